Background: an optimization exercise with open tools, aiming at small area. Do not read the settings as production practice.
In this exercise RTL edits were held to simulation tests only and were not proved equivalent to the original.
Order is by start time. A run may have started before the one above it ended, and the first run may already hold edits.
Not every run is shown, and edits may drop behaviour that the tests do not exercise.
The flow treats the clock pin as an ideal source, which a real chip does not have.
Power figures rest on the tool's default switching activity, not on a simulated workload.

### design.v
`timescale 1ns / 1ps
module hexto7segment(
    input[3:0] x,
    output reg [6:0] r
    );
    always@(*)
        case (x)
            4'b0000 : r = 7'b0000001;
            4'b0001 : r = 7'b1001111;
            4'b0010 : r = 7'b0010010;
            4'b0011 : r = 7'b0000110;
            4'b0100 : r = 7'b1001100;
            4'b0101 : r = 7'b0100100;
            4'b0110 : r = 7'b0100000;
            4'b0111 : r = 7'b0001111;
            4'b1000 : r = 7'b0000000;
            4'b1001 : r = 7'b0000100;
            default : r = 7'b1111111;
        endcase
endmodule
`timescale 1ns / 1ps
module clk_div_disp #(
    parameter WIDTH = 4
    )(
    input clk,
    input sys_reset,
    output slow_clk,
    output tick
    );
    reg[WIDTH-1:0] COUNT;
    wire[WIDTH-1:0] next_count = COUNT + 1'b1;
    assign slow_clk=COUNT[WIDTH-1];
    assign tick = next_count[WIDTH-1] & ~COUNT[WIDTH-1];
    always @(posedge clk)
    begin
        if (sys_reset)
            COUNT <= 0;
        else
            COUNT <= next_count;
    end
endmodule
`timescale 1ns / 1ps
module clk_div_timer #(
    parameter WIDTH = 6
    )(
    input clk,
    input sys_reset,
    output slow_clk,
    output tick
    );
    reg[WIDTH-1:0] COUNT;
    wire[WIDTH-1:0] next_count = slow_clk ? {WIDTH{1'b0}} : COUNT + 1'b1;
    assign slow_clk= COUNT[WIDTH-1]&COUNT[WIDTH-2]&COUNT[WIDTH-3]&COUNT[WIDTH-4];
    assign tick = (&next_count[WIDTH-1:WIDTH-4]) & ~slow_clk;
    always @(posedge clk)
    begin
    if (sys_reset)
        COUNT <= 0;
    else
        COUNT <= next_count;
    end
endmodule
`timescale 1ns / 1ps
module HLSM(
    input clk,
    input sys_reset,
    input reset,
    input start,
    output [2:0] state
    );
    reg [2:0] current_state;
    reg[2:0] next_state;
    assign state = current_state;
    localparam STATE0 = 3'b000,
               STATE1 = 3'b001,
               STATE2 = 3'b010,
               STATE3 = 3'b011,
               STATE4 = 3'b100,
               STATE5 = 3'b101;
    always @(*) begin
        case (current_state)
            STATE0: begin
                if(start) next_state = STATE3;
                else next_state = STATE0;
                end
            STATE1: begin
                if (reset) next_state = STATE4;
                else if (start) next_state = STATE5;
                else next_state = STATE1;
                end
            STATE2 : begin
                if (reset) next_state = STATE4;
                else if (start) next_state = STATE3;
                else next_state = STATE2;
                end
            STATE3 : begin
                if (!start) next_state = STATE1;
                else next_state = STATE3;
                end
            STATE4: begin
                if (!reset) next_state = STATE0;
                else next_state = STATE4;
                end
            STATE5: begin
                if (!start) next_state = STATE2;
                else next_state = STATE5;
                end
            default : begin
                if(reset && !start) next_state = STATE4;
                else if (start && !reset) next_state = STATE3;
                else if (start && reset) next_state = STATE3;
                else if (!start && !reset) next_state = STATE0;
                else next_state = STATE0;
                end
       endcase
    end
    always @(posedge clk) begin
        if (sys_reset) current_state <= STATE0;
        else current_state <= next_state;
    end
endmodule
`timescale 1ns / 1ps
module time_count(
    input clk,
    input sys_reset,
    input en,
    input [2:0] state,
    input [1:0] m,
    input [3:0] load1,
    input [3:0] load2,
    output [3:0] time0,
    output [3:0] time1,
    output [3:0] time2,
    output [3:0] time3
    );
    reg [14:0] count;
    reg [1:0] current_mode;
    wire [14:0] initial_load;
    assign time0 = count % 10;
    assign time1 = (count/10) % 10;
    assign time2 = (count/100) % 10;
    assign time3 = (count/1000) % 10;
    assign initial_load = ((load2%10)*1000) + ((load1%10)*100);
    always@ (*) begin
        case(m)
            2'b00: current_mode = 2'b00;
            2'b01: current_mode = 2'b01;
            2'b10: current_mode = 2'b10;
            2'b11: current_mode = 2'b11;
            default : current_mode = 2'b00;
        endcase
    end
    always@ (posedge clk) begin
        if (sys_reset) count <= 0;
        else if (en)
        case (current_mode)
            2'b00: case(state)
                    3'b000 : count <= 0;
                    3'b001 : begin
                        if (count >= 9999) count <= 9999;
                        else count <= count +1;
                        end
                    default : count <= count;
                  endcase
            2'b01: case(state)
                     3'b000 : count <= initial_load;
                     3'b001 : begin
                        if (count >= 9999) count <= 9999;
                        else count <= count +1;
                        end
                     default : count <= count;
                   endcase
            2'b10: case(state)
                    3'b000 : count <= 9999;
                    3'b001 : begin
                        if (count == 0) count <= 0;
                        else count <= count -1;
                        end
                    default : count <= count;
                  endcase
             2'b11: case (state)
                      3'b000: count <= initial_load;
                      3'b001 : begin
                        if (count == 0) count <= 0;
                        else count <= count -1;
                        end
                      default : count <= count;
                    endcase
            default : count <= count;
        endcase
    end
endmodule
`timescale 1ns / 1ps
module time_mux_state_machine(
    input clk,
    input sys_reset,
    input en,
    input [6:0] in0,
    input [6:0] in1,
    input [6:0] in2,
    input [6:0] in3,
    output reg [3:0] an,
    output reg [6:0] sseg,
    output reg dp
    );
    reg [1:0] cs;
    reg [1:0] ns;
    always @(*) begin
        case(cs)
            2'b00 : ns = 2'b01;
            2'b01 : ns = 2'b10;
            2'b10 : ns = 2'b11;
            2'b11 : ns = 2'b00;
            default : ns = 2'b00;
         endcase
      end
      always @(*) begin
        case (cs)         
            2'b00 : sseg = in0;
            2'b01 : sseg = in1;
            2'b10 : sseg = in2;
            2'b11 : sseg = in3;
            default : sseg = in0;
         endcase
        case (cs)
            2'b00 : begin
                an = 4'b1110;
                dp = 1'b1;
                end
            2'b01 : begin
                an = 4'b1101;
                dp = 1'b1;
                end
            2'b10 : begin
                an = 4'b1011;
                dp = 1'b0;
                end
            2'b11 : begin
                an = 4'b0111;
                dp = 1'b1;
                end
            default : begin
                an = 4'b1110;
                dp = 1'b1;
                end
        endcase
      end
      always @(posedge clk) begin
            if (sys_reset) cs <= 2'b00;
            else if (en) cs <= ns;
       end
endmodule
`timescale 1ns / 1ps
module time_multiplexing_main(
    input clk,
    input sys_reset,
    input reset,
    input start,
    input [1:0] m,
    input [3:0] load1,
    input [3:0] load2,
    output [3:0] an,
    output [6:0] sseg,
    output dp
    );
    wire [6:0] in0, in1, in2, in3;
    wire [3:0] time0, time1, time2, time3;
    wire slow_clk_t, slow_clk_d;
    wire tick_t, tick_d;
    wire [2:0] state;
    hexto7segment c1(.x(time0), .r(in0));
    hexto7segment c2(.x(time1), .r(in1));
    hexto7segment c3(.x(time2), .r(in2));
    hexto7segment c4(.x(time3), .r(in3));
    clk_div_disp c5 (.clk(clk), .sys_reset(sys_reset), .slow_clk(slow_clk_d), .tick(tick_d));
    clk_div_timer c6 (.clk(clk), .sys_reset(sys_reset), .slow_clk(slow_clk_t), .tick(tick_t));
    HLSM c8 (.clk(clk), .sys_reset(sys_reset), .reset(reset), .start(start), .state(state)); 
    time_count timer(.clk(clk), .sys_reset(sys_reset), .en(tick_t), .state(state), .m(m), .load1(load1), .load2(load2), .time0(time0), .time1(time1), .time2(time2), .time3(time3));
    time_mux_state_machine c7 (
        .clk (clk),
        .sys_reset (sys_reset),
        .en (tick_d),
        .in0 (in0),
        .in1 (in1),
        .in2 (in2),
        .in3 (in3),
        .an (an),
        .sseg (sseg),
        .dp(dp));
endmodule
### run.sh
#!/bin/bash
# synth_recipe.tcl (not shown) runs the flow's synth.tcl, then flattens the netlist and writes it again
# the make line also repeats each setting of config.mk as NAME=value (left out here)
make -C /OpenROAD-flow-scripts/flow DESIGN_CONFIG=/design/flow/config.mk WORK_HOME=/design/flow/orfs CLKGATE_MAP_FILE= SYNTH_SCRIPT=/design/flow/synth_recipe.tcl finish
### config.mk
export PLATFORM = sky130hd
export DESIGN_NAME = time_multiplexing_main
export DESIGN_NICKNAME = time_multiplexing_main
export VERILOG_FILES = /design/flow/design.v
export SDC_FILE = /design/flow/constraint.sdc
export NUM_CORES = 4
export LEC_CHECK = 0
export CAP_MARGIN = 20
export CORE_MARGIN = 2
export CORE_UTILIZATION = 40
export SLEW_MARGIN = 20
### constraint.sdc
create_clock -name core_clock -period 25.0 [get_ports {clk}]
set_input_delay 5.0000 -clock core_clock [delete_from_list [all_inputs] [get_ports {clk}]]
set_output_delay 5.0000 -clock core_clock [all_outputs]
set_load 0.01 [all_outputs]
==> flow_summary.yaml, run 1 <==
sta:
  hold_violations: 0
  fin_setup_tns_ns: 0
  fin_crit_sh_pct: 76.8
  finClkSkew_ns: 0.00951
  rsz0062_at_grt: "false"
  max_freq_mhz: 52.1
  final-setup-viol-count: 0
  tightest_slew_ns: 1.01
  period_minus_slack_ns: 19.20
  drv_slew: 0
  relSlewSlack_pct: 32.3
pwr:
  power.share.switching_pct: 44.0
  power_leakage_nw: 6.00
  p_int_mw: 0.260
  power_frac_clock_pct: 18.0
  power_switching_mw: 0.204
  comb_power_share_pct: 71.0
  power_frac_seq_pct: 11.0
  total_power_mw: 0.464
  worst_ir_drop_vdd_mv: 0.0415
  power_density_nw_per_um2: 31.9
cts:
  clk_path_buf_depth: 2
  root_buffer: "clkbuf_16"
  path_clk_slew_ns: 0.06
  cts_buffers: 5
  cts_tree: "built"
  postCtsSetupBuffers: 0
  cts.repair.resized: 0
  clock-sinks: 30
  ctsHoldBuffers: 0
  clk_latency_ns: 0.29
  htree_num_levels: 2
hold_path:
  hold_path_end: "c6.COUNT[0]"
  hp-class: "reg2reg"
  min-delay-start: "c6.COUNT[0]"
  min_delay_path_depth: 1
drt:
  num_vias: 14800
  drtIter0Drc: 1388
  dr.pass1.iters: 5
  drc: 0
  via_per_inst: 6.20
  wl_per_cell_um: 17.1
  postRouteAntennaNets: 0
  drt_wl_total_um: 40800
yosys:
  syn_inst: 1976
  synth_edf_count: 0
  synth.top_cell.area_share_pct: 10.5
  synthXorXnorAreaFrac_pct: 8.40
  synth_cell_type_count: 124
  syn-cell-area_um2: 13800
  ys_ff_latch: 30
  synth_flop_cell: "dfxtp_1"
  yosysTopAreaCell: "ha_1"
  ys_warn_count: 6
  synth-compound-area-share_pct: 34.1
  synth.most_common_cell: "nor2_1"
  synthAdderAreaFrac_pct: 16.0
  synthTopCellsByArea: "ha_1 (11%), xnor2_1 (6.4%), nor2_1 (5.4%)"
  synth_top_family_by_area: "compound AO/OA/AOI/OAI gates"
  async_reset_ff_share_pct: 0
  postSynthAreaPerCell_um2: 6.98
  synthSimpleGateAreaFrac_pct: 26.2
  seq_area_frac_synth_pct: 4.35
  synthMuxAreaShare_pct: 3.70
  synth_commonest_cells: "nor2_1 (199), nand2_1 (152), inv_1 (127)"
place:
  port_buffers: 25
  gp_congestion: 0.908
  post-dp-hpwl_um: 31300
critical_path:
  critPathMaxStageDelay_ns: 0.75
  r2r_start: "timer.count[8]"
  cp_max_fo: 38
  reg2regPathDepth: 12
  arrival_ns: 14.20
  rr_endpoint: "timer.count[7]"
  crit_path_start_kind: "flop"
  crit_slowest_cell: "nor3_2"
  worst-setup-path-type: "reg2out"
  critPathRequiredTime_ns: 20.00
  crit_top_cell: "ha_1"
  endpoint_kind: "primary output"
  r2r_setup_slack_ns: 21.21
global_route:
  grt_use_met3_pct: 1.79
  grt-ovfl-total: 0
  grt_pass1_wl_um: 68400
  grt_max_degree: 45
  grt_antenna_before_repair: 0
  met1_usage_pct: 31.0
  grt_use_met2_pct: 37.2
  grt_pass1_vias: 13800
  track_usage_pct: 22.3
  grt.busiest_layer: "met2"
die:
  coreArea_um2: 34300
  die_x_um: 190
  initial_core_util_pct: 40.2
  die-area_um2: 36000
  die_h_um: 190
  rows: 68
  ios: 26
flow_run:
  cap_violations: 0
run_status:
  status: "timing/DRC/antenna clean"
finish:
  diodes: 0
  area_delta_synth_final_pct: 5.48
  num-nets-final: 2098
  drive_gt1_share_pct: 6.97
routing by layer:
metal	wire length, um	up-vias
li1	-	7258
met1	18900	6988
met2	18600	516
met3	2390	68
met4	980	0
met5	0	-
power groups by stage:
stage | sequential (mW) | combinational [mW] | clock [mW]
floorplan | 0.0513 | 0.261 | 0
global placement | 0.0521 | 0.323 | 0
detailed placement | 0.0522 | 0.333 | 0
CTS | 0.0512 | 0.335 | 0.0846
global route | 0.0515 | 0.378 | 0.0862
finish | 0.0513 | 0.329 | 0.0836
registers in the layout (all words and copies together), names as in the netlist:
register          cells
c7.cs                 2
c8.current_state      3
timer.count          15
c5.COUNT              4
c6.COUNT              6
cell usage in the layout (no fill, tap or decap), types with 23 or more instances in the layout:
| master | instances |
|---|---|
| o211ai_1 | 24 |
| a211oi_1 | 29 |
| o21a_1 | 27 |
| a21oi_1 | 126 |
| nor3_1 | 57 |
| dfxtp_1 | 30 |
| a31oi_1 | 39 |
| ha_1 | 116 |
| fa_1 | 31 |
| inv_1 | 127 |
| nand2b_1 | 30 |
| nand2_1 | 152 |
| a21o_1 | 23 |
| or3_1 | 28 |
| nand3_1 | 57 |
| nor2_1 | 199 |
| xnor2_1 | 101 |
| xor2_1 | 25 |
| mux2i_1 | 33 |
| clkdlybuf4s50_1 | 24 |
| o21ai_0 | 101 |
| nand4_1 | 23 |
worst max path at each step:
stage | startpoint | endpoint | slack [ns] | cells after the start
floorplan | timer.count[12] | sseg[2] | 9.46 | 43
global placement | timer.count[12] | sseg[6] | 6.83 | 39
detailed placement | timer.count[12] | sseg[3] | 6.31 | 39
CTS | timer.count[12] | sseg[6] | 5.96 | 39
global route | timer.count[12] | sseg[6] | 4.78 | 39
finish | timer.count[12] | sseg[6] | 5.80 | 39
logic make-up after synthesis:
logic type,after synthesis
AO/OA/AOI/OAI,646
XOR/XNOR,129
adder cells (fa/ha/maj),161
buffers and inverters,245
flip-flops,30
multiplexers,49
other,2
AND/OR/NAND/NOR,714
final cells by class:
type / count / area (um^2)
fill: 3540 / 19700
sequential: 30 / 601
inverter: 138 / 518
clock inverter: 2 / 60.1
timing repair buffer: 45 / 393
clock buffer: 6 / 139
tap: 455 / 569
multi-input combinational: 1717 / 12300
critical path, delay by kind of cell, from the launching register on:
family	cells	cell delay, ns
AOI/OAI and AO/OA	19	6.00
xor gates and xnor gates	1	0.40
and+or+nand+nor	11	4.96
buffers and inverters	4	1.00
adders and majority gates	4	1.23
DFF	1	0.29
metrics by stage:
step	cells	utilization [%]	setup slack (ns)	hold WS, ns	area (um^2)
2_1_floorplan	1992	-	9.46	0.413	13900
3_3_place_gp	2384	41.9	6.83	0.429	14400
3_5_place_dp	2384	41.9	6.31	0.440	14400
4_1_cts	2392	42.4	5.96	0.451	14500
5_1_grt	2393	42.4	4.78	0.464	14600
6_report	2393	42.4	5.80	0.450	14600
==> run 2, diff against run 1 <==
==> design.v (replaced) <==
`timescale 1ns / 1ps
module time_multiplexing_main(
    input clk,
    input sys_reset,
    input reset,
    input start,
    input [1:0] m,
    input [3:0] load1,
    input [3:0] load2,
    output [3:0] an,
    output [6:0] sseg,
    output dp
    );
    reg [5:0] dc;
    wire [5:0] dc_c = {&dc[4:0], &dc[3:0], &dc[2:0], &dc[1:0], dc[0], 1'b1};
    always @(posedge clk)
        if (sys_reset) dc <= 6'b001000;
        else dc <= dc ^ dc_c;
    wire [1:0] P = dc[5:4];
    reg [5:0] T;
    wire [5:0] T_c = {&T[4:0], &T[3:0], &T[2:0], &T[1:0], T[0], 1'b1};
    always @(posedge clk)
        if (sys_reset | (&T[5:2])) T <= 6'd0;
        else T <= T ^ T_c;
    wire tick_t = T[5] & T[4] & T[3] & ~T[2] & T[1] & T[0];    
    localparam IDLE = 3'd0, RUN = 3'd1, PAUSE = 3'd2, ARM = 3'd3, CLR = 3'd4, HOLD_R = 3'd5;
    reg [2:0] S, S_n;
    always @(*)
        case (S)
            IDLE:    S_n = start ? ARM : IDLE;
            RUN:     S_n = reset ? CLR : start ? HOLD_R : RUN;
            PAUSE:   S_n = reset ? CLR : start ? ARM : PAUSE;
            ARM:     S_n = start ? ARM : RUN;
            CLR:     S_n = reset ? CLR : IDLE;
            HOLD_R:  S_n = start ? HOLD_R : PAUSE;
            default: S_n = IDLE;
        endcase
    always @(posedge clk)
        if (sys_reset) S <= IDLE;
        else S <= S_n;
    reg [15:0] d;
    wire up = ~m[1];
    wire ld = tick_t & (S == IDLE);
    function [3:0] mod10;
        input [3:0] x;
        reg ge;
        begin
            ge = x[3] & (x[2] | x[1]);
            mod10 = {x[3] & ~ge, ge ? x[2] & x[1] : x[2], ge ? x[2] & ~x[1] : x[1], x[0]};
        end
    endfunction
    wire nine = m[1] & ~m[0];
    wire [3:0] l1 = mod10(load1), l2 = mod10(load2);
    wire [15:0] L = {m[0] ? l2 : {nine, 2'b00, nine},
                     m[0] ? l1 : {nine, 2'b00, nine},
                     nine, 2'b00, nine, nine, 2'b00, nine};
    function term;
        input [3:0] a;
        input u;
        term = u ? (a[3] & a[0]) : ~(a[3] | a[2] | a[1] | a[0]);
    endfunction
    function [3:0] step;
        input [3:0] a;
        input u;
        step = u ? {(a[3] & ~a[0]) | (a[2] & a[1] & a[0]),
                    a[2] ^ (a[1] & a[0]),
                    ~a[3] & (a[1] ^ a[0]),
                    ~a[0]}
                 : {~a[2] & ~a[1] & ~(a[3] ^ a[0]),
                    (a[2] & (a[1] | a[0])) | (a[3] & ~a[0]),
                    ~(a[1] ^ a[0]) & (a[3] | a[2] | a[1]),
                    ~a[0]};
    endfunction
    wire t0 = term(d[3:0], up), t1 = term(d[7:4], up), t2 = term(d[11:8], up), t3 = term(d[15:12], up);
    wire e0 = tick_t & (S == RUN) & ~(t0 & t1 & t2 & t3);
    wire e1 = e0 & t0, e2 = e1 & t1, e3 = e2 & t2;
    wire [15:0] St = {step(d[15:12], up), step(d[11:8], up), step(d[7:4], up), step(d[3:0], up)};
    always @(posedge clk)
        if (sys_reset) d <= 16'd0;
        else if (ld) d <= L;
        else begin
            if (e0) d[3:0] <= St[3:0];
            if (e1) d[7:4] <= St[7:4];
            if (e2) d[11:8] <= St[11:8];
            if (e3) d[15:12] <= St[15:12];
        end
    wire [3:0] x = P[1] ? (P[0] ? d[15:12] : d[11:8]) : (P[0] ? d[7:4] : d[3:0]);
    reg [6:0] seg;
    always @(*)
        case (x)
            4'd0: seg = 7'b0000001;
            4'd1: seg = 7'b1001111;
            4'd2: seg = 7'b0010010;
            4'd3: seg = 7'b0000110;
            4'd4: seg = 7'b1001100;
            4'd5: seg = 7'b0100100;
            4'd6: seg = 7'b0100000;
            4'd7: seg = 7'b0001111;
            4'd8: seg = 7'b0000000;
            4'd9: seg = 7'b0000100;
            default: seg = 7'b1111111;
        endcase
    assign sseg = seg;
    assign an = {~(P[1] & P[0]), ~(P[1] & ~P[0]), ~(~P[1] & P[0]), ~(~P[1] & ~P[0])};
    assign dp = ~(P[1] & ~P[0]);
endmodule
--- a/config.mk
+++ b/config.mk
@@ -6,4 +6,5 @@
 export NUM_CORES = 4
 export LEC_CHECK = 0
+export ABC_AREA = 1
 export CAP_MARGIN = 20
 export CORE_MARGIN = 2
==> flow_summary.yaml, run 2 <==
run_status:
  status: "timing/DRC/antenna clean"
finish:
  largest_reg_flops: 14
  diodes: 0
  num-nets-final: 409
  reg_top3: "d: 14 flops, T: 6 flops, dc: 6 flops"
  area_delta_synth_final_pct: 16.1
  layout_common_cells: "inv_1 (44), nor2_1 (41), nand2_1 (39)"
  final_common_cell: "inv_1"
  drive_gt1_share_pct: 13.6
  utilization_pct: 48.6
  finish.instance_area_um2: 2890
  regMostFlops: "d"
  stdcell_count: 443
drt:
  drtIter0Drc: 239
  drc: 0
  via_per_inst: 5.00
  wl_per_cell_um: 11.9
  dr.pass1.iters: 4
  num_vias: 2217
  drt_wl_total_um: 5260
  postRouteAntennaNets: 0
global_route:
  grt-ovfl-total: 0
  grt_antenna_before_repair: 0
  track_usage_pct: 16.2
  grt_pass1_vias: 2123
  grt_pass1_wl_um: 9470
  grt_max_degree: 21
yosys:
  ys_warn_count: 1
  synth_edf_count: 0
  synth.most_common_cell: "inv_1"
  seq_area_frac_synth_pct: 24.9
  yosysTopAreaCell: "dfxtp_1"
  async_reset_ff_share_pct: 0
  synth_flop_cell: "dfxtp_1"
  synthTopCellsByArea: "dfxtp_1 (25%), ha_1 (14%), inv_1 (6.6%)"
  syn-cell-area_um2: 2490
  synth_commonest_cells: "inv_1 (44), nor2_1 (41), nand2_1 (39)"
  synth.top_cell.area_share_pct: 24.9
  postSynthAreaPerCell_um2: 7.26
  syn_inst: 343
  synth_cell_type_count: 49
  ys_ff_latch: 31
critical_path:
  reg2regPathDepth: 5
  crit_chain: "inv_1 -> nand2_1 -> nor2_1 -> nor4_1 -> inv_1 -> ha_1 -> o21ai_0 -> o21ai_0 -> clkdlybuf4s50_1"
  crit_slowest_cell: "nor4_1"
  critPathMaxStageDelay_ns: 0.69
  critPathRequiredTime_ns: 20.00
  rr_endpoint: "d[3]"
  r2r_start: "S[1]"
  endpoint_kind: "primary output"
  worst-setup-path-type: "reg2out"
  crit_path_start_kind: "flop"
  r2r_setup_slack_ns: 23.26
  cp_max_fo: 5
  startpoint: "dc[5]"
  arrival_ns: 2.86
sta:
  max_freq_mhz: 127
  drv_slew: 0
  fin_crit_sh_pct: 31.4
  hold_violations: 0
  fin_ws_ns: 17.14
  whs_ns: 0.419
  finClkSkew_ns: 0.00217
  relSlewSlack_pct: 46.3
  fin_setup_tns_ns: 0
  rsz0062_at_grt: "false"
  period_minus_slack_ns: 7.86
  tightest_slew_ns: 0.798
  final-setup-viol-count: 0
place:
  placed_area_um2: 2790
  dpl.cell_count: 435
  port_buffers: 25
  pre_cts_ws_ns: 17.41
  gp_congestion: 0.833
  post-dp-hpwl_um: 4170
cts:
  path_clk_slew_ns: 0.07
  clk_path_buf_depth: 2
  postCtsSetupBuffers: 0
  cts_buffers: 5
  cts.repair.resized: 0
  htree_num_levels: 2
  clock-sinks: 31
  ctsHoldBuffers: 0
  root_buffer: "clkbuf_8"
  clk_latency_ns: 0.28
  cts_tree: "built"
pwr:
  power_density_nw_per_um2: 38.2
  total_power_mw: 0.110
  power_leakage_nw: 1.27
  worst_ir_drop_vdd_mv: 0.0248
flow_run:
  cap_violations: 0
hold_path:
  hold_path_end: "dc[0]"
  hp-class: "reg2reg"
  min-delay-start: "dc[0]"
  min_delay_path_depth: 1
die:
  die_x_um: 82.9
  coreArea_um2: 5960
  rows: 28
  die_h_um: 82.9
  initial_core_util_pct: 41.8
  ios: 26
  die-area_um2: 6870
==> run 2: changes by cell type after synthesis, sizes merged, moves of 81 or more <==
cell	change
a21oi	-109
ha	-88
inv	-81
nand2	-102
nor2	-154
xnor2	-97
==> run 2: kinds of logic (layout without fill, tap and decap cells) <==
family                   Yosys count  count (layout)  synth area share (%)
AND/OR/NAND/NOR                  136             136                  28.6
AO/OA/AOI/OAI                     79              79                  19.5
buffers and inverters             60              85                  9.79
flip-flops                        31              31                  24.9
adder cells (fa/ha/maj)           28              28                  14.1
XOR/XNOR                           9               9                  3.16
==> run 2: metal layers <==
metal  routed length [um]  up-vias  track usage [%]
met5                    0        -                0
met4                   92        0             5.81
met3                  244        9             3.78
met2                 2270       62             25.5
met1                 2660      963             21.6
li1                     -     1183                -
==> run 2: worst max path at each step <==
stage,slack (ns),to,depth (start not counted)
after floorplan,18.05,sseg[3],8
after global placement,17.43,sseg[1],8
after detailed placement,17.41,sseg[3],8
after CTS,17.10,sseg[3],9
after global routing,16.82,sseg[1],8
final,17.14,sseg[6],9
==> run 2: final cells by class <==
class	instances	area, um^2
sequential	31	621
timing repair buffer	25	250
tap	75	93.8
clock inverter	1	7.51
clock buffer	7	96.3
multi-input combinational	252	1630
inverter	52	196
fill	598	3060
==> run 2: worst max-delay path, delay by kind of cell, from the launching register on <==
| kind | cells | cell delay (ns) |
|---|---|---|
| AND/OR/NAND/NOR | 3 | 0.90 |
| buffers and inverters | 3 | 0.75 |
| flip-flops | 1 | 0.38 |
| AO/OA/AOI/OAI | 2 | 0.31 |
| adder cells (fa/ha/maj) | 1 | 0.24 |
==> run 2: power breakdown <==
part | total [mW] | switching, mW | leakage, nW | internal (mW)
registers | 0.0523 | 0.00137 | 0.252 | 0.0509
logic | 0.0138 | 0.00805 | 0.971 | 0.00577
clock network | 0.0444 | 0.0193 | 0.0505 | 0.0250
total | 0.110 | 0.0288 | 1.27 | 0.0817
==> run 3, diff against run 2 <==
--- a/design.v
+++ b/design.v
@@ -41,5 +41,7 @@
     reg [15:0] d;
     wire up = ~m[1];
-    wire ld = tick_t & (S == IDLE);
+    wire ld = sys_reset | (tick_t & (S == IDLE));
+    wire nine = ~sys_reset & m[1] & ~m[0];
+    wire lsel = ~sys_reset & m[0];
     function [3:0] mod10;
         input [3:0] x;
@@ -50,39 +52,26 @@
         end
     endfunction
-    wire nine = m[1] & ~m[0];
     wire [3:0] l1 = mod10(load1), l2 = mod10(load2);
-    wire [15:0] L = {m[0] ? l2 : {nine, 2'b00, nine},
-                     m[0] ? l1 : {nine, 2'b00, nine},
+    wire [15:0] L = {lsel ? l2 : {nine, 2'b00, nine},
+                     lsel ? l1 : {nine, 2'b00, nine},
                      nine, 2'b00, nine, nine, 2'b00, nine};
     function term;
-        input [3:0] a;
+        input [3:0] q;
         input u;
-        term = u ? (a[3] & a[0]) : ~(a[3] | a[2] | a[1] | a[0]);
+        term = u ? (q[3] & q[0]) : ~(q[3] | q[2] | q[1] | q[0]);
     endfunction
-    function [3:0] step;
-        input [3:0] a;
+    function [3:0] delta;
+        input [3:0] q;
         input u;
-        step = u ? {(a[3] & ~a[0]) | (a[2] & a[1] & a[0]),
-                    a[2] ^ (a[1] & a[0]),
-                    ~a[3] & (a[1] ^ a[0]),
-                    ~a[0]}
-                 : {~a[2] & ~a[1] & ~(a[3] ^ a[0]),
-                    (a[2] & (a[1] | a[0])) | (a[3] & ~a[0]),
-                    ~(a[1] ^ a[0]) & (a[3] | a[2] | a[1]),
-                    ~a[0]};
+        delta = u ? {q[0] & (q[3] | (q[1] & q[2])), q[0] & q[1], q[0] & ~q[3], 1'b1}
+                  : {~q[0] & ~q[1] & ~q[2], ~q[0] & ~q[1] & (q[2] | q[3]), ~q[0] & (q[1] | q[2] | q[3]), 1'b1};
     endfunction
     wire t0 = term(d[3:0], up), t1 = term(d[7:4], up), t2 = term(d[11:8], up), t3 = term(d[15:12], up);
     wire e0 = tick_t & (S == RUN) & ~(t0 & t1 & t2 & t3);
     wire e1 = e0 & t0, e2 = e1 & t1, e3 = e2 & t2;
-    wire [15:0] St = {step(d[15:12], up), step(d[11:8], up), step(d[7:4], up), step(d[3:0], up)};
+    wire [15:0] tg = {{4{e3}} & delta(d[15:12], up), {4{e2}} & delta(d[11:8], up),
+                      {4{e1}} & delta(d[7:4], up), {4{e0}} & delta(d[3:0], up)};
     always @(posedge clk)
-        if (sys_reset) d <= 16'd0;
-        else if (ld) d <= L;
-        else begin
-            if (e0) d[3:0] <= St[3:0];
-            if (e1) d[7:4] <= St[7:4];
-            if (e2) d[11:8] <= St[11:8];
-            if (e3) d[15:12] <= St[15:12];
-        end
+        d <= ld ? L : d ^ tg;
     wire [3:0] x = P[1] ? (P[0] ? d[15:12] : d[11:8]) : (P[0] ? d[7:4] : d[3:0]);
     reg [6:0] seg;
==> flow/run.sh (new file) <==
#!/bin/bash
# Own layout flow: the standard synthesis, then the combinational logic between the
# standard synthesis's registers is re-mapped for area (registers untouched), then the
# standard ORFS layout with small port buffers and a lean clock tree.
set -euo pipefail
W=$(pwd)
R=$W/orfs/results/${FLOW_PLATFORM:-sky130hd}/time_multiplexing_main/base
YOSYS=$(command -v yosys || echo $FLOW_HOME/../tools/install/yosys/bin/yosys)
LIB=$FLOW_HOME/platforms/sky130hd/lib/sky130_fd_sc_hd__tt_025C_1v80.lib

bash standard.sh synth > $W/flow_synth.log 2>&1

python3 flow/mkmap.py $LIB $W/cellmap.v > $W/flow_mkmap.log 2>&1
cp $R/1_2_yosys.v $W/std_netlist.v
sed -e "s|@LIB@|$LIB|g" -e "s|@IN@|$W/std_netlist.v|g" -e "s|@OUT@|$R/1_2_yosys.v|g" \
    -e "s|@MAP@|$W/cellmap.v|g" -e "s|@ABC@|$W/flow/area.abc|g" flow/resyn.ys > $W/resyn.ys
$YOSYS -s $W/resyn.ys > $W/flow_resyn.log 2>&1
rm -f $R/1_synth.odb $R/1_synth.sdc

bash standard.sh \
    "BUFFER_PORTS_ARGS=-buffer_cell sky130_fd_sc_hd__buf_1" \
    "CTS_ARGS=-sink_clustering_enable -repair_clock_nets -dont_use_dummy_load -buf_list sky130_fd_sc_hd__clkbuf_4" \
    finish > $W/flow_layout.log 2>&1
==> flow/area.abc (new file) <==
strash
&get -n
&deepsyn -T 10 -S 7
&put
dch -f
amap
==> flow/mkmap.py (new file) <==
# Writes a Yosys techmap file that turns each combinational liberty cell into its function.
import re, sys
txt = open(sys.argv[1]).read()
out = []
for m in re.finditer(r'\n\s*cell\s*\(\s*"?(\w+)"?\s*\)\s*\{', txt):
    name, i, depth = m.group(1), m.end(), 1
    start = i
    while depth:
        depth += {'{': 1, '}': -1}.get(txt[i], 0)
        i += 1
    body = txt[start:i]
    if re.search(r'\b(ff|latch|statetable)\s*\(', body):
        continue
    ins, outs = [], []
    for pn, pb in re.findall(r'\n\s*pin\s*\(\s*"?(\w+)"?\s*\)\s*\{(.*?)\n\s{8}\}', body, re.S):
        d = re.search(r'direction\s*:\s*"?(\w+)', pb)
        f = re.search(r'function\s*:\s*"([^"]*)"', pb)
        if d and d.group(1) == 'input':
            ins.append(pn)
        elif d and d.group(1) == 'output' and f:
            outs.append((pn, f.group(1)))
    if not outs:
        continue
    def conv(f):
        f = f.replace('!', '~')
        f = re.sub(r'(?<=[\w)])\s+(?=[\w(~])', ' & ', f)
        return f.replace('+', '|').replace('*', '&')
    s = "module %s(%s);\n" % (name, ", ".join(ins + [o for o, _ in outs]))
    s += "".join("  input %s;\n" % p for p in ins)
    s += "".join("  output %s;\n  assign %s = %s;\n" % (o, o, conv(f)) for o, f in outs)
    out.append(s + "endmodule\n")
open(sys.argv[2], 'w').write("".join(out))
==> flow/resyn.ys (new file) <==
# re-map the combinational logic of the standard synthesis netlist; the flip-flops
# (liberty blackboxes, not in the map) keep their cells and instance names
read_liberty -lib @LIB@
read_verilog @IN@
hierarchy -top time_multiplexing_main
techmap -map @MAP@
techmap
opt -fast
opt_clean
abc -script @ABC@ -liberty @LIB@ -dont_use *probe* -dont_use *lpflow*
opt_clean -purge
hilomap -singleton -hicell sky130_fd_sc_hd__conb_1 HI -locell sky130_fd_sc_hd__conb_1 LO
splitnets
opt_clean -purge
insbuf -buf sky130_fd_sc_hd__buf_1 A X
check -assert
tee -o resyn_stat.txt stat -liberty @LIB@
write_verilog -noattr -nohex -nodec @OUT@
==> standard.sh (new file) <==
#!/bin/bash
# synth_recipe.tcl (not shown) runs the flow's synth.tcl, then flattens the netlist and writes it again
# the make line also repeats each setting of config.mk as NAME=value (left out here)
make -C /OpenROAD-flow-scripts/flow DESIGN_CONFIG=/design/flow/config.mk WORK_HOME=/design/flow/orfs CLKGATE_MAP_FILE= SYNTH_SCRIPT=/design/flow/synth_recipe.tcl "${@:-finish}"
removed: run.sh
==> flow_summary.yaml, run 3 <==
global_route:
  grt_pass1_wl_um: 7220
  grt_max_degree: 12
  grt-ovfl-total: 0
  track_usage_pct: 18.4
  grt_antenna_before_repair: 0
  grt_pass1_vias: 1601
finish:
  regArea_um2: 621
  regMostFlops: "d"
  drive_gt1_share_pct: 2.11
  stdcell_count: 334
  area_delta_synth_final_pct: 11.5
  fill_cells: 424
  largest_reg_flops: 16
  reg_top3: "d: 16 flops, T: 6 flops, dc: 6 flops"
  multi_input_area_um2: 950
  num-nets-final: 300
  layout_common_cells: "nor2_1 (51), clkinv_1 (37), dfxtp_1 (31)"
  final_common_cell: "nor2_1"
  diodes: 0
pwr:
  power.share.switching_pct: 26.9
  comb_power_share_pct: 12.1
  power_switching_mw: 0.0238
  power_density_nw_per_um2: 46.3
  total_power_mw: 0.0885
  worst_ir_drop_vdd_mv: 0.0348
  power_frac_seq_pct: 59.4
  power_leakage_nw: 0.627
  p_int_mw: 0.0647
  power_frac_clock_pct: 28.5
cts:
  cts_buffers: 5
  clk_latency_ns: 0.33
  postCtsSetupBuffers: 0
  root_buffer: "clkbuf_4"
  cts_tree: "built"
  cts.repair.resized: 0
  path_clk_slew_ns: 0.09
  ctsHoldBuffers: 0
  clock-sinks: 31
  clk_path_buf_depth: 2
  htree_num_levels: 2
sta:
  relSlewSlack_pct: 59.9
  tightest_slew_ns: 0.595
  rsz0062_at_grt: "false"
  hold_violations: 0
  fin_setup_tns_ns: 0
  finClkSkew_ns: 0.0167
  drv_slew: 0
  period_minus_slack_ns: 7.64
  whs_ns: 0.439
  max_freq_mhz: 131
  final-setup-viol-count: 0
  fin_crit_sh_pct: 30.6
die:
  die-area_um2: 4820
  die_h_um: 69.4
  die_x_um: 69.4
  initial_core_util_pct: 42.2
  ios: 26
  coreArea_um2: 4060
  rows: 23
place:
  port_buffers: 25
  gp_congestion: 0.846
  dpl.cell_count: 329
  post-dp-hpwl_um: 3210
drt:
  num_vias: 1778
  via_per_inst: 5.32
  drc: 0
  drt_wl_total_um: 4080
  drtIter0Drc: 66
  wl_per_cell_um: 12.2
  postRouteAntennaNets: 0
  dr.pass1.iters: 4
yosys:
  ys_warn_count: 1
  syn_inst: 254
  syn-cell-area_um2: 1710
  postSynthAreaPerCell_um2: 6.74
critical_path:
  cp_max_fo: 11
  critPathRequiredTime_ns: 25.27
  worst-setup-path-type: "in2reg"
  arrival_ns: 7.91
  crit_path_start_kind: "input port"
  endpoint_kind: "flop"
run_status:
  status: "timing/DRC/antenna clean"
flow_run:
  cap_violations: 0
hold_path:
  hp-class: "reg2reg"
-- run 3: per-layer routing --
metal	global-route usage, %	share of wire [%]
met1	24.9	50
met2	28.7	43
met3	4.36	5.0
met4	6.54	1.7
met5	0	0
-- run 3: power by group through the flow --
stage / Sequential (mW) / Clock (mW) / Combinational [mW]
detailed placement: 0.0537 / 0 / 0.0108
global placement: 0.0537 / 0 / 0.0107
floorplan: 0.0533 / 0 / 0.00766
CTS: 0.0525 / 0.0266 / 0.0108
global route: 0.0528 / 0.0290 / 0.0126
finish: 0.0525 / 0.0252 / 0.0107
-- run 3: worst paths after layout --
path,start,endpoint,slack [ns],cells after the start
setup / recovery,m[1],d[10],17.36,16
hold / removal,T[0],T[0],0.44,1
setup reg to reg,d[5],d[10],22.11,15
hold reg to reg,T[0],T[0],0.44,1
-- run 3: layout make-up --
| type | instances | share of cell area [%] |
|---|---|---|
| Sequential cell | 31 | 32.5 |
| Tap cell | 50 | 3.27 |
| Timing Repair Buffer | 26 | 5.30 |
| Inverter | 37 | 7.27 |
| Multi-Input combinational cell | 185 | 49.7 |
| Clock buffer | 5 | 1.96 |
-- run 3: critical path: stages --
cell and delay, ns:
buf_1 0.28, clkinv_1 0.37, a311oi_1 0.36, a21oi_1 0.13
clkinv_1 0.08, nor4_1 0.05, nor2_1 0.17, clkinv_1 0.11
nor2_1 0.18, clkinv_1 0.14, nor2_1 0.17, nand2_1 0.12
nor4_1 0.35, nor2_1 0.07, a211oi_1 0.19, a31o_1 0.12
-- run 3: through the flow --
| step | setup WS, ns | utilization (%) | instance area (um^2) |
|---|---|---|---|
| 2_1_floorplan | 17.86 | - | 1710 |
| 4_1_cts | 17.39 | 47.1 | 1910 |
| 6_report | 17.36 | 47.1 | 1910 |
| 3_5_place_dp | 17.04 | 46.2 | 1870 |
| 3_3_place_gp | 17.18 | 46.2 | 1870 |
| 5_1_grt | 16.94 | 47.1 | 1910 |
==> run 4, diff against run 3 <==
==> design.v (replaced) <==
`timescale 1ns / 1ps
module time_multiplexing_main(
    input clk,
    input sys_reset,
    input reset,
    input start,
    input [1:0] m,
    input [3:0] load1,
    input [3:0] load2,
    output [3:0] an,
    output [6:0] sseg,
    output dp
    );
    reg [5:0] dc;
    wire [5:0] dc_c = {&dc[4:0], &dc[3:0], &dc[2:0], &dc[1:0], dc[0], 1'b1};
    always @(posedge clk)
        if (sys_reset) dc <= 6'b001000;
        else dc <= dc ^ dc_c;
    wire [1:0] P = dc[5:4];
    reg [5:0] T;
    wire [5:0] T_c = {&T[4:0], &T[3:0], &T[2:0], &T[1:0], T[0], 1'b1};
    wire tick_t = &T;
    always @(posedge clk)
        if (sys_reset) T <= 6'd4;
        else T <= (T ^ T_c) | {4'b0, tick_t, tick_t};
    localparam IDLE = 3'd0, RUN = 3'd1, PAUSE = 3'd2, ARM = 3'd3, CLR = 3'd4, HOLD_R = 3'd5;
    reg [2:0] S, S_n;
    always @(*)
        case (S)
            IDLE:    S_n = start ? ARM : IDLE;
            RUN:     S_n = reset ? CLR : start ? HOLD_R : RUN;
            PAUSE:   S_n = reset ? CLR : start ? ARM : PAUSE;
            ARM:     S_n = start ? ARM : RUN;
            CLR:     S_n = reset ? CLR : IDLE;
            HOLD_R:  S_n = start ? HOLD_R : PAUSE;
            default: S_n = IDLE;
        endcase
    always @(posedge clk)
        if (sys_reset) S <= IDLE;
        else S <= S_n;
    reg [15:0] s;
    reg c;
    wire ld = sys_reset | (tick_t & (S == IDLE));
    wire flip = c ^ m[1];
    function [3:0] comp9;             
        input [3:0] q;
        input f;
        comp9 = {f ? ~(q[3] | q[2] | q[1]) : q[3], q[2] ^ (f & q[1]), q[1], q[0] ^ f};
    endfunction
    function [3:0] mod10;
        input [3:0] x;
        reg ge;
        begin
            ge = x[3] & (x[2] | x[1]);
            mod10 = {x[3] & ~ge, ge ? x[2] & x[1] : x[2], ge ? x[2] & ~x[1] : x[1], x[0]};
        end
    endfunction
    wire lsel = ~sys_reset & m[0];
    wire [15:0] L = {lsel ? mod10(load2) : 4'd0, lsel ? mod10(load1) : 4'd0, 8'd0};
    wire [15:0] si = {comp9(s[15:12], flip), comp9(s[11:8], flip), comp9(s[7:4], flip), comp9(s[3:0], flip)};
    wire n0 = si[3] & si[0], n1 = si[7] & si[4], n2 = si[11] & si[8], n3 = si[15] & si[12];
    wire e0 = tick_t & (S == RUN) & ~(n0 & n1 & n2 & n3);
    wire e1 = e0 & n0, e2 = e1 & n1, e3 = e2 & n2;
    function [3:0] incd;              
        input [3:0] q;
        incd = {q[0] & (q[3] | (q[1] & q[2])), q[0] & q[1], q[0] & ~q[3], 1'b1};
    endfunction
    wire [15:0] tg = {{4{e3}} & incd(si[15:12]), {4{e2}} & incd(si[11:8]),
                      {4{e1}} & incd(si[7:4]), {4{e0}} & incd(si[3:0])};
    always @(posedge clk) begin
        s <= ld ? L : si ^ tg;
        c <= ld ? ~sys_reset & m[1] & ~m[0] : m[1];
    end
    wire [3:0] xs = P[1] ? (P[0] ? s[15:12] : s[11:8]) : (P[0] ? s[7:4] : s[3:0]);
    wire [3:0] x = comp9(xs, c);
    wire [6:0] seg_on = {
        x[3] | x[1] | (x[2] & x[0]) | (~x[2] & ~x[0]),                                      
        ~x[2] | (~x[1] & ~x[0]) | (x[1] & x[0]),                                            
        x[2] | ~x[1] | x[0],                                                                
        x[3] | (~x[2] & ~x[0]) | (~x[2] & x[1]) | (x[1] & ~x[0]) | (x[2] & ~x[1] & x[0]),   
        (~x[2] & ~x[0]) | (x[1] & ~x[0]),                                                   
        x[3] | (~x[1] & ~x[0]) | (x[2] & ~x[1]) | (x[2] & ~x[0]),                           
        x[3] | (~x[2] & x[1]) | (x[2] & ~x[1]) | (x[1] & ~x[0])};                           
    wire [6:0] seg = ~seg_on;
    assign sseg = seg;
    assign an = {~(P[1] & P[0]), ~(P[1] & ~P[0]), ~(~P[1] & P[0]), ~(~P[1] & ~P[0])};
    assign dp = ~(P[1] & ~P[0]);
endmodule
--- a/flow/run.sh
+++ b/flow/run.sh
@@ -20,4 +20,4 @@
 bash standard.sh \
     "BUFFER_PORTS_ARGS=-buffer_cell sky130_fd_sc_hd__buf_1" \
-    "CTS_ARGS=-sink_clustering_enable -repair_clock_nets -dont_use_dummy_load -buf_list sky130_fd_sc_hd__clkbuf_4" \
+    "CTS_ARGS=${CTS_OVR:-$(cat flow/cts_args)}" \
     finish > $W/flow_layout.log 2>&1
==> flow/cts_args (new file) <==
-sink_clustering_enable -repair_clock_nets -dont_use_dummy_load -buf_list sky130_fd_sc_hd__clkbuf_4
==> flow_summary.yaml, run 4 <==
cts:
  cts.repair.resized: 0
  clk_latency_ns: 0.34
  path_clk_slew_ns: 0.11
  postCtsSetupBuffers: 0
  cts_buffers: 5
  htree_num_levels: 2
  clk_path_buf_depth: 2
  clock-sinks: 32
  cts_tree: "built"
  root_buffer: "clkbuf_4"
  ctsHoldBuffers: 0
critical_path:
  arrival_ns: 8.71
  crit_chain: "buf_1 -> nor2_1 -> a21oi_1 -> clkinv_1 -> o32ai_1 -> clkinv_1 -> nor4_1 -> nor2_1 -> nand3_1 -> nor2_1 -> and3_1 -> nand2_1 -> clkinv_1 -> o32ai_1"
  critPathRequiredTime_ns: 25.23
  crit_slowest_cell: "a21oi_1"
  worst-setup-path-type: "in2reg"
  cp_max_fo: 13
  endpoint_kind: "flop"
  crit_path_start_kind: "input port"
  critPathMaxStageDelay_ns: 0.74
die:
  die-area_um2: 4690
  ios: 26
  initial_core_util_pct: 41.5
  rows: 23
  coreArea_um2: 4000
  die_x_um: 68.5
  die_h_um: 68.5
place:
  port_buffers: 25
  post-dp-hpwl_um: 2970
  gp_congestion: 0.926
global_route:
  grt_use_met2_pct: 28.4
  grt_pass1_vias: 1472
  grt_pass1_wl_um: 6180
  grt_use_met3_pct: 4.44
  grt_max_degree: 16
  grt.busiest_layer: "met2"
  grt_antenna_before_repair: 0
  met1_usage_pct: 23.4
  track_usage_pct: 17.9
  grt-ovfl-total: 0
pwr:
  power_switching_mw: 0.0299
  power_density_nw_per_um2: 53.8
  power_leakage_nw: 0.642
  worst_ir_drop_vdd_mv: 0.0288
  p_int_mw: 0.0702
  power.share.switching_pct: 29.9
  total_power_mw: 0.100
  comb_power_share_pct: 18.6
  power_frac_seq_pct: 56.1
  power_frac_clock_pct: 25.4
sta:
  rsz0062_at_grt: "false"
  drv_slew: 0
  relSlewSlack_pct: 36.1
  fin_setup_tns_ns: 0
  period_minus_slack_ns: 8.48
  finClkSkew_ns: 0.0235
  max_freq_mhz: 118
  final-setup-viol-count: 0
  tightest_slew_ns: 0.959
  fin_crit_sh_pct: 33.9
  hold_violations: 0
finish:
  layout_common_cells: "nor2_1 (52), clkinv_1 (39), dfxtp_1 (32)"
  reg_top3: "s: 16 flops, T: 6 flops, dc: 6 flops"
  diodes: 0
  drive_gt1_share_pct: 2.19
  largest_reg_flops: 16
  num-nets-final: 290
  area_delta_synth_final_pct: 11.9
  utilization_pct: 46.5
  regMostFlops: "s"
  final_common_cell: "nor2_1"
drt:
  drc: 0
  wl_per_cell_um: 11.8
  via_per_inst: 5.22
  dr.pass1.iters: 4
  num_vias: 1692
  postRouteAntennaNets: 0
  drt_wl_total_um: 3810
  drtIter0Drc: 65
run_status:
  status: "timing/DRC/antenna clean"
hold_path:
  hp-class: "reg2reg"
flow_run:
  cap_violations: 0
yosys:
  syn_inst: 244
  ys_warn_count: 1
  syn-cell-area_um2: 1660
  postSynthAreaPerCell_um2: 6.81
==> run 4: cell count changes in the layout (fill, tap and decap cells not counted), moves of 2 or more <==
cell,delta
a21oi_1,-8
a22oi_1,-2
a31oi_1,-2
and3_1,+3
clkinv_1,+2
nand3_1,+5
nor3_1,+2
o211ai_1,-3
o21ai_0,-11
o221ai_1,-4
o22ai_1,+3
o32ai_1,+7
==> run 4: metrics by stage <==
| step | area, um^2 | cells | worst slack [ns] | hold slack (ns) |
|---|---|---|---|---|
| after detailed placement | 1820 | 319 | 16.26 | 0.442 |
| after global placement | 1820 | 319 | 16.36 | 0.434 |
| after global routing | 1860 | 324 | 16.14 | 0.489 |
| final | 1860 | 324 | 16.52 | 0.460 |
| after floorplan | 1660 | 244 | 17.11 | 0.416 |
| after CTS | 1860 | 324 | 16.60 | 0.466 |
==> run 4: metal layers <==
layer / routed length, um / vias up
li1: - / 910
met4: 60 / 0
met2: 1700 / 26
met3: 133 / 6
met5: 0 / -
met1: 1920 / 750
==> run 4: critical path: cells and delay by family <==
family / cells / cell delay [ns]
and+or+nand+nor: 7 / 1.15
buffers and inverters: 4 / 0.91
AOI/OAI and AO/OA: 3 / 1.65
==> run 4: layout make-up <==
type	instances	area (um^2)
Fill cell	445	2140
Multi-Input combinational cell	172	871
Clock buffer	5	37.5
Sequential cell	32	641
Inverter	39	146
Tap cell	50	62.6
Timing Repair Buffer	26	101
==> run 4: path summary, 6_finish.rpt <==
kind	slack (ns)	depth (start not counted)	from	to
hold reg to reg	0.46	1	dc[0]	dc[0]
hold / removal	0.46	1	dc[0]	dc[0]
setup reg to reg	20.92	13	c	s[12]
setup / recovery	16.52	14	m[1]	s[12]
==> run 4: power by group through the flow <==
| stage | clock network (mW) | logic [mW] | registers (mW) |
|---|---|---|---|
| floorplan | 0 | 0.0137 | 0.0567 |
| CTS | 0.0265 | 0.0186 | 0.0561 |
| global route | 0.0283 | 0.0215 | 0.0566 |
| detailed placement | 0 | 0.0185 | 0.0573 |
| global placement | 0 | 0.0184 | 0.0573 |
| finish | 0.0254 | 0.0186 | 0.0561 |
==> run 5, diff against run 4 <==
--- a/design.v
+++ b/design.v
@@ -19,10 +19,9 @@
     wire [1:0] P = dc[5:4];
     reg [5:0] T;
-    wire [5:0] T_c = {&T[4:0], &T[3:0], &T[2:0], &T[1:0], T[0], 1'b1};
-    wire tick_t = &T;
+    wire tick_t = T[4] & ~T[3] & T[2] & ~T[1] & T[0];
     always @(posedge clk)
-        if (sys_reset) T <= 6'd4;
-        else T <= (T ^ T_c) | {4'b0, tick_t, tick_t};
-    localparam IDLE = 3'd0, RUN = 3'd1, PAUSE = 3'd2, ARM = 3'd3, CLR = 3'd4, HOLD_R = 3'd5;
+        if (sys_reset) T <= 6'b010111;
+        else T <= {T[4:0], (T[5] ^ T[4]) | tick_t};
+    localparam IDLE = 3'd1, RUN = 3'd3, PAUSE = 3'd7, ARM = 3'd2, CLR = 3'd5, HOLD_R = 3'd6;
     reg [2:0] S, S_n;
     always @(*)
--- a/flow/run.sh
+++ b/flow/run.sh
@@ -13,11 +13,26 @@
 python3 flow/mkmap.py $LIB $W/cellmap.v > $W/flow_mkmap.log 2>&1
 cp $R/1_2_yosys.v $W/std_netlist.v
-sed -e "s|@LIB@|$LIB|g" -e "s|@IN@|$W/std_netlist.v|g" -e "s|@OUT@|$R/1_2_yosys.v|g" \
-    -e "s|@MAP@|$W/cellmap.v|g" -e "s|@ABC@|$W/flow/area.abc|g" flow/resyn.ys > $W/resyn.ys
-$YOSYS -s $W/resyn.ys > $W/flow_resyn.log 2>&1
+# a few random seeds of the re-mapping, in parallel; the smallest netlist is kept
+SEEDS="1 2 3 4 5 6 7 8 9 10 11 12"
+for S in $SEEDS; do
+  sed "s|@SEED@|$S|" flow/area.abc > $W/area_$S.abc
+  sed -e "s|@LIB@|$LIB|g" -e "s|@IN@|$W/std_netlist.v|g" -e "s|@OUT@|$W/resyn_$S.v|g" \
+      -e "s|@MAP@|$W/cellmap.v|g" -e "s|@ABC@|$W/area_$S.abc|g" -e "s|@STAT@|$W/resyn_stat_$S.txt|g" \
+      flow/resyn.ys > $W/resyn_$S.ys
+  $YOSYS -s $W/resyn_$S.ys > $W/flow_resyn_$S.log 2>&1 &
+  if (( $(jobs -r | wc -l) >= ${NUM_CORES:-4} )); then wait -n; fi
+done
+wait
+BEST=$(for S in $SEEDS; do echo "$(awk '/Chip area/ {print $NF}' $W/resyn_stat_$S.txt) $S"; done | sort -n | head -1 | cut -d' ' -f2)
+echo "re-mapping seeds: $(grep -h 'Chip area' $W/resyn_stat_*.txt | tr -s ' ' | tr '\n' ';'); kept seed $BEST" > $W/flow_resyn.log
+cp $W/resyn_$BEST.v $R/1_2_yosys.v
 rm -f $R/1_synth.odb $R/1_synth.sdc
 
-bash standard.sh \
-    "BUFFER_PORTS_ARGS=-buffer_cell sky130_fd_sc_hd__buf_1" \
-    "CTS_ARGS=${CTS_OVR:-$(cat flow/cts_args)}" \
-    finish > $W/flow_layout.log 2>&1
+bash standard.sh "BUFFER_PORTS_ARGS=-buffer_cell sky130_fd_sc_hd__buf_1" place > $W/flow_place.log 2>&1
+# the fewest clock buffers whose estimated worst flip-flop clock slew stays under 100 ps
+for K in 3 4 5 6 7 8; do
+  RESULTS=$R LIB=$LIB CLK_K=$K CLK_BUF=clkbuf_4 openroad -no_init -exit flow/cts1.tcl > $W/flow_cts_$K.log 2>&1
+  SLEW=$(awk '/worst flip-flop clock slew/ {print $NF}' $W/flow_cts_$K.log)
+  if awk -v s="$SLEW" 'BEGIN {exit !(s < 0.100)}'; then break; fi
+done
+bash standard.sh "BUFFER_PORTS_ARGS=-buffer_cell sky130_fd_sc_hd__buf_1" finish > $W/flow_layout.log 2>&1
==> flow/area.abc (replaced) <==
strash
&get -n
&deepsyn -T 10 -S @SEED@
&put
dch -f
amap
==> flow/cts1.tcl (new file) <==
# Clock tree of one level: the flip-flops are split into CLK_K groups by position (k-means),
# and the clk port drives one CLK_BUF buffer per group, placed at the group's centre.
read_liberty $::env(LIB)
set R $::env(RESULTS)
read_db $R/3_place.odb
read_sdc $R/3_place.sdc
source $::env(FLOW_HOME)/platforms/sky130hd/setRC.tcl
set K $::env(CLK_K); set B $::env(CLK_BUF)
# flops with location
set ffs {}
foreach inst [[odb::get_block] getInsts] {
  if {[string match "*__df*" [[$inst getMaster] getName]]} {
    set bb [$inst getBBox]
    lappend ffs [list [$inst getName] [expr {([$bb xMin]+[$bb xMax])/2.0}] [expr {([$bb yMin]+[$bb yMax])/2.0}]]
  }
}
# k-means
set cents {}
set sorted [lsort -real -index 1 $ffs]
set n [llength $sorted]
for {set k 0} {$k < $K} {incr k} { set f [lindex $sorted [expr {int(($k+0.5)*$n/$K)}]]; lappend cents [list [lindex $f 1] [lindex $f 2]] }
for {set it 0} {$it < 20} {incr it} {
  set groups {}
  for {set k 0} {$k < $K} {incr k} { lappend groups {} }
  foreach f $ffs {
    set best 0; set bd 1e18
    for {set k 0} {$k < $K} {incr k} { set c [lindex $cents $k]; set d [expr {pow([lindex $f 1]-[lindex $c 0],2)+pow([lindex $f 2]-[lindex $c 1],2)}]; if {$d < $bd} {set bd $d; set best $k} }
    lset groups $best [concat [lindex $groups $best] [list $f]]
  }
  set cents {}
  foreach g $groups { set sx 0; set sy 0; foreach f $g { set sx [expr {$sx+[lindex $f 1]}]; set sy [expr {$sy+[lindex $f 2]}] }; set m [llength $g]; if {$m == 0} {set m 1}; lappend cents [list [expr {$sx/$m}] [expr {$sy/$m}]] }
}
set dbu [[odb::get_block] getDbUnitsPerMicron]
for {set k 0} {$k < $K} {incr k} {
  set pins {}
  foreach f [lindex $groups $k] { lappend pins [get_pins [lindex $f 0]/CLK] }
  set c [lindex $cents $k]
  puts "cluster $k: [llength $pins] flops"
  insert_buffer -buffer_cell sky130_fd_sc_hd__$B -net clk -load_pins $pins -location [list [expr {[lindex $c 0]/$dbu}] [expr {[lindex $c 1]/$dbu}]] -buffer_name clkleaf$k -net_name clk_ff$k
}
detailed_placement
set_propagated_clock [all_clocks]
estimate_parasitics -placement
set w 0
foreach p [get_pins -hierarchical */CLK] { set s [get_property $p slew_max]; if {$s > $w} {set w $s} }
puts "clusters: $K of $B, worst flip-flop clock slew $w"
foreach i [[odb::get_block] getInsts] {
  if {[string match "clkleaf*" [$i getName]]} {
    foreach it [$i getITerms] { set net [$it getNet]; if {$net ne "NULL"} { $net setSigType CLOCK } }
  }
}
check_placement
report_clock_skew
report_checks -path_delay min_max
write_db $R/4_1_cts.odb
write_sdc $R/4_cts.sdc
--- a/flow/resyn.ys
+++ b/flow/resyn.ys
@@ -15,4 +15,4 @@
 insbuf -buf sky130_fd_sc_hd__buf_1 A X
 check -assert
-tee -o resyn_stat.txt stat -liberty @LIB@
+tee -o @STAT@ stat -liberty @LIB@
 write_verilog -noattr -nohex -nodec @OUT@
removed: flow/cts_args
==> flow_summary.yaml, run 5 <==
pwr:
  comb_power_share_pct: 17.6
  worst_ir_drop_vdd_mv: 0.0238
  power_switching_mw: 0.0246
  p_int_mw: 0.0675
  power_frac_clock_pct: 21.7
  power_frac_seq_pct: 60.7
  power_leakage_nw: 0.621
  power_density_nw_per_um2: 52.3
  total_power_mw: 0.0921
  power.share.switching_pct: 26.7
sta:
  drv_slew: 0
  whs_ns: 0.444
  period_minus_slack_ns: 8.58
  rsz0062_at_grt: "false"
  fin_crit_sh_pct: 34.3
  relSlewSlack_pct: 39.0
  fin_setup_tns_ns: 0
  final-setup-viol-count: 0
  fin_ws_ns: 16.42
  tightest_slew_ns: 0.915
  max_freq_mhz: 117
  hold_violations: 0
  finClkSkew_ns: 0.0169
place:
  port_buffers: 25
  gp_congestion: 0.876
  pre_cts_ws_ns: 16.33
  post-dp-hpwl_um: 2710
  placed_area_um2: 1730
  dpl.cell_count: 293
critical_path:
  cp_max_fo: 12
  crit_path_start_kind: "input port"
  crit_top_cell: "clkinv_1"
  crit_slowest_cell: "a21oi_1"
  critPathMaxStageDelay_ns: 0.71
  crit_chain: "buf_1 -> nor2_1 -> a21oi_1 -> clkinv_1 -> o32ai_1 -> nand4_1 -> clkinv_1 -> a41oi_1 -> nand2_1 -> clkinv_1 -> nand4_1 -> or2_0 -> nor2_1 -> a211oi_1 -> a31o_1"
  r2r_setup_slack_ns: 20.90
  critPathRequiredTime_ns: 25.11
  endpoint_kind: "flop"
  worst-setup-path-type: "in2reg"
  arrival_ns: 8.69
hold_path:
  hp-class: "reg2reg"
yosys:
  syn_inst: 221
  ys_warn_count: 1
  syn-cell-area_um2: 1580
  postSynthAreaPerCell_um2: 7.15
finish:
  num-nets-final: 265
  area_delta_synth_final_pct: 11.4
  diodes: 0
  regMostFlops: "s"
  finish.instance_area_um2: 1760
  final_common_cell: "nor2_1"
  largest_reg_flops: 16
  utilization_pct: 47.4
  drive_gt1_share_pct: 1.61
  layout_common_cells: "nor2_1 (41), clkinv_1 (38), dfxtp_1 (32)"
  reg_top3: "s: 16 flops, T: 6 flops, dc: 6 flops"
  stdcell_count: 297
drt:
  num_vias: 1521
  via_per_inst: 5.12
  drtIter0Drc: 67
  postRouteAntennaNets: 0
  wl_per_cell_um: 11.5
  dr.pass1.iters: 4
  drc: 0
  drt_wl_total_um: 3410
die:
  die_h_um: 66.9
  die-area_um2: 4470
  die_x_um: 66.9
  coreArea_um2: 3720
  ios: 26
  rows: 22
  initial_core_util_pct: 42.5
cts:
  path_clk_slew_ns: 0.09
  clk_latency_ns: 0.16
global_route:
  track_usage_pct: 17.4
  grt_pass1_wl_um: 6240
  grt_pass1_vias: 1352
  grt_max_degree: 15
  grt_antenna_before_repair: 0
  grt-ovfl-total: 0
flow_run:
  cap_violations: 0
run_status:
  status: "timing/DRC/antenna clean"
run 5: worst paths after layout:
| check | cells past startpoint | startpoint | to |
|---|---|---|---|
| min | 1 | T[0] | T[1] |
| max | 15 | m[1] | s[10] |
| min reg2reg | 1 | T[0] | T[1] |
| max reg2reg | 14 | c | s[10] |
run 5: area by class of cell:
cell class	count	area [um^2]
Inverter	38	143
Fill cell	413	1960
Tap cell	48	60.1
Clock buffer	4	30.0
Multi-Input combinational cell	150	793
Sequential cell	32	641
Timing Repair Buffer	25	93.8
run 5: metal layers:
| layer | part of all wire [%] | GRT usage (%) |
|---|---|---|
| met4 | 1.0 | 1.53 |
| met1 | 52 | 26.9 |
| met2 | 42 | 26.9 |
| met3 | 4.4 | 1.52 |
| met5 | 0 | 0 |
run 5: critical path: cells and delay by family:
| family | cells | cell delay [ns] |
|---|---|---|
| buf+inv | 4 | 0.84 |
| compound gates | 5 | 1.91 |
| simple gates | 6 | 0.94 |
run 5: power groups by stage:
stage / clock network (mW) / registers, mW / logic [mW]
2_1_floorplan: 0 / 0.0565 / 0.0120
3_3_place_gp: 0 / 0.0572 / 0.0162
3_5_place_dp: 0 / 0.0571 / 0.0163
5_1_grt: 0.0233 / 0.0564 / 0.0188
6_report: 0.0200 / 0.0559 / 0.0162
==> run 6, diff against run 5 <==
--- a/design.v
+++ b/design.v
@@ -12,17 +12,21 @@
     output dp
     );
-    reg [5:0] dc;
+    reg [5:0] dc_q;   
+    wire [5:0] dc = dc_q ^ 6'b010000;
     wire [5:0] dc_c = {&dc[4:0], &dc[3:0], &dc[2:0], &dc[1:0], dc[0], 1'b1};
     always @(posedge clk)
-        if (sys_reset) dc <= 6'b001000;
-        else dc <= dc ^ dc_c;
+        if (sys_reset) dc_q <= (6'b001000) ^ 6'b010000;
+        else dc_q <= (dc ^ dc_c) ^ 6'b010000;
     wire [1:0] P = dc[5:4];
-    reg [5:0] T;
+    reg [5:0] T_q;   
+    wire [5:0] T = T_q ^ 6'b010000;
     wire tick_t = T[4] & ~T[3] & T[2] & ~T[1] & T[0];
     always @(posedge clk)
-        if (sys_reset) T <= 6'b010111;
-        else T <= {T[4:0], (T[5] ^ T[4]) | tick_t};
+        if (sys_reset) T_q <= (6'b010111) ^ 6'b010000;
+        else T_q <= ({T[4:0], (T[5] ^ T[4]) | tick_t}) ^ 6'b010000;
     localparam IDLE = 3'd1, RUN = 3'd3, PAUSE = 3'd7, ARM = 3'd2, CLR = 3'd5, HOLD_R = 3'd6;
-    reg [2:0] S, S_n;
+    reg [2:0] S_n;
+    reg [2:0] S_q;   
+    wire [2:0] S = S_q ^ 3'b001;
     always @(*)
         case (S)
@@ -36,7 +40,8 @@
         endcase
     always @(posedge clk)
-        if (sys_reset) S <= IDLE;
-        else S <= S_n;
-    reg [15:0] s;
+        if (sys_reset) S_q <= (IDLE) ^ 3'b001;
+        else S_q <= (S_n) ^ 3'b001;
+    reg [15:0] s_q;   
+    wire [15:0] s = s_q ^ 16'b0000010000000100;
     reg c;
     wire ld = sys_reset | (tick_t & (S == IDLE));
@@ -68,5 +73,5 @@
                       {4{e1}} & incd(si[7:4]), {4{e0}} & incd(si[3:0])};
     always @(posedge clk) begin
-        s <= ld ? L : si ^ tg;
+        s_q <= (ld ? L : si ^ tg) ^ 16'b0000010000000100;
         c <= ld ? ~sys_reset & m[1] & ~m[0] : m[1];
     end
--- a/flow/run.sh
+++ b/flow/run.sh
@@ -30,9 +30,16 @@
 
 bash standard.sh "BUFFER_PORTS_ARGS=-buffer_cell sky130_fd_sc_hd__buf_1" place > $W/flow_place.log 2>&1
-# the fewest clock buffers whose estimated worst flip-flop clock slew stays under 100 ps
-for K in 3 4 5 6 7 8; do
-  RESULTS=$R LIB=$LIB CLK_K=$K CLK_BUF=clkbuf_4 openroad -no_init -exit flow/cts1.tcl > $W/flow_cts_$K.log 2>&1
-  SLEW=$(awk '/worst flip-flop clock slew/ {print $NF}' $W/flow_cts_$K.log)
-  if awk -v s="$SLEW" 'BEGIN {exit !(s < 0.100)}'; then break; fi
+# four clock buffers; a group whose estimated clock slew is 100 ps or more gets a stronger one
+BUFS=(clkbuf_4 clkbuf_4 clkbuf_4 clkbuf_4)
+for TRY in 1 2 3 4 5; do
+  RESULTS=$R LIB=$LIB CLK_BUFS="${BUFS[*]}" openroad -no_init -exit flow/cts1.tcl > $W/flow_cts_$TRY.log 2>&1
+  UP=0
+  for G in 0 1 2 3; do
+    S=$(awk -v g="group $G:" 'index($0, g) == 1 {print $NF}' $W/flow_cts_$TRY.log)
+    if awk -v s="$S" 'BEGIN {exit !(s >= 0.100)}'; then
+      case ${BUFS[$G]} in clkbuf_4) BUFS[$G]=clkbuf_8; UP=1 ;; clkbuf_8) BUFS[$G]=clkbuf_16; UP=1 ;; esac
+    fi
+  done
+  [ $UP = 0 ] && break
 done
 bash standard.sh "BUFFER_PORTS_ARGS=-buffer_cell sky130_fd_sc_hd__buf_1" finish > $W/flow_layout.log 2>&1
==> flow/cts1.tcl (replaced) <==
# Clock tree of one level: the flip-flops are split into four groups of equal size by
# position (halved by x, then each half by y), and the clk port drives one clock buffer
# per group (cell types from CLK_BUFS), placed at the group's centre.
set R $::env(RESULTS)
read_liberty $::env(LIB)
read_db $R/3_place.odb
read_sdc $R/3_place.sdc
source $::env(FLOW_HOME)/platforms/sky130hd/setRC.tcl
set bufs $::env(CLK_BUFS)
# a buffer left between two output port buffers (two outputs with the same function) is
# not needed once each port has its own buffer
set extra {}
foreach inst [[odb::get_block] getInsts] {
  set m [[$inst getMaster] getName]
  if {[string match "sky130_fd_sc_hd__buf_*" $m] && ![string match "input*" [$inst getName]] && ![string match "output*" [$inst getName]]} {
    lappend extra [get_cells [$inst getName]]
  }
}
puts "removing [llength $extra] buffers"
if {[llength $extra] > 0} { remove_buffers $extra }
set ffs {}
foreach inst [[odb::get_block] getInsts] {
  if {[string match "*__df*" [[$inst getMaster] getName]]} {
    set bb [$inst getBBox]
    lappend ffs [list [$inst getName] [expr {([$bb xMin]+[$bb xMax])/2.0}] [expr {([$bb yMin]+[$bb yMax])/2.0}]]
  }
}
proc halves {l idx} {
  set s [lsort -real -index $idx $l]
  set h [expr {[llength $s] / 2}]
  return [list [lrange $s 0 [expr {$h - 1}]] [lrange $s $h end]]
}
set groups {}
foreach half [halves $ffs 1] { foreach q [halves $half 2] { lappend groups $q } }
set dbu [[odb::get_block] getDbUnitsPerMicron]
set k 0
foreach g $groups {
  set pins {}; set sx 0; set sy 0
  foreach f $g { lappend pins [get_pins [lindex $f 0]/CLK]; set sx [expr {$sx + [lindex $f 1]}]; set sy [expr {$sy + [lindex $f 2]}] }
  set n [llength $g]
  set x [expr {$sx / $n / $dbu}]; set y [expr {$sy / $n / $dbu}]
  insert_buffer -buffer_cell sky130_fd_sc_hd__[lindex $bufs $k] -net clk -load_pins $pins -location [list $x $y] -buffer_name clkleaf$k -net_name clk_ff$k
  incr k
}
foreach i [[odb::get_block] getInsts] {
  if {[string match "clkleaf*" [$i getName]]} {
    foreach it [$i getITerms] { set net [$it getNet]; if {$net ne "NULL"} { $net setSigType CLOCK } }
  }
}
detailed_placement
check_placement
set_propagated_clock [all_clocks]
estimate_parasitics -placement
set k 0
set worst 0
foreach g $groups {
  set w 0
  foreach f $g { set s [get_property [get_pins [lindex $f 0]/CLK] slew_max]; if {$s > $w} {set w $s} }
  puts "group $k: [llength $g] flip-flops, [lindex $bufs $k], worst clock slew $w"
  if {$w > $worst} {set worst $w}
  incr k
}
puts "worst flip-flop clock slew $worst"
report_clock_skew
report_checks -path_delay min_max
write_db $R/4_1_cts.odb
write_sdc $R/4_cts.sdc
--- a/config.mk
+++ b/config.mk
@@ -10,3 +10,4 @@
 export CORE_MARGIN = 2
 export CORE_UTILIZATION = 40
+export GPL_TIMING_DRIVEN = 0
 export SLEW_MARGIN = 20
==> flow_summary.yaml, run 6 <==
finish:
  stdcell_count: 294
  diodes: 0
  reg_top3: "s_q: 16 flops, T_q: 6 flops, dc_q: 6 flops"
  num-nets-final: 262
  largest_reg_flops: 16
  regMostFlops: "s_q"
  finish.instance_area_um2: 1750
  area_delta_synth_final_pct: 11.5
  final_common_cell: "nor2_1"
  drive_gt1_share_pct: 1.63
  utilization_pct: 47.1
  layout_common_cells: "nor2_1 (43), dfxtp_1 (32), clkinv_1 (32)"
cts:
  path_clk_slew_ns: 0.09
  clk_latency_ns: 0.16
place:
  post-dp-hpwl_um: 2650
  port_buffers: 25
  dpl.cell_count: 291
  gp_congestion: 0.806
  placed_area_um2: 1720
  pre_cts_ws_ns: 16.05
sta:
  hold_violations: 0
  drv_slew: 0
  rsz0062_at_grt: "false"
  final-setup-viol-count: 0
  finClkSkew_ns: 0.00969
  tightest_slew_ns: 0.697
  fin_crit_sh_pct: 35.2
  relSlewSlack_pct: 53.5
  period_minus_slack_ns: 8.81
  max_freq_mhz: 114
  fin_ws_ns: 16.19
  fin_setup_tns_ns: 0
die:
  coreArea_um2: 3720
  rows: 22
  initial_core_util_pct: 42.2
  ios: 26
  die_x_um: 66.6
  die_h_um: 66.6
  die-area_um2: 4440
pwr:
  worst_ir_drop_vdd_mv: 0.0314
  power_density_nw_per_um2: 53.3
  power_leakage_nw: 0.581
global_route:
  grt_pass1_wl_um: 5820
  grt_pass1_vias: 1289
  grt_antenna_before_repair: 0
  grt_max_degree: 19
  grt-ovfl-total: 0
  track_usage_pct: 16.2
hold_path:
  hold_path_end: "T_q[4]"
  min-delay-start: "T_q[3]"
  min_delay_path_depth: 1
  hp-class: "reg2reg"
drt:
  dr.pass1.iters: 4
  drtIter0Drc: 94
  wl_per_cell_um: 11.6
  num_vias: 1479
  drc: 0
  drt_wl_total_um: 3400
  postRouteAntennaNets: 0
  via_per_inst: 5.03
critical_path:
  r2r_start: "c"
  endpoint_kind: "flop"
  rr_endpoint: "s_q[14]"
  r2r_setup_slack_ns: 20.67
  reg2regPathDepth: 20
  critPathRequiredTime_ns: 25.05
  arrival_ns: 8.86
  worst-setup-path-type: "in2reg"
  crit_path_start_kind: "input port"
  cp_max_fo: 13
yosys:
  ys_warn_count: 1
  postSynthAreaPerCell_um2: 7.20
  syn-cell-area_um2: 1570
  syn_inst: 218
flow_run:
  cap_violations: 0
run_status:
  status: "timing/DRC/antenna clean"
==> run 6: area by class of cell <==
| cell class | instances | area [um^2] |
|---|---|---|
| fillers | 386 | 1970 |
| multi-input cells | 153 | 805 |
| inverters | 32 | 120 |
| clock buffers | 4 | 30.0 |
| flip-flops and latches | 32 | 641 |
| well taps | 48 | 60.1 |
| repair buffers | 25 | 93.8 |
==> run 6: layer usage <==
| layer | GRT usage [%] | routed length (um) | share of wire [%] |
|---|---|---|---|
| met5 | 0 | 0 | 0 |
| met4 | 2.30 | 50 | 1.5 |
| met3 | 1.35 | 151 | 4.4 |
| met2 | 25.3 | 1390 | 41 |
| met1 | 24.7 | 1800 | 53 |
==> run 6: worst max-delay path: stages <==
cell and delay, ns:
buf_1 0.11, nor2_1 0.05, a21oi_1 0.55, clkinv_1 0.52
a31oi_1 0.26, a21oi_1 0.11, clkinv_1 0.08, nor4_1 0.05
a41oi_1 0.30, nand2_1 0.14, nor2_1 0.20, clkinv_1 0.11
nor2_1 0.26, nand2_1 0.14, nor2_1 0.19, clkinv_1 0.10
nor2_1 0.17, nand2_1 0.11, nor2_1 0.13, a211oi_1 0.06
a31o_1 0.19
==> run 6: where the power goes <==
group	total (mW)	switching [mW]	leakage, nW	internal [mW]
sequential	0.0559	0.00190	0.263	0.0540
clock	0.0209	0.0133	0.0184	0.00765
combinational	0.0165	0.0104	0.299	0.00617
==> run 6: stage by stage <==
step,power (mW),hold slack (ns)
6_report,0.0933,0.410
5_1_grt,0.0986,0.440
3_5_place_dp,0.0735,0.401
3_3_place_gp,0.0734,0.392
2_1_floorplan,0.0685,0.385
==> run 6: worst max-delay path by stage <==
stage / start / to / slack [ns] / cells past startpoint
after floorplan: m[1] / s_q[14] / 17.01 / 20
after global placement: m[1] / s_q[14] / 16.03 / 21
after detailed placement: m[1] / s_q[14] / 16.05 / 21
after global routing: m[1] / s_q[14] / 15.67 / 21
final: m[1] / s_q[14] / 16.19 / 21
==> run 7, diff against run 6 <==
--- a/flow/run.sh
+++ b/flow/run.sh
@@ -14,16 +14,21 @@
 cp $R/1_2_yosys.v $W/std_netlist.v
 # a few random seeds of the re-mapping, in parallel; the smallest netlist is kept
-SEEDS="1 2 3 4 5 6 7 8 9 10 11 12"
-for S in $SEEDS; do
-  sed "s|@SEED@|$S|" flow/area.abc > $W/area_$S.abc
-  sed -e "s|@LIB@|$LIB|g" -e "s|@IN@|$W/std_netlist.v|g" -e "s|@OUT@|$W/resyn_$S.v|g" \
-      -e "s|@MAP@|$W/cellmap.v|g" -e "s|@ABC@|$W/area_$S.abc|g" -e "s|@STAT@|$W/resyn_stat_$S.txt|g" \
-      flow/resyn.ys > $W/resyn_$S.ys
-  $YOSYS -s $W/resyn_$S.ys > $W/flow_resyn_$S.log 2>&1 &
-  if (( $(jobs -r | wc -l) >= ${NUM_CORES:-4} )); then wait -n; fi
+# two script variants (with and without dc2 before the choice computation) times 12 seeds
+RUNS=""
+for S in 1 2 3 4 5 6 7 8 9 10 11 12; do RUNS="$RUNS a$S b$S"; done
+for RN in $RUNS; do
+  S=${RN:1}
+  PRE=""; [ ${RN:0:1} = b ] && PRE="dc2\n"
+  sed -e "s|@SEED@|$S|" -e "s|@PRE@|$PRE|" flow/area.abc > $W/area_$RN.abc
+  sed -e "s|@LIB@|$LIB|g" -e "s|@IN@|$W/std_netlist.v|g" -e "s|@OUT@|$W/resyn_$RN.v|g" \
+      -e "s|@MAP@|$W/cellmap.v|g" -e "s|@ABC@|$W/area_$RN.abc|g" -e "s|@STAT@|$W/resyn_stat_$RN.txt|g" \
+      flow/resyn.ys > $W/resyn_$RN.ys
+  $YOSYS -s $W/resyn_$RN.ys > $W/flow_resyn_$RN.log 2>&1 &
+  if (( $(jobs -r | wc -l) >= ${NUM_CORES:-4} )); then wait -n || true; fi
 done
-wait
-BEST=$(for S in $SEEDS; do echo "$(awk '/Chip area/ {print $NF}' $W/resyn_stat_$S.txt) $S"; done | sort -n | head -1 | cut -d' ' -f2)
-echo "re-mapping seeds: $(grep -h 'Chip area' $W/resyn_stat_*.txt | tr -s ' ' | tr '\n' ';'); kept seed $BEST" > $W/flow_resyn.log
+wait || true
+BEST=$(for RN in $RUNS; do [ -f $W/resyn_stat_$RN.txt ] && echo "$(awk '/Chip area/ {print $NF}' $W/resyn_stat_$RN.txt) $RN"; done | sort -n | head -1 | cut -d' ' -f2)
+for RN in $RUNS; do echo "$RN $(awk '/Chip area/ {print $NF}' $W/resyn_stat_$RN.txt 2>/dev/null)"; done > $W/flow_resyn.log
+echo "kept $BEST" >> $W/flow_resyn.log
 cp $W/resyn_$BEST.v $R/1_2_yosys.v
 rm -f $R/1_synth.odb $R/1_synth.sdc
==> flow/area.abc (replaced) <==
strash
&get -n
&deepsyn -T 10 -S @SEED@
&put
@PRE@dch -f
amap
==> flow_summary.yaml, run 7 <==
global_route:
  grt_pass1_vias: 1318
  track_usage_pct: 16.0
  grt_antenna_before_repair: 0
  grt_pass1_wl_um: 5750
  grt-ovfl-total: 0
  grt_max_degree: 19
place:
  port_buffers: 25
  post-dp-hpwl_um: 2520
  placed_area_um2: 1710
  pre_cts_ws_ns: 16.05
  gp_congestion: 0.772
drt:
  drt_wl_total_um: 3220
  num_vias: 1466
  drc: 0
  drtIter0Drc: 84
  dr.pass1.iters: 4
  wl_per_cell_um: 11.0
  via_per_inst: 5.02
  postRouteAntennaNets: 0
sta:
  max_freq_mhz: 114
  drv_slew: 0
  finClkSkew_ns: 0.0147
  relSlewSlack_pct: 41.4
  fin_setup_tns_ns: 0
  final-setup-viol-count: 0
  fin_crit_sh_pct: 35.1
  tightest_slew_ns: 0.878
  hold_violations: 0
  fin_ws_ns: 16.24
  rsz0062_at_grt: "false"
  period_minus_slack_ns: 8.76
  whs_ns: 0.414
critical_path:
  crit_top_cell: "nor2_1"
  critPathMaxStageDelay_ns: 0.72
  crit_path_start_kind: "input port"
  crit_chain: "buf_1 -> nor2_1 -> a21oi_1 -> clkinv_1 -> o32ai_1 -> nand2_1 -> nor2_1 -> clkinv_1 -> nor2_1 -> nand2_1 -> nor2_1 -> clkinv_1 -> nor2_1 -> nand2_1 -> nor2_1 -> a21oi_1 -> a32o_1"
  crit_family: "compound AO/OA/AOI/OAI gates"
  critPathRequiredTime_ns: 25.06
  worst-path-buf-inv: 4
  cp_max_fo: 12
  arrival_ns: 8.82
  worst-setup-path-type: "in2reg"
  crit_slowest_cell: "o32ai_1"
  r2r_setup_slack_ns: 20.73
  endpoint_kind: "flop"
yosys:
  syn_inst: 216
  syn-cell-area_um2: 1560
  ys_warn_count: 1
  postSynthAreaPerCell_um2: 7.21
pwr:
  worst_ir_drop_vdd_mv: 0.0388
  power_leakage_nw: 0.600
  power_density_nw_per_um2: 53.4
die:
  die_x_um: 66.4
  coreArea_um2: 3690
  die-area_um2: 4410
  initial_core_util_pct: 42.2
  die_h_um: 66.4
  rows: 22
  ios: 26
finish:
  regArea_um2: 641
  largest_reg_flops: 16
  finish.instance_area_um2: 1740
  num-nets-final: 260
  drive_gt1_share_pct: 1.64
  utilization_pct: 47.1
  diodes: 0
  multi_input_area_um2: 803
  reg_top3: "s_q: 16 flops, T_q: 6 flops, dc_q: 6 flops"
  regMostFlops: "s_q"
  layout_common_cells: "nor2_1 (46), dfxtp_1 (32), clkinv_1 (29)"
  final_common_cell: "nor2_1"
  fill_cells: 409
  area_delta_synth_final_pct: 11.6
cts:
  path_clk_slew_ns: 0.09
  clk_latency_ns: 0.15
hold_path:
  hp-class: "reg2reg"
run_status:
  status: "timing/DRC/antenna clean"
flow_run:
  cap_violations: 0
[run 7: layer usage]
layer | wire [um] | global-route usage (%) | vias to the layer above | part of all wire, %
li1 | - | - | 820 | -
met1 | 1700 | 23.6 | 599 | 53
met2 | 1230 | 24.6 | 39 | 38
met3 | 200 | 1.70 | 8 | 6.2
met4 | 87 | 4.08 | 0 | 2.7
met5 | 0 | 0 | - | 0
[run 7: worst paths after layout]
check / startpoint / end / cells after the start
worst max-delay path: m[1] / s_q[14] / 17
worst max register to register: c / s_q[14] / 16
worst min register to register: T_q[3] / T_q[4] / 1
worst min-delay path: T_q[3] / T_q[4] / 1
[run 7: report_power, final]
group / total [mW] / switching (mW) / internal [mW]
Clock: 0.0203 / 0.0127 / 0.00765
Sequential: 0.0560 / 0.00201 / 0.0540
Combinational: 0.0164 / 0.0103 / 0.00607
[run 7: final cells by class]
type,count,share of cell area [%]
multi-input combinational,154,46.3
sequential,32,36.9
inverter,29,6.27
timing repair buffer,25,5.40
tap,48,3.46
clock buffer,4,1.73
[run 7: per-stage QoR]
stage | cells | power [mW]
detailed placement | 289 | 0.0736
global route | 292 | 0.0984
global placement | 289 | 0.0734
finish | 292 | 0.0927
floorplan | 216 | 0.0687

==> static timing again, ports no longer ideal <==
In the flow no input, the clock included, has a driving cell. The finished layouts below were timed again as built, in two steps. Step 1: set_driving_cell puts a clkbuf_16 on clk and a buf_2 on each other input, an assumption about the parent block. Step 2 times the ports against the registers' clock, not the clock port: input delays grow and output delays shrink by t, the midpoint of the rising clock arrivals with the driver on. Three values: no drivers, after step 1, after step 2; two values: the first two.
run | t, ns | setup WS [ns] | hold WS [ns] | cell pins on the clock port's net
run 1 | 0.319 | 5.797 / 5.760 / 6.079 | 0.450 / 0.450 / 0.450 | 1
run 2 | 0.304 | 17.143 / 17.118 / 17.422 | 0.419 / 0.419 / 0.419 | 1
run 3 | 0.350 | 17.358 / 17.358 / 17.008 | 0.439 / 0.439 / 0.439 | 1
run 4 | 0.350 | 16.521 / 16.522 / 16.172 | 0.460 / 0.460 / 0.460 | 1
run 5 | 0.193 | 16.419 / 16.432 / 16.240 | 0.444 / 0.444 / 0.444 | 4
run 6 | 0.197 | 16.194 / 16.214 / 16.017 | 0.410 / 0.410 / 0.410 | 4
run 7 | 0.194 | 16.237 / 16.255 / 16.061 | 0.414 / 0.414 / 0.414 | 4
After both steps setup and hold are still met in every run listed. The setup slack of run 3, which loses most, moves by 0.000 ns with the drivers and by -0.350 ns with both steps.
